Context: an optimization exercise on an open-source flow, tuned for small area. The choices shown serve that exercise and are no tape-out recipe.
The RTL was checked by simulation tests, not by an equivalence proof against the original design.
Runs are listed by start time; runs that overlapped did not see each other's results, and the first one shown may already differ from the original design.
The series may have gaps, and a smaller design here may also do less where the tests do not look.
No activity file was given, so power comes from the tool's default toggle rates.

**config.mk**
```make
export PLATFORM = sky130hd
export DESIGN_NAME = cpu
export DESIGN_NICKNAME = cpu
export VERILOG_FILES = /design/flow/design.v
export SDC_FILE = /design/flow/constraint.sdc
export NUM_CORES = 4
export LEC_CHECK = 0
export CAP_MARGIN = 20
export CORE_MARGIN = 2
export CORE_UTILIZATION = 50
export CTS_CLUSTER_DIAMETER = 80
export CTS_CLUSTER_SIZE = 25
export SLEW_MARGIN = 20
export SYNTH_HIERARCHICAL = 1
export SYNTH_MINIMUM_KEEP_SIZE = 0
```
**constraint.sdc**
```tcl
create_clock -name core_clock -period 5.6 [get_ports {clock}]
set_input_delay 1.1200 -clock core_clock [delete_from_list [all_inputs] [get_ports {clock}]]
set_output_delay 1.1200 -clock core_clock [all_outputs]
set_load 0.01 [all_outputs]
```
**design.v**
```verilog
module rf_aoi222(a1, b1, a2, b2, a3, b3, y);
	input a1, b1, a2, b2, a3, b3;
	output y;
	assign y = ~((a1 & b1) | (a2 & b2) | (a3 & b3));
endmodule
module rf_read31(sel, d, y);
	input [30:0] sel;
	input [30:0] d;
	output y;
	wire [10:0] grp;
	genvar g;
	generate
		for (g = 0; g < 10; g = g + 1) begin : grpn
			rf_aoi222 u(.a1(sel[3*g]), .b1(d[3*g]), .a2(sel[3*g+1]), .b2(d[3*g+1]),
			            .a3(sel[3*g+2]), .b3(d[3*g+2]), .y(grp[g]));
		end
	endgenerate
	assign grp[10] = ~(sel[30] & d[30]);
	assign y = ~&grp;
endmodule
module rf_read33(sel, d, y);
	input [32:0] sel;
	input [32:0] d;
	output y;
	wire [10:0] grp;
	genvar g;
	generate
		for (g = 0; g < 11; g = g + 1) begin : grpn
			rf_aoi222 u(.a1(sel[3*g]), .b1(d[3*g]), .a2(sel[3*g+1]), .b2(d[3*g+1]),
			            .a3(sel[3*g+2]), .b3(d[3*g+2]), .y(grp[g]));
		end
	endgenerate
	assign y = ~&grp;
endmodule
module cpu(clock, reset, writeRegWb, resultWb, pcIf, pcSrcId, instrID,
		imem_rdata, dmem_addr, dmem_wdata, dmem_we, dmem_rdata);
	input clock;
	input reset;
	output [31:0] pcIf;
	output [1:0] pcSrcId;
	output [31:0] instrID;
	output [4:0] writeRegWb;
	output [31:0] resultWb;
	input  [31:0] imem_rdata;
	output [31:0] dmem_addr;
	output [31:0] dmem_wdata;
	output        dmem_we;
	input  [31:0] dmem_rdata;
	localparam OP_NONE = 2'd0, OP_ADD = 2'd1, OP_AND = 2'd2, OP_OR = 2'd3;
	reg [31:0] pcReg;           
	reg [31:0] ir;              
	reg [31:0] exV1, exV2;      
	reg [15:0] exImm;
	reg        exFwdA, exFwdB;  
	reg [1:0]  exOp;
	reg        exSub, exAluSrc;
	reg [4:0]  exWr;
	reg        exRegWrite, exMemtoReg, exMemWrite;
	reg [31:0] memAlu, memWdata;
	reg [4:0]  memWr;
	reg        memRegWrite, memMemtoReg, memMemWrite;
	reg [31:0] wbResult;
	reg [4:0]  wbWr;
	reg [31:0] ram [31:1];
	reg [31:1] nz;
	wire [5:0] op = ir[31:26];
	wire [5:0] funct = ir[5:0];
	wire [4:0] rs = ir[25:21];
	wire [4:0] rt = ir[20:16];
	wire [4:0] rd = ir[15:11];
	wire [15:0] imm = ir[15:0];
	wire isR  = (op == 6'b000000);
	wire iAdd = isR && (funct == 6'b100000);
	wire iSub = isR && (funct == 6'b100010);
	wire iAnd = isR && (funct == 6'b100100);
	wire iOr  = isR && (funct == 6'b100101);
	wire iJr  = isR && (funct == 6'b001000);
	wire iLw   = (op == 6'b100011);
	wire iSw   = (op == 6'b101011);
	wire iAddi = (op == 6'b001000);
	wire iSubi = (op == 6'b001100);
	wire iBeqz = (op == 6'b000100);
	wire regDst = iAdd | iSub | iAnd | iOr;
	wire regWriteId = regDst | iLw | iAddi | iSubi;
	wire aluSrcId = iAddi | iLw | iSw | iSubi;
	wire subId = iSub | iBeqz | iSubi;
	wire [1:0] opId = (iAdd | iLw | iSw | iAddi | subId) ? OP_ADD :
	                  iAnd ? OP_AND : iOr ? OP_OR : OP_NONE;
	wire [4:0] wrId = regDst ? rd : rt;
	wire [31:0] memResult = memMemtoReg ? dmem_rdata : memAlu;
	always @(posedge clock)
		if (memRegWrite && !reset && memWr != 5'd0) begin
			ram[memWr] <= memResult;
			nz[memWr] <= (memResult != 32'd0);
		end
	wire exFwdAId  = (rs != 5'd0) && (rs == exWr) && exRegWrite;
	wire exFwdBId  = (rt != 5'd0) && (rt == exWr) && exRegWrite;
	wire memFwdA = (rs != 5'd0) && (rs == memWr) && memRegWrite;
	wire memFwdB = (rt != 5'd0) && (rt == memWr) && memRegWrite;
	wire [30:0] sel1;
	wire [31:0] sel2;
	wire [31:0] rdata1, v2;
	wire rsNonzero;
	genvar gk, gb;
	generate
		for (gk = 1; gk < 32; gk = gk + 1) begin : rsel
			assign sel1[gk-1] = (rs == gk);
			assign sel2[gk-1] = (rt == gk) && !memFwdB;
		end
		for (gb = 0; gb < 32; gb = gb + 1) begin : rbit
			wire [30:0] d;
			for (gk = 1; gk < 32; gk = gk + 1) begin : w
				assign d[gk-1] = ram[gk][gb];
			end
			rf_read31 p1(.sel(sel1), .d(d), .y(rdata1[gb]));
			rf_read33 p2(.sel({1'b0, sel2}), .d({1'b0, memResult[gb], d}), .y(v2[gb]));
		end
	endgenerate
	assign sel2[31] = memFwdB;
	rf_read31 pz(.sel(sel1), .d(nz), .y(rsNonzero));
	wire [31:0] v1 = memFwdA ? memResult : rdata1;
	wire stall = exMemtoReg && ((rs == exWr) || (rt == exWr));
	wire zeroId = memFwdA ? (memAlu == 32'd0) : !rsNonzero;
	wire taken = iBeqz & zeroId;
	assign pcSrcId = {iJr, taken};
	wire [31:0] pcPlus4 = pcReg + 32'd4;
	wire [31:0] pcBranch = pcReg + {{14{imm[15]}}, imm, 2'b00};
	wire [31:0] pcNext = ({32{!taken && !iJr}} & pcPlus4) |
	                     ({32{taken}} & pcBranch) |
	                     ({32{iJr}} & rdata1);
	wire [31:0] srcA = exFwdA ? memAlu : exV1;
	wire [31:0] regB = exFwdB ? memAlu : exV2;
	wire [31:0] srcB = exAluSrc ? {{16{exImm[15]}}, exImm} : regB;
	wire [31:0] sum = srcA + (exSub ? ~srcB : srcB) + {31'd0, exSub};
	wire [31:0] aluResult = (exOp == OP_AND) ? (srcA & srcB) :
	                        (exOp == OP_OR) ? (srcA | srcB) : sum;
	always @(posedge clock) begin
		if (reset) pcReg <= 32'd0;
		else if (!stall) pcReg <= pcNext;
		if (reset || taken || iJr) ir <= 32'd0;
		else if (!stall) ir <= imem_rdata;
		exV1 <= v1;
		exV2 <= v2;
		exImm <= imm;
		exSub <= subId;
		exAluSrc <= aluSrcId;
		exFwdA <= exFwdAId;
		exFwdB <= exFwdBId;
		if (reset || stall) begin
			exWr <= 5'd0;
			exOp <= OP_NONE;
			exRegWrite <= 1'b0;
			exMemtoReg <= 1'b0;
			exMemWrite <= 1'b0;
		end else begin
			exWr <= wrId;
			exOp <= opId;
			exRegWrite <= regWriteId;
			exMemtoReg <= iLw;
			exMemWrite <= iSw;
		end
		memWdata <= regB;
		if (reset) begin
			memAlu <= 32'd0;
			memWr <= 5'd0;
			memRegWrite <= 1'b0;
			memMemtoReg <= 1'b0;
			memMemWrite <= 1'b0;
		end else begin
			if (exOp != OP_NONE) memAlu <= aluResult;
			memWr <= exWr;
			memRegWrite <= exRegWrite;
			memMemtoReg <= exMemtoReg;
			memMemWrite <= exMemWrite;
		end
		if (reset) begin
			wbResult <= 32'd0;
			wbWr <= 5'd0;
		end else begin
			wbResult <= memResult;
			wbWr <= memWr;
		end
	end
	assign pcIf = pcReg;
	assign instrID = ir;
	assign dmem_addr = memAlu;
	assign dmem_wdata = memWdata;
	assign dmem_we = memMemWrite;
	assign writeRegWb = wbWr;
	assign resultWb = wbResult;
endmodule
```
**run.sh**
```bash
#!/bin/bash
# synth_recipe.tcl (not shown) runs the flow's synth.tcl, then flattens the netlist and writes it again
# the make line also repeats each setting of config.mk as NAME=value (left out here)
make -C /OpenROAD-flow-scripts/flow DESIGN_CONFIG=/design/flow/config.mk WORK_HOME=/design/flow/orfs CLKGATE_MAP_FILE= SYNTH_SCRIPT=/design/flow/synth_recipe.tcl finish
```
==> results.txt, run 1 <==
outcome no timing/DRC/antenna violations; worst r2r path cells 14; post-synthesis mux area share 0.02490; most frequent cells in the layout edfxtp_1 (1,023), a222oi_1 (687), dfxtp_1 (264); post-route ant nets 0; Setup Fix Bufs, Post-CTS 0; DPL Wire Length 141,800 um; first-pass GRT wire length 293,400 um; GRT overflow 0; Via Count 43,530; delay of the slowest cell on the worst path 690 ps; H-tree levels 3; Worst-path clk slew 110 ps; most common cell after layout, fill and taps aside edfxtp_1; Die X 336.5 um; Placed Area 61,230 um^2; Die ar. 113,200 um^2; I/O Pins 234; number of global-route vias before repair 39,760; Mapped Cells 3,945; WL final 212,100 um; Clock Path Buffers 3; Nets 4,519; Crit path max-delay family simple AND/OR/NAND/NOR gates; First DRT Iteration DRCs 9,623; Synth Area in Adders 0.02001; WS Path Type flip-flop to output port; Worst Skew 29.85 ps; top routing layer used met5; final critical-path share of the clock period 0.9552; fmax 187.0 MHz; Worst-Margin Slew 1318 ps; CTS Buf Count 66; post-CTS resize count 0; area grow syn2layout 14.51%; vias per cell 7.370; largest family of logic cells by synthesized area compound AO/OA/AOI/OAI gates; Core ar. 109,300 um^2; Buf/Inv on CP 3; Max FO, Critical Path 11; worst skew pair latency 690 ps; die height 336.5 um; initial antenna violation count 16; P_leak 21.07 nW; Yosys cell types 86; worst vdd ir 0.2482 mV; Final Slew Violations 0; Primary FF master, synth edfxtp_1; CP Cell Sequence nand2b_1 > nor2_2 > a222oi_1 > nand2_1 > a2111o_1 > inv_1 > mux2i_1 > or3_4 > inv_2 > clkdlybuf4s50_1; Setup TNS 0 ps; Hold Path Depth 0; initial core utilization 0.5057; clk sinks 1,290; largest net degree at the start of global routing 65; Warnings, synthesis 7; met3 WL 29,310 um; Min Hold Slack 443.6 ps; Post-Layout Cell Count 5,906; # DRC 0; Syn Std Cell Area 55,280 um^2; minimum clock period 5349 ps; compound-cell area share of the yosys netlist 0.1901; CTS tree built; Critical-path top delay cell nand2b_1; Clock Root Buffer clkbuf_16; post-synthesis area per instance 14.01 um^2; dpl ws 703.9 ps; met2 WL 93,550 um; CP Capture Type output port; gr usage total 0.3625; fill count 8,907; Power Density 307.1 nW/um^2; hold_buf cts 0; row count 121; Post-synth EDFFs 1,023; Placed Cells 5,785; CP Launch Type flip-flop; data required time at the worst endpoint 4480 ps; final setup margin 251.1 ps; #FFs+latches synth 1,290; RePlAce Congestion 0.9566; CP arrival 4230 ps; port buffer count 233; Design Area, Final 63,300 um^2; post-DR wirelength/cell 35.92 um; layout cells sized above 1 0.1057; Final Hold Viols 0; Relative slew margins 0.1203; Synth Area in XOR/XNOR 0.01790; # setup viols final 0; simple logic cell fraction of the synthesized area 0.08169; type of the worst min-delay path flip-flop to flip-flop; max_cap viols 0; post-synthesis sequential area ratio 0.6524; Pre-antenna DRT Iters 13; FFs w/ async S/R, synth 0; CP Depth 10; WL met1 81,800 um; unrepaired setup endpoints after global routing false
cell usage after synthesis, drive strengths merged (8+ instances only):
| master | instances | area [um^2] |
|---|---|---|
| a2111o | 35 | 394.1 |
| a2111oi | 8 | 95.09 |
| a211oi | 32 | 240.2 |
| a21o | 27 | 202.7 |
| a21oi | 149 | 745.7 |
| a221oi | 32 | 286.5 |
| a222oi | 687 | 6877 |
| a31oi | 20 | 125.1 |
| and2 | 10 | 62.56 |
| and3 | 11 | 68.82 |
| buf | 35 | 171.4 |
| clkbuf | 83 | 312.8 |
| dfxtp | 267 | 5345 |
| edfxtp | 1023 | 30720 |
| ha | 74 | 925.9 |
| inv | 61 | 229.0 |
| maj3 | 14 | 140.1 |
| mux2 | 68 | 765.7 |
| mux2i | 61 | 610.6 |
| nand2 | 210 | 788.3 |
| nand2b | 12 | 75.07 |
| nand3 | 76 | 385.4 |
| nand3b | 12 | 90.09 |
| nand4 | 159 | 994.7 |
| nor2 | 277 | 1042 |
| nor2b | 19 | 118.9 |
| nor3 | 32 | 165.2 |
| nor3b | 9 | 72.57 |
| nor4 | 18 | 112.6 |
| o21a | 21 | 157.7 |
| o21ai | 106 | 530.5 |
| o31ai | 42 | 320.3 |
| or3 | 47 | 299.0 |
| xnor2 | 67 | 586.8 |
| xor2 | 46 | 402.9 |
area by class of cell:
type                            count  area, um^2  share of cell area
Tap cell                         1476        1847             0.02917
Clock buffer                       95        1877             0.02965
Multi-Input combinational cell   2538       19320              0.3051
Clock inverter                     14       166.4            0.002629
Sequential cell                  1290       36070              0.5698
Antenna cell                       12       30.03           0.0004744
Inverter                           62       232.7            0.003676
Timing Repair Buffer              419        3764             0.05946
per-stage QoR:
| step | utilization | total power [mW] |
|---|---|---|
| 4_1_cts | 0.5788 | 19.37 |
| 3_5_place_dp | 0.5601 | 13.90 |
| 5_1_grt | 0.5790 | 19.97 |
| 2_1_floorplan | - | 12.60 |
| 3_3_place_gp | 0.5601 | 13.89 |
| 6_report | 0.5791 | 19.44 |
modules after synthesis, one instance, submodules excluded:
module / flops+latches / cell area [um^2] / copies in the design / cells inside
rf_read33: 0 / 23.77 / 32 / 4
rf_aoi222: 0 / 10.01 / 682 / 1
rf_read31: 0 / 27.53 / 33 / 4
cpu: 1290 / 46780 / 1 / 3003
worst register-to-register path, delay by kind of cell (launching register included):
kind | cells | cell delay (ps)
xor+xnor | 1 | 660
flops | 1 | 450
simple gates | 6 | 2020
buf+inv | 1 | 170
fa+ha+maj | 2 | 550
compound gates | 4 | 750
flip-flops by register name, summed over array words and instances, names as in the netlist, 16 cells and up:
register / flops
exV2: 32
nz: 31
exV1: 32
wbResult: 32
exImm: 16
memWdata: 32
ir: 32
ram: 992
memAlu: 32
pcReg: 32
layer usage:
metal	vias to the layer above	GRT usage
met5	-	0
met4	8	0.1212
met3	391	0.1093
met2	3245	0.5560
met1	21820	0.4934
li1	18060	-
cells by family (layout without fill, tap and decap cells):
logic type                 count (synthesis)  after routing
buffers and inverters                    180            590
adders and majority gates                 90             90
and+or+nand+nor                          921            921
xor gates and xnor gates                 113            113
muxes                                    129            129
AOI/OAI and AO/OA                       1221           1221
DFF                                     1290           1290
other                                      1             76
report_power, final:
part,switching (mW),leakage [nW],internal (mW)
sequential,0.210,11.6,10.6
clock,3.22,0.994,2.42
combinational,1.90,8.48,1.09
path summary, 6_finish.rpt:
| kind | slack (ps) | start | to |
|---|---|---|---|
| max | 250 | ir[24]$_SDFFE_PP0N_ | pcSrcId[0] |
| min | 440 | ir[9]$_SDFFE_PP0N_ | exImm[9]$_DFF_P_ |
| max reg2reg | 730 | memWr[1]$_SDFF_PP0_ | nz[19]$_DFFE_PP_ |
| min reg2reg | 440 | ir[9]$_SDFFE_PP0N_ | exImm[9]$_DFF_P_ |
==> inputs of run 2 (changes only) <==
--- a/design.v
+++ b/design.v
@@ -18,18 +18,24 @@
 	assign grp[10] = ~(sel[30] & d[30]);
 	assign y = ~&grp;
 endmodule
-module rf_read33(sel, d, y);
-	input [32:0] sel;
-	input [32:0] d;
+module rf_aoi22(a1, b1, a2, b2, y);
+	input a1, b1, a2, b2;
+	output y;
+	assign y = ~((a1 & b1) | (a2 & b2));
+endmodule
+module rf_read32(sel, d, y);
+	input [31:0] sel;
+	input [31:0] d;
 	output y;
 	wire [10:0] grp;
 	genvar g;
 	generate
-		for (g = 0; g < 11; g = g + 1) begin : grpn
+		for (g = 0; g < 10; g = g + 1) begin : grpn
 			rf_aoi222 u(.a1(sel[3*g]), .b1(d[3*g]), .a2(sel[3*g+1]), .b2(d[3*g+1]),
 			            .a3(sel[3*g+2]), .b3(d[3*g+2]), .y(grp[g]));
 		end
 	endgenerate
+	rf_aoi22 u10(.a1(sel[30]), .b1(d[30]), .a2(sel[31]), .b2(d[31]), .y(grp[10]));
 	assign y = ~&grp;
 endmodule
 module cpu(clock, reset, writeRegWb, resultWb, pcIf, pcSrcId, instrID,
@@ -113,7 +119,7 @@
 				assign d[gk-1] = ram[gk][gb];
 			end
 			rf_read31 p1(.sel(sel1), .d(d), .y(rdata1[gb]));
-			rf_read33 p2(.sel({1'b0, sel2}), .d({1'b0, memResult[gb], d}), .y(v2[gb]));
+			rf_read32 p2(.sel(sel2), .d({memResult[gb], d}), .y(v2[gb]));
 		end
 	endgenerate
 	assign sel2[31] = memFwdB;
==> flow/run.sh (new file) <==
#!/bin/bash
# The standard layout, with the port buffers that global placement inserts
# made from the smallest buffer (sky130_fd_sc_hd__buf_1) instead of the
# default clkdlybuf4s50_1. Every input and output port still gets its own
# buffer; later repair steps may still resize them.
set -euo pipefail
export BUFFER_PORTS_ARGS="-buffer_cell sky130_fd_sc_hd__buf_1"
bash standard.sh > standard.log 2>&1
==> standard.sh (new file) <==
#!/bin/bash
# synth_recipe.tcl (not shown) runs the flow's synth.tcl, then flattens the netlist and writes it again
# the make line also repeats each setting of config.mk as NAME=value (left out here)
make -C /OpenROAD-flow-scripts/flow DESIGN_CONFIG=/design/flow/config.mk WORK_HOME=/design/flow/orfs CLKGATE_MAP_FILE= SYNTH_SCRIPT=/design/flow/synth_recipe.tcl "${@:-finish}"
--- a/config.mk
+++ b/config.mk
@@ -7,7 +7,7 @@
 export LEC_CHECK = 0
 export CAP_MARGIN = 20
 export CORE_MARGIN = 2
-export CORE_UTILIZATION = 50
+export CORE_UTILIZATION = 45
 export CTS_CLUSTER_DIAMETER = 80
 export CTS_CLUSTER_SIZE = 25
 export SLEW_MARGIN = 20
removed: run.sh
==> run 2 against run 1 <==
Compared with the run above:
- still clean
- sequential share of layout area grew 1.5 points
- first-iteration DRC count grew 13%
- clock skew shrank 8.6 ps
- die area grew 10%
- maximum frequency grew 5.7%
- power shrank 3.7%
- clock power shrank 4.8%
- critical endpoint unchanged
- largest power group unchanged
- highest routed layer unchanged
==> results.txt, run 2 <==
Via Count 43,730 (+0.47%); WS Path Type flip-flop to output port; CP Capture Type output port; max_cap viols 0 (unchanged); worst skew pair latency 750 ps (+60 ps); CTS Buf Count 61 (-7.6%); #FFs+latches synth 1,290 (unchanged); simple logic cell fraction of the synthesized area 0.08284 (+0.001156); Power Density 303.5 nW/um^2 (-1.2%); delay of the slowest cell on the worst path 730 ps (+40 ps); Hold Path Depth 0 (unchanged); Max FO, Critical Path 9 (-2); dpl ws 808.9 ps (+105.0 ps); Die ar. 125,000 um^2 (+10%); outcome no timing/DRC/antenna violations; top-count cell post-synth edfxtp_1; port buffer count 233 (unchanged); WL met1 79,400 um (-2.9%); Crit Reg-Reg Startpoint memWr[1]$_SDFF_PP0_; Worst-Margin Slew 1229 ps (-89.04 ps); reg-to-reg slack, setup 750 ps (+20 ps); critical hold path startpoint ir[7]$_SDFFE_PP0N_; post-synthesis sequential area ratio 0.6558 (+0.003414); Worst Skew 21.28 ps (-8.563 ps); Mapped Cells 3,892 (-1.3%); Top reg by flops ram; Logic pwr share 0.135 (-0.019); minimum clock period 5061 ps (-287.8 ps); data required time at the worst endpoint 4480 ps (about the same); number of global-route vias before repair 40,700 (+2.3%); met2 WL 95,560 um (+2.2%); type of the worst min-delay path flip-flop to flip-flop; I/O Pins 234 (unchanged); Clock Path Buffers 3 (unchanged); largest family of logic cells by synthesized area compound AO/OA/AOI/OAI gates; Critical R2R Capture nz[13]$_DFFE_PP_; Clock power frac 0.287 (-0.003); Nets 4,406 (-2.5%); Core ar. 121,600 um^2 (+11%); most common cell after layout, fill and taps aside edfxtp_1; Pre-antenna DRT Iters 12 (-1); first-pass GRT wire length 309,100 um (+5.4%); switching share of power 0.2739 (-0.0003750); Clock Root Buffer clkbuf_16; initial core utilization 0.4524 (-0.05333); Crit path max-delay family simple AND/OR/NAND/NOR gates; unrepaired setup endpoints after global routing false; top routing layer used met5; worst r2r path cells 14 (unchanged); H-tree levels 2 (-1); area grow syn2layout 12.13%; compound-cell area share of the yosys netlist 0.1810 (-0.009017); Synth Area in XOR/XNOR 0.01863 (+0.0007308); CP Launch Point ir[24]$_SDFFE_PP0N_; Psw 5.127 mW (-3.9%); share of Yosys cell area claimed by the top area cell type 0.5586 (+0.002908); Syn Std Cell Area 54,990 um^2 (-0.52%); Primary FF master, synth edfxtp_1; FFs w/ async S/R, synth 0 (unchanged); fmax 197.6 MHz (+5.7%); Critical-path top delay cell nand2b_1; First DRT Iteration DRCs 10,830 (+13%); most frequent cells after synthesis edfxtp_1 (1,023), a222oi_1 (655), nor2_1 (322), dfxtp_1 (267), nand2_1 (200); WL final 225,900 um (+6.5%); Relative slew margins 0.1786 (+0.05836); GRT overflow 0 (unchanged); DPL Wire Length 134,800 um (-4.9%); vias per cell 7.354 (-0.22%); CTS tree built; CP Cell Sequence nand2b_1 > nor2_4 > a222oi_1 > nand2_1 > a2111o_1 > or2_1 > a211oi_4 > buf_12 > buf_1; initial antenna violation count 15 (-1); post-route ant nets 0 (unchanged); Yosys cell types 81 (-5.8%); most frequent cells in the layout edfxtp_1 (1,023), a222oi_1 (655), dfxtp_1 (262); clk sinks 1,290 (unchanged); post-synth top area cell edfxtp_1; Post-synth EDFFs 1,023 (unchanged); Final Slew Violations 0 (unchanged); gr usage total 0.3483 (-0.01417); Die X 353.6 um (+5.1%); layout cells sized above 1 0.1177 (+0.01197); hold_buf cts 0 (unchanged); Final Hold Viols 0 (unchanged); post-synthesis area per instance 14.13 um^2 (+0.83%); post-DR wirelength/cell 37.99 um (+5.8%); Hold EP exImm[7]$_DFF_P_; Worst-path clk slew 100 ps (about the same); Setup TNS 0 ps (unchanged); max FFs per register 992 (unchanged); final critical-path share of the clock period 0.9038 (-0.05139); sequential power share 0.578 (+0.022); Buf/Inv on CP 2 (-1); CP arrival 3940 ps (-290 ps); RePlAce Congestion 0.9155 (-4.3%); post-synthesis mux area share 0.02883 (+0.003930); row count 128 (+5.8%); P_leak 20.41 nW (-3.1%); final setup margin 538.9 ps (+287.8 ps); worst vdd ir 0.2919 mV (+18%); Synth Area in Adders 0.02084 (+0.0008328); largest net degree at the start of global routing 76 (+17%); largest cells by area after synthesis edfxtp_1 (56%), a222oi_1 (12%), dfxtp_1 (9.7%), nor2_1 (2.2%), mux2_2 (1.8%); Cell Int Power 13.59 mW (-3.7%); Warnings, synthesis 7 (unchanged); die height 353.6 um (+5.1%); met3 WL 35,640 um (+22%); # setup viols final 0 (unchanged); # DRC 0 (unchanged); CP Launch Type flip-flop
## run 2: cell families after synthesis
logic type	count (synthesis)
XOR/XNOR	117
AO/OA/AOI/OAI	1129
buffers and inverters	167
AND/OR/NAND/NOR	948
multiplexers	147
flip-flops	1290
adder cells (fa/ha/maj)	94
## run 2: per-layer routing
metal / vias to the layer above / track usage
li1: 17600 / -
met1: 21460 / 0.4448
met2: 3864 / 0.5117
met3: 797 / 0.1246
met4: 8 / 0.2019
met5: - / 0.003396
## run 2: worst max path at each step
stage	to	slack, ps	depth (start not counted)
floorplan	ram[25][0]$_DFFE_PP_	570	3
global placement	pcReg[8]$_SDFFE_PP0N_	930	13
detailed placement	nz[13]$_DFFE_PP_	810	14
CTS	pcSrcId[0]	80	8
global route	pcSrcId[0]	430	9
finish	pcSrcId[0]	540	9
## run 2: cell type report
cell class                 count  area [um^2]
antenna                        5        12.51
clock buffer                  98         1675
clock inverter                18        201.4
fill                       10360        59890
inverter                      62        232.7
multi-input combinational   2435        19020
sequential                  1290        36070
tap                         1625         2033
timing repair buffer         414         2412
## run 2: Yosys stat by module, one instance, submodules excluded
module,cell area [um^2],flops+latches,copies in the design
cpu,46420,1290,1
rf_aoi22,12.51,0,32
rf_aoi222,10.01,0,650
rf_read31,27.53,0,33
rf_read32,23.77,0,32
## run 2: stage by stage
stage                     cell area, um^2  hold WS [ps]  utilization  total power, mW  instances
after CTS                           61610         424.0       0.5069            18.61       5939
after detailed placement            59730         403.1       0.4914            13.45       5823
after global routing                61650         436.4       0.5072            19.21       5942
after floorplan                     55000         408.3            -            12.38       3892
after global placement              59730         410.4       0.4914            13.44       5823
final                               61660         416.5       0.5073            18.72       5947
## run 2: what timing repair did
| action | CTS | global route |
|---|---|---|
| resized for setup | 0 | 1 |
| endpoints found under the setup margin | 0 | 1 |
| buffers inserted | 0 | 3 |
## run 2: power by group through the flow
stage	Combinational, mW	Sequential [mW]	Clock (mW)
after floorplan	1.46	10.9	0
after global placement	2.41	11.0	0
after detailed placement	2.43	11.0	0
after CTS	2.44	10.8	5.36
after global routing	2.68	10.8	5.69
final	2.53	10.8	5.37
==> inputs of run 3 (changes only) <==
--- a/design.v
+++ b/design.v
@@ -129,8 +129,16 @@
 	wire zeroId = memFwdA ? (memAlu == 32'd0) : !rsNonzero;
 	wire taken = iBeqz & zeroId;
 	assign pcSrcId = {iJr, taken};
-	wire [31:0] pcPlus4 = pcReg + 32'd4;
-	wire [31:0] pcBranch = pcReg + {{14{imm[15]}}, imm, 2'b00};
+	wire [16:0] brLo = {1'b0, pcReg[17:2]} + {1'b0, imm};
+	wire [16:0] incLo = {1'b0, pcReg[17:2]} + 17'd1;
+	wire [13:0] pcUp = pcReg[31:18];
+	wire [13:0] pcUpInc = pcUp + 14'd1;
+	wire [13:0] pcUpDec = pcUp - 14'd1;
+	wire [13:0] brUp = (brLo[16] && !imm[15]) ? pcUpInc :
+	                   (!brLo[16] && imm[15]) ? pcUpDec : pcUp;
+	wire [13:0] incUp = incLo[16] ? pcUpInc : pcUp;
+	wire [31:0] pcPlus4 = {incUp, incLo[15:0], pcReg[1:0]};
+	wire [31:0] pcBranch = {brUp, brLo[15:0], pcReg[1:0]};
 	wire [31:0] pcNext = ({32{!taken && !iJr}} & pcPlus4) |
 	                     ({32{taken}} & pcBranch) |
 	                     ({32{iJr}} & rdata1);
==> run 3 against run 2 <==
Compared with the run above:
- still clean on timing, DRC and antenna
- synthesized area grew 0.60%
- combinational power grew 5%
- die area grew 0.60%
- power grew 3.7%
- register-to-register slack gained 190 ps
- first-iteration DRC count shrank 5.7%
- clock skew grew 36 ps
- final area grew 1.2%
- sequential cell count is the same
- via count grew 1.1%
- non-clock buffer count grew 16
- routed wire length shrank 0.63%
- critical endpoint unchanged
- largest cell class unchanged
- largest power group unchanged
==> results.txt, run 3 <==
outcome no timing/DRC/antenna violations; dpl ws 1034 ps (+225.6 ps); post-synthesis sequential area ratio 0.6519 (-0.003916); post-route ant nets 0 (unchanged); H-tree levels 3 (+1); WS Path Type flip-flop to output port; CTS tree built; Top reg by flops ram; hold_buf cts 0 (unchanged); GRT overflow 0 (unchanged); I/O Pins 234 (unchanged); Worst-path clk slew 90 ps (about the same); Setup Fix Bufs, Post-CTS 0 (unchanged); area grow syn2layout 12.76%; post-synth top area cell edfxtp_1; Die ar. 125,800 um^2 (+0.60%); Mapped Cells 3,919 (+0.69%); First DRT Iteration DRCs 10,210 (-5.7%); fmax 196.2 MHz (-0.69%); Placed Cells 5,848 (+0.43%); RePlAce Congestion 0.9540 (+4.2%); initial antenna violation count 15 (unchanged); most frequent cells in the layout edfxtp_1 (1,023), a222oi_1 (651), dfxtp_1 (262); Pre-antenna DRT Iters 13 (+1); number of global-route vias before repair 41,220 (+1.3%); CP Cell Sequence nand2b_1 > nor2_4 > a222oi_1 > nand2_1 > a2111o_1 > mux2i_4 > nand2_2 > inv_2 > buf_1; most common cell after layout, fill and taps aside edfxtp_1; Clock Path Buffers 3 (unchanged); Max FO, Critical Path 17 (+8); most frequent cells after synthesis edfxtp_1 (1,023), a222oi_1 (651), dfxtp_1 (267), nor2_1 (262), nand2_1 (219); # setup viols final 0 (unchanged); Warnings, synthesis 7 (unchanged); final setup margin 503.9 ps (-34.99 ps); die height 354.6 um (+0.30%); Buf/Inv on CP 2 (unchanged); worst vdd ir 0.2779 mV (-4.8%); Post-Layout Cell Count 5,975 (+0.47%); P_leak 20.48 nW (+0.36%); CP Capture Type output port; #FFs+latches synth 1,290 (unchanged); Min Hold Slack 403.7 ps (-12.84 ps); max FFs per register 992 (unchanged); delay of the slowest cell on the worst path 710 ps (-20 ps); Die X 354.6 um (+0.30%); vias per cell 7.398 (+0.60%); post-DR wirelength/cell 37.57 um (-1.1%); CP Launch Type flip-flop; port buffer count 233 (unchanged); row count 128 (unchanged); max_cap viols 0 (unchanged); first-pass GRT wire length 308,000 um (-0.35%); CP arrival 3980 ps (+40 ps); Final Hold Viols 0 (unchanged); Setup TNS 0 ps (unchanged); minimum clock period 5096 ps (+34.99 ps); Critical-path top delay cell nand2b_1; Nets 4,427 (+0.48%); Power Density 311.1 nW/um^2 (+2.5%); Core ar. 121,900 um^2 (+0.26%); post-synthesis area per instance 14.12 um^2 (about the same); DPL Wire Length 144,300 um (+7.1%); top-count cell post-synth edfxtp_1; WL final 224,500 um (-0.63%); FFs w/ async S/R, synth 0 (unchanged); Worst-Margin Slew 1125 ps (-103.8 ps); Crit path max-delay family simple AND/OR/NAND/NOR gates; Design Area, Final 62,380 um^2 (+1.2%); largest net degree at the start of global routing 69 (-9.2%); post-CTS resize count 0 (unchanged); data required time at the worst endpoint 4480 ps (about the same); Worst Skew 57.42 ps (+36.13 ps); type of the worst min-delay path flip-flop to flip-flop; worst skew pair latency 720 ps (-30 ps); CTS Buf Count 70 (+15%); Final Slew Violations 0 (unchanged); unrepaired setup endpoints after global routing false; final critical-path share of the clock period 0.9100 (+0.006248); Primary FF master, synth edfxtp_1; share of Yosys cell area claimed by the top area cell type 0.5553 (-0.003335); Placed Area 60,090 um^2 (+0.59%); # DRC 0 (unchanged); largest cells by area after synthesis edfxtp_1 (56%), a222oi_1 (12%), dfxtp_1 (9.7%), nand4_1 (1.9%), nor2_1 (1.8%); Via Count 44,200 (+1.1%); initial core utilization 0.4539 (+0.001521); Relative slew margins 0.2490 (+0.07033); Syn Std Cell Area 55,320 um^2 (+0.60%); clk sinks 1,290 (unchanged); Clock Root Buffer clkbuf_16; layout cells sized above 1 0.1266 (+0.008908); Post-synth EDFFs 1,023 (unchanged); Yosys cell types 96 (+19%); gr usage total 0.3443 (-0.004072)
==> run 3: worst paths after layout <==
kind                        from                 to  slack (ps)  cells after the start
max          ir[23]$_SDFFE_PP0N_         pcSrcId[0]         500                      9
min          ir[10]$_SDFFE_PP0N_  exImm[10]$_DFF_P_         400                      0
max reg2reg  memWr[2]$_SDFF_PP0_    nz[7]$_DFFE_PP_         940                      8
min reg2reg  ir[10]$_SDFFE_PP0N_  exImm[10]$_DFF_P_         400                      0
==> run 3: logic make-up after synthesis <==
family | synth area share
DFF | 0.6519
AOI/OAI and AO/OA | 0.1883
and+or+nand+nor | 0.08332
buffers and inverters | 0.01436
muxes | 0.02771
xor gates and xnor gates | 0.01676
adders and majority gates | 0.01764
==> run 3: metal layers <==
| metal | vias up | GRT usage | part of all wire |
|---|---|---|---|
| met2 | 3712 | 0.4980 | 0.42 |
| met4 | 22 | 0.1736 | 0.057 |
| li1 | 17810 | - | - |
| met1 | 22050 | 0.4488 | 0.36 |
| met5 | - | 0.01396 | 0.0017 |
| met3 | 610 | 0.1332 | 0.16 |
==> run 3: Yosys stat by module, one instance, submodules excluded <==
| module | area [um^2] | cells inside |
|---|---|---|
| cpu | 46750 | 2977 |
| rf_aoi22 | 12.51 | 1 |
| rf_aoi222 | 10.01 | 1 |
| rf_read32 | 23.77 | 4 |
| rf_read31 | 27.53 | 4 |
==> run 3: area by class of cell <==
cell class,count,area (um^2)
Clock inverter,28,349.1
Sequential cell,1290,36070
Tap cell,1625,2033
Clock buffer,92,1898
Multi-Input combinational cell,2435,19200
Timing Repair Buffer,430,2550
Inverter,70,262.8
Fill cell,10450,59500
Antenna cell,5,12.51
==> run 3: report_power, final <==
group          internal (mW)  leakage, nW  switching [mW]
combinational          0.850         7.88            1.80
sequential              10.6         11.5           0.217
clock                   2.57         1.08            3.40
total                   14.0         20.5            5.42
==> run 3: through the flow <==
stage | total power, mW | util
floorplan | 12.41 | -
global placement | 13.52 | 0.4930
detailed placement | 13.51 | 0.4930
CTS | 19.32 | 0.5115
global route | 19.92 | 0.5118
finish | 19.41 | 0.5118
==> inputs of run 4 (changes only) <==
--- a/design.v
+++ b/design.v
@@ -3,10 +3,10 @@
 	output y;
 	assign y = ~((a1 & b1) | (a2 & b2) | (a3 & b3));
 endmodule
-module rf_read31(sel, d, y);
+module rf_read31(sel, d, ny);
 	input [30:0] sel;
 	input [30:0] d;
-	output y;
+	output [2:0] ny;
 	wire [10:0] grp;
 	genvar g;
 	generate
@@ -16,7 +16,7 @@
 		end
 	endgenerate
 	assign grp[10] = ~(sel[30] & d[30]);
-	assign y = ~&grp;
+	assign ny = {~&grp[10:8], ~&grp[7:4], ~&grp[3:0]};
 endmodule
 module rf_aoi22(a1, b1, a2, b2, y);
 	input a1, b1, a2, b2;
@@ -68,7 +68,6 @@
 	reg [31:0] wbResult;
 	reg [4:0]  wbWr;
 	reg [31:0] ram [31:1];
-	reg [31:1] nz;
 	wire [5:0] op = ir[31:26];
 	wire [5:0] funct = ir[5:0];
 	wire [4:0] rs = ir[25:21];
@@ -97,7 +96,6 @@
 	always @(posedge clock)
 		if (memRegWrite && !reset && memWr != 5'd0) begin
 			ram[memWr] <= memResult;
-			nz[memWr] <= (memResult != 32'd0);
 		end
 	wire exFwdAId  = (rs != 5'd0) && (rs == exWr) && exRegWrite;
 	wire exFwdBId  = (rt != 5'd0) && (rt == exWr) && exRegWrite;
@@ -106,7 +104,7 @@
 	wire [30:0] sel1;
 	wire [31:0] sel2;
 	wire [31:0] rdata1, v2;
-	wire rsNonzero;
+	wire [95:0] rsPart;    
 	genvar gk, gb;
 	generate
 		for (gk = 1; gk < 32; gk = gk + 1) begin : rsel
@@ -118,15 +116,17 @@
 			for (gk = 1; gk < 32; gk = gk + 1) begin : w
 				assign d[gk-1] = ram[gk][gb];
 			end
-			rf_read31 p1(.sel(sel1), .d(d), .y(rdata1[gb]));
+			wire [2:0] ny1;
+			rf_read31 p1(.sel(sel1), .d(d), .ny(ny1));
+			assign rdata1[gb] = |ny1;
+			assign rsPart[3*gb +: 3] = ny1;
 			rf_read32 p2(.sel(sel2), .d({memResult[gb], d}), .y(v2[gb]));
 		end
 	endgenerate
 	assign sel2[31] = memFwdB;
-	rf_read31 pz(.sel(sel1), .d(nz), .y(rsNonzero));
 	wire [31:0] v1 = memFwdA ? memResult : rdata1;
 	wire stall = exMemtoReg && ((rs == exWr) || (rt == exWr));
-	wire zeroId = memFwdA ? (memAlu == 32'd0) : !rsNonzero;
+	wire zeroId = memFwdA ? (memAlu == 32'd0) : !(|rsPart);
 	wire taken = iBeqz & zeroId;
 	assign pcSrcId = {iJr, taken};
 	wire [16:0] brLo = {1'b0, pcReg[17:2]} + {1'b0, imm};
==> run 4 against run 3 <==
Compared with the run above:
- the layout now fails its checks (setup timing)
- count of clock-buffer cells in the layout fell by 16
- die area fell by 4.1%
- routed wire length fell by 2.8%
- power fell by 8.2%
- sequential power fell by 4%
- sequential share of layout area rose by 0.66 points
- clock power fell by 13%
- setup slack got worse by 580 ps
- clock skew fell by 19 ps
- global-route usage rose by 0.35 points
==> results.txt, run 4 <==
outcome failed layout checks; SO Viols setup timing; Design Area, Final 60,110 um^2 (-3.6%); Cell Int Power 13.16 mW (-6.0%); most common cell after layout, fill and taps aside edfxtp_1; Placed Cells 5,584 (-4.5%); P_leak 19.53 nW (-4.7%); Relative slew margins 0.08616 (-0.1628); sequential power share 0.584 (+0.028); post-synthesis area per instance 14.17 um^2 (+0.40%); H-tree levels 2 (-1); gr usage total 0.3478 (+0.003515); Logic pwr share 0.124 (-0.012); Post-Layout Cell Count 5,698 (-4.6%); # setup viols final 1 (+1); largest cells by area after synthesis edfxtp_1 (56%), a222oi_1 (12%), dfxtp_1 (10%), mux2i_1 (1.8%), nand4_1 (1.8%); CP Launch Point ir[24]$_SDFFE_PP0N_; Post-synth EDFFs 992 (-3.0%); max_cap viols 0 (unchanged); Critical-path top delay cell a222oi_1; fmax 176.0 MHz (-10%); Psw 4.670 mW (-14%); #FFs+latches synth 1,259 (-2.4%); Warnings, synthesis 7 (unchanged); number of global-route vias before repair 40,120 (-2.7%); top-count cell post-synth edfxtp_1; CTS tree built; CP Cell Sequence or3b_2 > nor2_4 > a222oi_1 > nand4_1 > nor3_2 > nand4_1 > nor4_2 > nand3b_1 > a211o_1 > inv_2 > clkbuf_2; Clock Root Buffer clkbuf_16; crit path to pcSrcId[0]; Top reg by flops ram; Crit path max-delay family simple AND/OR/NAND/NOR gates; WS Path Type flip-flop to output port; dpl ws 58.34 ps (-976.1 ps); Final Hold Viols 0 (unchanged); total power 17.83 mW (-8.2%); vias per cell 7.453 (+0.75%); # DRC 0 (unchanged); die height 347.3 um (-2.1%); GRT overflow 0 (unchanged); FFs w/ async S/R, synth 0 (unchanged); data required time at the worst endpoint 4480 ps (about the same); area grow syn2layout 13.35%; Worst Skew 38.78 ps (-18.64 ps); first-pass GRT wire length 298,900 um (-3.0%); Clock Path Buffers 3 (unchanged); Yosys cell types 80 (-17%); worst vdd ir 0.2521 mV (-9.3%); Nets 4,261 (-3.7%); Syn Std Cell Area 53,030 um^2 (-4.1%); post-DR wirelength/cell 38.30 um (+1.9%); crit-path most repeated cell nand4_1; type of the worst min-delay path flip-flop to flip-flop; DPL Wire Length 141,000 um (-2.3%); Placed Area 57,880 um^2 (-3.7%); switching share of power 0.2620 (-0.01705); worst skew pair latency 750 ps (+30 ps); post-synth top area cell edfxtp_1; RePlAce Congestion 0.9693 (+1.6%); Core ar. 116,500 um^2 (-4.4%); Via Count 42,470 (-3.9%); I/O Pins 234 (unchanged); clk sinks 1,259 (-2.4%); post-route ant nets 0 (unchanged); reg-to-reg slack, setup 580 ps (-360 ps); worst r2r path cells 17 (+9); Buf/Inv on CP 2 (unchanged); Worst-path clk slew 100 ps (about the same); WL final 218,200 um (-2.8%); post-synthesis sequential area ratio 0.6625 (+0.01059); Clock power frac 0.292 (-0.016); Primary FF master, synth edfxtp_1; CP Launch Type flip-flop; Power Density 296.6 nW/um^2 (-4.7%); layout cells sized above 1 0.1330 (+0.006416); initial antenna violation count 13 (-2); CP Capture Type output port; Pre-antenna DRT Iters 13 (unchanged); share of Yosys cell area claimed by the top area cell type 0.5617 (+0.006421); Die ar. 120,600 um^2 (-4.1%); minimum clock period 5680 ps (+584.2 ps); row count 125 (-2.3%); Worst-Margin Slew 1369 ps (+244.0 ps); fill count 9,808 (-6.1%); final critical-path share of the clock period 1.014 (+0.1043); Max FO, Critical Path 25 (+8); delay of the slowest cell on the worst path 710 ps (about the same); Die X 347.3 um (-2.1%); Mapped Cells 3,742 (-4.5%); CP arrival 4560 ps (+580 ps); initial core utilization 0.4551 (+0.001225); most frequent cells after synthesis edfxtp_1 (992), a222oi_1 (645), dfxtp_1 (267), nor2_1 (240), nand2_1 (196); final setup margin -80.27 ps (-584.2 ps); Critical R2R Capture pcReg[29]$_SDFFE_PP0N_; Crit Reg-Reg Startpoint ir[24]$_SDFFE_PP0N_; largest net degree at the start of global routing 68 (-1.4%); port buffer count 233 (unchanged); CP Depth 11 (+2); CTS Buf Count 60 (-14%); most frequent cells in the layout edfxtp_1 (992), a222oi_1 (645), dfxtp_1 (257); First DRT Iteration DRCs 10,130 (-0.74%); max FFs per register 992 (unchanged); Final Slew Violations 0 (unchanged)
run 4: cell types whose count changed in the layout (fill, tap and decap cells not counted), moves of 17 or more:
cell,before,now
nand2_1,219,195
xor2_1,46,29
nor2_1,169,147
o21ai_0,53,74
edfxtp_1,1023,992
a21oi_1,163,122
nand3_1,68,98
mux2i_1,67,94
a2111o_1,33,1
run 4: cell type report:
| type | instances | area (um^2) | area share |
|---|---|---|---|
| Antenna cell | 1 | 2.502 | 0.00004163 |
| Clock buffer | 76 | 1625 | 0.02704 |
| Clock inverter | 18 | 190.2 | 0.003164 |
| Inverter | 69 | 259.0 | 0.004309 |
| Multi-Input combinational cell | 2300 | 18110 | 0.3013 |
| Sequential cell | 1259 | 35160 | 0.5849 |
| Tap cell | 1524 | 1907 | 0.03172 |
| Timing Repair Buffer | 451 | 2855 | 0.04750 |
run 4: repair_timing:
action | 4_1_cts | 5_1_grt
gates resized for setup | 36 | 18
pin swaps | 8 | 9
endpoints found under the setup margin | 1 | 1
hold buffers | 0 | 0
setup buffers | 8 | 7
cloned | 2 | 1
run 4: kinds of logic (layout without fill, tap and decap cells):
family                   after synthesis  in the layout  share of synthesized area
XOR/XNOR                             101            101                    0.01668
AND/OR/NAND/NOR                      908            911                    0.08406
multiplexers                         156            156                    0.03095
AO/OA/AOI/OAI                       1060           1060                     0.1757
adder cells (fa/ha/maj)               72             72                    0.01642
flip-flops                          1259           1259                     0.6625
other                                  0              1                          0
buffers and inverters                186            614                    0.01364
run 4: how the worst min path moves through the flow:
stage,end,from,slack (ps),cells after the start
global route,exImm[9]$_DFF_P_,ir[9]$_SDFFE_PP0N_,430,0
detailed placement,exImm[9]$_DFF_P_,ir[9]$_SDFFE_PP0N_,410,0
global placement,exImm[9]$_DFF_P_,ir[9]$_SDFFE_PP0N_,410,0
floorplan,exImm[10]$_DFF_P_,ir[10]$_SDFFE_PP0N_,410,0
CTS,exImm[9]$_DFF_P_,ir[9]$_SDFFE_PP0N_,420,0
finish,exImm[9]$_DFF_P_,ir[9]$_SDFFE_PP0N_,420,0
run 4: per-layer routing:
layer  routed length [um]  vias up  global-route usage
met5                  111        -            0.004402
met4                15080        8              0.1934
met3                30800      797             0.09666
met2                97870     3841              0.5491
met1                74350    20810              0.4320
li1                     -    17010                   -
run 4: worst reg2reg max path, stage by stage (launching register included):
cell	delay, ps
dfxtp_4	450
or3b_2	290
nor2_4	260
a222oi_1	720
nand4_1	210
nor3_2	710
nand4_1	210
nor4_2	240
nand3b_1	170
a211o_1	330
buf_4	150
buf_4	180
nand2_1	90
buf_4	140
o32ai_1	100
a221oi_1	310
a211oi_1	110
a41o_1	240
run 4: power by group through the flow:
stage                     combinational (mW)  sequential (mW)  clock, mW
after floorplan                         1.21             10.6          0
after global placement                  2.07             10.6          0
after detailed placement                2.08             10.6          0
after CTS                               2.12             10.4       5.23
after global routing                    2.34             10.4       5.53
final                                   2.22             10.4       5.20
run 4: stage by stage:
stage	hold WS (ps)	utilization	TNS, ps
finish	422.4	0.5159	-80.27
global route	431.1	0.5159	-25.13
CTS	420.4	0.5144	0
detailed placement	407.1	0.4967	0
global placement	408.8	0.4967	-1.948
floorplan	408.3	-	0
run 4: Yosys stat by module, one instance, submodules excluded:
module | flip-flops and latches | copies in the design | cells
rf_read32 | 0 | 32 | 4
rf_aoi22 | 0 | 32 | 1
rf_aoi222 | 0 | 640 | 1
rf_read31 | 0 | 32 | 4
cpu | 1259 | 1 | 2814
==> inputs of run 5 (changes only) <==
--- a/config.mk
+++ b/config.mk
@@ -10,6 +10,7 @@
 export CORE_UTILIZATION = 45
 export CTS_CLUSTER_DIAMETER = 80
 export CTS_CLUSTER_SIZE = 25
+export SETUP_SLACK_MARGIN = 0.15
 export SLEW_MARGIN = 20
 export SYNTH_HIERARCHICAL = 1
 export SYNTH_MINIMUM_KEEP_SIZE = 0
==> run 5 against run 4 <==
Compared with the run above:
- the layout fails its checks (capacitance limit, slew limit)
- worst hold slack improved by 1.7 ps
- sequential share of layout area fell by 0.51 points
- cell count rose by 0.86%
- setup slack improved by 210 ps
- critical path depth rose by 2
- first-iteration DRC count rose by 4.5%
- routed wire length rose by 2.3%
- die area did not move
- largest power group unchanged
- count of clock-buffer cells in the layout did not move
- synthesized area did not move
==> results.txt, run 5 <==
outcome failed layout checks; SO Viols capacitance limit, slew limit; CP Launch Type flip-flop; #FFs+latches synth 1,259 (unchanged); Via Count 43,000 (+1.2%); WL final 223,300 um (+2.3%); Warnings, synthesis 7 (unchanged); Worst-Margin Slew 1526 ps (+156.7 ps); largest net degree at the start of global routing 68 (unchanged); post-route ant nets 0 (unchanged); gr usage total 0.3504 (+0.002591); post-synthesis area per instance 14.17 um^2 (unchanged); final core utilization 0.5205 (+0.004563); WS Path Type flip-flop to output port; first-pass GRT wire length 300,700 um (+0.61%); FFs w/ async S/R, synth 0 (unchanged); Syn Std Cell Area 53,030 um^2 (unchanged); vias per cell 7.482 (+0.38%); unrepaired setup endpoints after global routing false; Core ar. 116,500 um^2 (unchanged); Placed Area 57,880 um^2 (unchanged); worst vdd ir 0.2562 mV (+1.6%); final setup margin 132.4 ps (+212.7 ps); most common cell after layout, fill and taps aside edfxtp_1; post-synth top area cell edfxtp_1; row count 125 (unchanged); CP Capture Type output port; I/O Pins 234 (unchanged); hold_buf cts 0 (unchanged); Design Area, Final 60,640 um^2 (+0.88%); Nets 4,307 (+1.1%); most frequent cells in the layout edfxtp_1 (992), a222oi_1 (645), dfxtp_1 (257); largest cells by area after synthesis edfxtp_1 (56%), a222oi_1 (12%), dfxtp_1 (10%), mux2i_1 (1.8%), nand4_1 (1.8%); H-tree levels 2 (unchanged); worst skew pair latency 750 ps (about the same); clk sinks 1,259 (unchanged); layout cells sized above 1 0.1434 (+0.01040); Worst Skew 40.99 ps (+2.207 ps); die height 347.3 um (unchanged); Clock Root Buffer clkbuf_16; # DRC 0 (unchanged); area grow syn2layout 14.35%; initial antenna violation count 10 (-3); Post-synth EDFFs 992 (unchanged); share of Yosys cell area claimed by the top area cell type 0.5617 (unchanged); max FFs per register 992 (unchanged); most frequent cells after synthesis edfxtp_1 (992), a222oi_1 (645), dfxtp_1 (267), nor2_1 (240), nand2_1 (196); minimum clock period 5468 ps (-212.7 ps); top-count cell post-synth edfxtp_1; max_cap viols 2 (+2); RePlAce Congestion 0.9693 (unchanged); final critical-path share of the clock period 0.9764 (-0.03798); CTS Buf Count 60 (unchanged); fmax 182.9 MHz (+3.9%); CTS tree built; Final Hold Viols 0 (unchanged); post-DR wirelength/cell 38.86 um (+1.5%); Primary FF master, synth edfxtp_1; type of the worst min-delay path flip-flop to flip-flop; Final Slew Violations 14 (+14); Die X 347.3 um (unchanged); Power Density 295.1 nW/um^2 (-0.49%); Top reg by flops ram; GRT overflow 0 (unchanged); number of global-route vias before repair 40,180 (+0.15%); DPL Wire Length 141,000 um (unchanged); # setup viols final 0 (-1); Pre-antenna DRT Iters 15 (+2); Clock Path Buffers 3 (unchanged); First DRT Iteration DRCs 10,590 (+4.5%); Yosys cell types 80 (unchanged); P_leak 19.78 nW (+1.3%); Relative slew margins -0.01840 (-0.1046); data required time at the worst endpoint 4480 ps (about the same); Mapped Cells 3,742 (unchanged); dpl ws 58.34 ps (unchanged); CP arrival 4350 ps (-210 ps); initial core utilization 0.4551 (unchanged); Die ar. 120,600 um^2 (unchanged); post-synthesis sequential area ratio 0.6625 (unchanged); Max FO, Critical Path 10 (-60%); total power 17.90 mW (+0.39%); Worst-path clk slew 100 ps (about the same); port buffer count 233 (unchanged)
run 5: cell counts after synthesis:
No cell type changed its count.
run 5: worst max-delay path: stages, from the launching register on:
cell      delay, ps
dfxtp_4         420
nand3b_1        150
buf_4           240
nor2_4          110
buf_4           230
a222oi_1        390
nand4_1         170
nor3_2          560
nand4_1         360
nor4_2          230
nand3b_1        170
a211o_1         360
inv_2            90
buf_4           130
run 5: layer usage:
metal,track usage,share of wire,vias to the layer above
met2,0.5502,0.44,3964
li1,-,-,17120
met4,0.2032,0.075,8
met3,0.1003,0.14,859
met1,0.4326,0.34,21050
met5,0.004402,0.00055,-
run 5: Yosys stat by module, one instance, submodules excluded:
module / copies in the design / flip-flops and latches / area, um^2
cpu: 1 / 1259 / 44780
rf_aoi22: 32 / 0 / 12.51
rf_aoi222: 640 / 0 / 10.01
rf_read31: 32 / 0 / 21.27
rf_read32: 32 / 0 / 23.77
run 5: timing repair:
item	CTS	global route
hold endpoints to repair	0	0
cloned	5	8
pin swaps	16	44
setup endpoints to repair	2	1
gates resized for setup	49	35
buffers inserted	12	39
run 5: per-stage QoR:
step	setup TNS, ps	instances	hold slack (ps)
2_1_floorplan	0	3742	408.3
3_3_place_gp	-1.948	5584	408.8
3_5_place_dp	0	5584	407.1
4_1_cts	0	5695	420.4
5_1_grt	0	5743	431.1
6_report	0	5747	424.0
run 5: cells by family after synthesis:
logic type	Yosys count	synth area share
mux	156	0.03095
fa+ha+maj	72	0.01642
simple gates	908	0.08406
buf+inv	186	0.01364
compound gates	1060	0.1757
xor+xnor	101	0.01668
flops	1259	0.6625
run 5: report_power, final:
part | switching (mW) | internal (mW)
Clock | 3.08 | 2.14
Combinational | 1.50 | 0.778
Sequential | 0.139 | 10.3
Total | 4.71 | 13.2
run 5: path summary, 6_finish.rpt:
path / start / end / slack [ps] / depth (start not counted)
worst max-delay path: ir[25]$_SDFFE_PP0N_ / pcSrcId[0] / 130 / 13
worst min-delay path: ir[9]$_SDFFE_PP0N_ / exImm[9]$_DFF_P_ / 420 / 0
worst max register to register: ir[19]$_SDFFE_PP0N_ / exV2[5]$_DFF_P_ / 560 / 10
worst min register to register: ir[9]$_SDFFE_PP0N_ / exImm[9]$_DFF_P_ / 420 / 0
run 5: cell type report:
cell class / instances / area (um^2)
diodes: 4 / 10.01
clock buffers: 76 / 1625
clock inverters: 18 / 190.2
fillers: 9764 / 55870
inverters: 69 / 259.0
multi-input cells: 2309 / 18260
flip-flops and latches: 1259 / 35160
well taps: 1524 / 1907
repair buffers: 488 / 3238
==> inputs of run 6 (changes only) <==
--- a/config.mk
+++ b/config.mk
@@ -7,10 +7,10 @@
 export LEC_CHECK = 0
 export CAP_MARGIN = 20
 export CORE_MARGIN = 2
-export CORE_UTILIZATION = 45
+export CORE_UTILIZATION = 50
 export CTS_CLUSTER_DIAMETER = 80
 export CTS_CLUSTER_SIZE = 25
-export SETUP_SLACK_MARGIN = 0.15
+export SETUP_SLACK_MARGIN = 0.1
 export SLEW_MARGIN = 20
 export SYNTH_HIERARCHICAL = 1
 export SYNTH_MINIMUM_KEEP_SIZE = 0
==> run 6 against run 5 <==
Compared with the run above:
- the layout fails its checks (setup timing)
- final area is 0.17% higher
- combinational power hardly changed
- clock skew shrank 6.8 ps
==> results.txt, run 6 <==
outcome failed layout checks; SO Viols setup timing; sequential power share 0.578 (-0.004); worst r2r path cells 17 (+7); Placed Area 57,800 um^2 (-0.13%); Logic pwr share 0.127 (about the same); Worst-path clk slew 100 ps (about the same); CTS tree built; # setup viols final 1 (+1); Power Density 296.1 nW/um^2 (+0.34%); Design Area, Final 60,740 um^2 (+0.17%); largest cells by area after synthesis edfxtp_1 (56%), a222oi_1 (12%), dfxtp_1 (10%), mux2i_1 (1.8%), nand4_1 (1.8%); Clock Root Buffer clkbuf_16; worst skew pair latency 750 ps (about the same); data required time at the worst endpoint 4480 ps (about the same); minimum clock period 5689 ps (+221.1 ps); Core ar. 105,300 um^2 (-9.7%); Final Slew Violations 0 (-14); post-synth top area cell edfxtp_1; layout cells sized above 1 0.1450 (+0.001618); top-count cell post-synth edfxtp_1; Worst-Margin Slew 1270 ps (-256.2 ps); Clock Path Buffers 3 (unchanged); number of global-route vias before repair 39,900 (-0.68%); FFs w/ async S/R, synth 0 (unchanged); H-tree levels 2 (unchanged); Die X 329.7 um (-5.1%); Min Hold Slack 401.1 ps (-22.88 ps); post-DR wirelength/cell 39.71 um (+2.2%); port buffer count 233 (unchanged); # DRC 0 (unchanged); post-synthesis sequential area ratio 0.6625 (unchanged); Nets 4,319 (+0.28%); Worst Skew 34.19 ps (-6.797 ps); WS Path Type flip-flop to output port; Psw 4.760 mW (+1.0%); Relative slew margins 0.1526 (+0.1710); met3 WL 32,910 um (+1.7%); clk sinks 1,259 (unchanged); gr usage total 0.3990 (+0.04863); Hold Path Depth 0 (unchanged); First DRT Iteration DRCs 10,510 (-0.80%); largest net degree at the start of global routing 69 (+1.5%); CP Capture Type output port; I/O Pins 234 (unchanged); Yosys cell types 80 (unchanged); most frequent cells in the layout edfxtp_1 (992), a222oi_1 (645), dfxtp_1 (257); Post-synth EDFFs 992 (unchanged); post-synthesis area per instance 14.17 um^2 (unchanged); max_cap viols 0 (-2); RePlAce Congestion 0.9846 (+1.6%); P_leak 19.88 nW (+0.51%); WL met1 74,930 um (about the same); most common cell after layout, fill and taps aside edfxtp_1; Via Count 43,070 (+0.17%); first-pass GRT wire length 303,200 um (+0.83%); Max FO, Critical Path 13 (+3); final critical-path share of the clock period 1.016 (+0.03948); share of Yosys cell area claimed by the top area cell type 0.5617 (unchanged); #FFs+latches synth 1,259 (unchanged); met2 WL 97,770 um (-1.5%); WL final 223,400 um (about the same); type of the worst min-delay path flip-flop to flip-flop; Pre-antenna DRT Iters 13 (-2); row count 119 (-4.8%); Cell Int Power 13.23 mW (+0.32%); Top reg by flops ram; vias per cell 7.654 (+2.3%); final setup margin -88.66 ps (-221.1 ps); initial core utilization 0.5038 (+0.04864); Die ar. 108,700 um^2 (-9.9%); unrepaired setup endpoints after global routing true; Syn Std Cell Area 53,030 um^2 (unchanged); DPL Wire Length 144,500 um (+2.5%); CP Launch Type flip-flop; initial antenna violation count 15 (+5); CTS Buf Count 61 (+1.7%); area grow syn2layout 14.54%; Clock power frac 0.294 (+0.003); post-route ant nets 0 (unchanged); fmax 175.8 MHz (-3.9%); most frequent cells after synthesis edfxtp_1 (992), a222oi_1 (645), dfxtp_1 (267), nor2_1 (240), nand2_1 (196); GRT overflow 0 (unchanged); Mapped Cells 3,742 (unchanged); switching share of power 0.2647 (+0.001402); Primary FF master, synth edfxtp_1; Setup TNS -88.66 ps (-88.66 ps); CP arrival 4570 ps (+220 ps); top routing layer used met5; die height 329.7 um (-5.1%); fill count 8,425 (-14%); Warnings, synthesis 7 (unchanged); worst vdd ir 0.2700 mV (+5.4%); max FFs per register 992 (unchanged); Final Hold Viols 0 (unchanged)
-- run 6: cell types whose count changed in the layout (fill, tap and decap cells not counted), sizes merged --
cell / delta
bufinv: +1
diode: -2
clkbuf: -1
clkinvlp: +2
clkinv: -3
buf: +9
inv: +4
nor2: +3
-- run 6: per-layer routing --
metal / up-vias / GRT usage
met5: - / 0.0004348
met4: 18 / 0.2665
li1: 17150 / -
met1: 21200 / 0.4940
met3: 901 / 0.1270
met2: 3806 / 0.6013
-- run 6: kinds of logic after synthesis --
logic type | count (synthesis) | share of synthesized area
and+or+nand+nor | 908 | 0.08406
AOI/OAI and AO/OA | 1060 | 0.1757
muxes | 156 | 0.03095
DFF | 1259 | 0.6625
adders and majority gates | 72 | 0.01642
buffers and inverters | 186 | 0.01364
xor gates and xnor gates | 101 | 0.01668
-- run 6: critical path, stage by stage (launching register included) --
cell	delay [ps]
dfxtp_4	410
or2_1	160
buf_12	190
nor2_4	170
a222oi_1	440
nand4_1	380
nor3_4	400
nand4_1	470
nor4_2	380
nand3b_1	220
a211o_1	330
inv_2	110
buf_2	140
-- run 6: cell type report --
cell class / count / area [um^2] / area share
diodes: 2 / 5.005 / 0.00008239
clock buffers: 76 / 1604 / 0.02641
clock inverters: 22 / 254.0 / 0.004181
inverters: 69 / 259.0 / 0.004264
multi-input cells: 2312 / 18260 / 0.3006
flip-flops and latches: 1259 / 35160 / 0.5788
well taps: 1391 / 1740 / 0.02865
repair buffers: 496 / 3466 / 0.05706
-- run 6: Yosys stat by module (local to each module, per instance) --
module     times used  cell area [um^2]  cells inside
rf_aoi22           32             12.51             1
rf_read31          32             21.27             4
cpu                 1             44780          2814
rf_read32          32             23.77             4
rf_aoi222         640             10.01             1
-- run 6: stage by stage --
step                      utilization  cells  power [mW]  worst slack [ps]
after global routing           0.5771   5627       18.41            -40.08
after CTS                      0.5759   5621       17.89             112.9
final                          0.5771   5627       17.99            -88.66
after floorplan                     -   3742       11.79             895.1
after global placement         0.5490   5452       12.70            -55.10
after detailed placement       0.5491   5452       12.70            -177.6
-- run 6: power by group through the flow --
| stage | sequential [mW] | combinational (mW) | clock (mW) |
|---|---|---|---|
| after floorplan | 10.6 | 1.21 | 0 |
| after global placement | 10.6 | 2.08 | 0 |
| after CTS | 10.4 | 2.18 | 5.31 |
| after global routing | 10.4 | 2.40 | 5.60 |
| after detailed placement | 10.6 | 2.09 | 0 |
| final | 10.4 | 2.29 | 5.30 |
-- run 6: final timing paths --
path	startpoint	to	slack (ps)
worst max-delay path	ir[22]$_SDFFE_PP0N_	pcSrcId[0]	-90
worst min-delay path	ir[8]$_SDFFE_PP0N_	exImm[8]$_DFF_P_	400
worst max register to register	ir[22]$_SDFFE_PP0N_	pcReg[21]$_SDFFE_PP0N_	710
worst min register to register	ir[8]$_SDFFE_PP0N_	exImm[8]$_DFF_P_	400
-- run 6: what timing repair did --
| action | 4_1_cts | 5_1_grt |
|---|---|---|
| resized for setup | 66 | 4 |
| setup endpoints to repair | 10 | 1 |
| buffers inserted | 56 | 1 |
| pin swaps | 42 | 3 |
| gates cloned | 15 | 0 |
| hold endpoints to repair | 0 | 0 |
| hold buffers | 0 | 0 |
==> inputs of run 7 (changes only) <==
==> flow/run.sh (replaced) <==
#!/bin/bash
# The standard layout, with the port buffers that global placement inserts
# made from the smallest buffer (sky130_fd_sc_hd__buf_1) instead of the
# default clkdlybuf4s50_1, and without gate cloning in timing repair (a
# cloned driver left after global routing can exceed the slew limit).
# Every input and output port still gets its own buffer; later repair steps
# may still resize them.
set -euo pipefail
export BUFFER_PORTS_ARGS="-buffer_cell sky130_fd_sc_hd__buf_1"
export SKIP_GATE_CLONING=1
bash standard.sh > standard.log 2>&1
--- a/config.mk
+++ b/config.mk
@@ -7,10 +7,10 @@
 export LEC_CHECK = 0
 export CAP_MARGIN = 20
 export CORE_MARGIN = 2
-export CORE_UTILIZATION = 50
+export CORE_UTILIZATION = 45
 export CTS_CLUSTER_DIAMETER = 80
 export CTS_CLUSTER_SIZE = 25
-export SETUP_SLACK_MARGIN = 0.1
+export SETUP_SLACK_MARGIN = 0.3
 export SLEW_MARGIN = 20
 export SYNTH_HIERARCHICAL = 1
 export SYNTH_MINIMUM_KEEP_SIZE = 0
==> run 7 against run 6 <==
Compared with the run above:
- the run now finishes clean
- combinational power about the same
- sequential power hardly changed
- maximum frequency is 3.6% higher
- highest routed layer unchanged
- worst hold slack better by 23 ps
- die area up 11%
==> results.txt, run 7 <==
Worst Skew 37.49 ps (+3.298 ps); gr usage total 0.3567 (-0.04227); Worst-path clk slew 90 ps (about the same); vias per cell 7.476 (-2.3%); first-pass GRT wire length 304,900 um (+0.58%); Post-synth EDFFs 992 (unchanged); # DRC 0 (unchanged); worst skew pair latency 750 ps (about the same); clk sinks 1,259 (unchanged); CP Launch Type flip-flop; Clock Root Buffer clkbuf_16; Top reg by flops ram; fmax 182.0 MHz (+3.6%); Primary FF master, synth edfxtp_1; fill count 9,731 (+16%); initial core utilization 0.4551 (-0.04864); dpl ws 58.34 ps (+235.9 ps); Final Slew Violations 0 (unchanged); reg-to-reg slack, setup 730 ps (+20 ps); Relative slew margins 0.1602 (+0.007609); final critical-path share of the clock period 0.9809 (-0.03490); Final Hold Viols 0 (unchanged); post-synthesis area per instance 14.17 um^2 (unchanged); post-DR wirelength/cell 39.08 um (-1.6%); First DRT Iteration DRCs 10,160 (-3.3%); CTS tree built; outcome no timing/DRC/antenna violations; number of global-route vias before repair 40,540 (+1.6%); RePlAce Congestion 0.9693 (-1.6%); initial antenna violation count 16 (+1); hold_buf cts 0 (unchanged); Nets 4,302 (-0.39%); FFs w/ async S/R, synth 0 (unchanged); CP Capture Type output port; Yosys cell types 80 (unchanged); Die ar. 120,600 um^2 (+11%); Pre-antenna DRT Iters 14 (+1); Hold EP exImm[9]$_DFF_P_; Mapped Cells 3,742 (unchanged); Power Density 294.4 nW/um^2 (-0.59%); minimum clock period 5493 ps (-195.5 ps); post-route ant nets 0 (unchanged); Min Hold Slack 423.8 ps (+22.66 ps); P_leak 19.85 nW (-0.13%); area grow syn2layout 14.61% (about the same); Via Count 42,930 (-0.31%); post-synthesis sequential area ratio 0.6625 (unchanged); Worst-Margin Slew 1257 ps (-13.03 ps); worst r2r path cells 10 (-7); CTS Buf Count 60 (-1.6%); port buffer count 233 (unchanged); Warnings, synthesis 7 (unchanged); critical hold path startpoint ir[9]$_SDFFE_PP0N_; Syn Std Cell Area 53,030 um^2 (unchanged); FF/Latch Area 35,160 um^2 (about the same); max_cap viols 0 (unchanged); worst vdd ir 0.2534 mV (-6.1%); die height 347.3 um (+5.3%); post-synth top area cell edfxtp_1; final setup margin 106.8 ps (+195.5 ps); most frequent cells in the layout edfxtp_1 (992), a222oi_1 (645), dfxtp_1 (257); largest net degree at the start of global routing 68 (-1.4%); top-count cell post-synth edfxtp_1; most common cell after layout, fill and taps aside edfxtp_1; GRT overflow 0 (unchanged); Hold Path Depth 0 (unchanged); multi-input logic area 18,160 um^2 (-0.55%); Core ar. 116,500 um^2 (+11%); max FFs per register 992 (unchanged); # setup viols final 0 (-1); Placed Cells 5,584 (+2.4%); most frequent cells after synthesis edfxtp_1 (992), a222oi_1 (645), dfxtp_1 (267), nor2_1 (240), nand2_1 (196); data required time at the worst endpoint 4480 ps (about the same); row count 125 (+5.0%); type of the worst min-delay path flip-flop to flip-flop; WL final 224,500 um (+0.46%); CP arrival 4370 ps (-200 ps); Clock Path Buffers 3 (unchanged); Post-Layout Cell Count 5,743 (+2.1%); H-tree levels 2 (unchanged); Crit Reg-Reg Startpoint ir[19]$_SDFFE_PP0N_; #FFs+latches synth 1,259 (unchanged); Critical R2R Capture exV2[2]$_DFF_P_; DPL Wire Length 141,000 um (-2.5%); WS Path Type flip-flop to output port; Die X 347.3 um (+5.3%); Max FO, Critical Path 22 (+9); share of Yosys cell area claimed by the top area cell type 0.5617 (unchanged); largest cells by area after synthesis edfxtp_1 (56%), a222oi_1 (12%), dfxtp_1 (10%), mux2i_1 (1.8%), nand4_1 (1.8%); unrepaired setup endpoints after global routing true; I/O Pins 234 (unchanged); layout cells sized above 1 0.1419 (-0.003109)
==> run 7: changes by cell type in the layout (fill, tap and decap cells not counted), sizes merged <==
| cell | delta |
|---|---|
| nor2 | -15 |
| inv | -4 |
| clkinv | +3 |
| diode | +3 |
| clkinvlp | -2 |
| buf | -1 |
| bufinv | -1 |
==> run 7: layout make-up <==
class,instances,area share
clock buffers,76,0.02674
multi-input cells,2297,0.2988
repair buffers,495,0.05710
diodes,5,0.0002059
well taps,1524,0.03137
flip-flops and latches,1259,0.5784
clock inverters,18,0.003129
inverters,69,0.004261
==> run 7: timing repair <==
| item | CTS | global route |
|---|---|---|
| cloned | 0 | 0 |
| pin swaps | 28 | 32 |
| buffers inserted | 47 | 12 |
| endpoints found under the setup margin | 35 | 1 |
| gates resized for setup | 64 | 10 |
==> run 7: Yosys stat by module (local to each module, per instance) <==
module	flops+latches	area, um^2	copies in the design
rf_aoi222	0	10.01	640
rf_read31	0	21.27	32
cpu	1259	44780	1
rf_read32	0	23.77	32
rf_aoi22	0	12.51	32
==> run 7: cell families after synthesis <==
logic type | Yosys count | synth area share
DFF | 1259 | 0.6625
AOI/OAI and AO/OA | 1060 | 0.1757
and+or+nand+nor | 908 | 0.08406
buffers and inverters | 186 | 0.01364
muxes | 156 | 0.03095
xor gates and xnor gates | 101 | 0.01668
adders and majority gates | 72 | 0.01642
==> run 7: power by group <==
part / leakage (nW) / total [mW] / switching, mW / internal (mW)
logic: 7.64 / 2.27 / 1.49 / 0.775
clock network: 0.888 / 5.22 / 3.08 / 2.14
registers: 11.3 / 10.4 / 0.139 / 10.3
==> run 7: worst max-delay path by stage <==
stage	start	slack, ps	to
2_1_floorplan	ir[23]$_SDFFE_PP0N_	900	pcSrcId[0]
3_3_place_gp	ir[23]$_SDFFE_PP0N_	-2	pcSrcId[0]
6_report	ir[22]$_SDFFE_PP0N_	110	pcSrcId[0]
5_1_grt	ir[23]$_SDFFE_PP0N_	120	pcSrcId[0]
3_5_place_dp	ir[23]$_SDFFE_PP0N_	60	pcSrcId[0]
4_1_cts	ir[23]$_SDFFE_PP0N_	270	pcSrcId[0]
==> run 7: worst max-delay path, stage by stage (launching register included) <==
cell	delay (ps)
dfxtp_4	390
or2_1	130
buf_6	170
buf_4	160
nor2_4	170
buf_4	250
a222oi_1	390
nand4_1	310
nor3_4	400
nand4_1	200
nor4_1	320
nand3b_1	180
a211o_1	360
inv_2	100
buf_6	110
==> run 7: stage by stage <==
| stage | setup TNS (ps) | total power [mW] | util | area, um^2 |
|---|---|---|---|---|
| floorplan | 0 | 11.79 | - | 53030 |
| global placement | -1.948 | 12.69 | 0.4967 | 57870 |
| detailed placement | 0 | 12.70 | 0.4967 | 57880 |
| CTS | 0 | 17.79 | 0.5197 | 60550 |
| global route | 0 | 18.33 | 0.5215 | 60770 |
| finish | 0 | 17.89 | 0.5217 | 60780 |
==> run 7: metal layers <==
| layer | vias to the layer above | routed length [um] | part of all wire | global-route usage |
|---|---|---|---|---|
| met2 | 3969 | 99410 | 0.44 | 0.5591 |
| met5 | - | 129 | 0.00057 | 0.004402 |
| met3 | 871 | 32410 | 0.14 | 0.1062 |
| met1 | 20980 | 75710 | 0.34 | 0.4375 |
| met4 | 12 | 16800 | 0.075 | 0.2099 |
| li1 | 17100 | - | - | - |

-- separate check: timing with driven ports --
The results above use ideal ports. As a check the final layouts listed here were re-extracted and re-timed, cells and wires unchanged.
Step 1 assumes that a clkbuf_16 drives the clock port and a buf_2 every other input.
Step 2 moves the port delays by t, midway between the first and last clock arrival at a register: inputs arrive t later, outputs are due t later. That takes back most of the time a late clock gives input paths.
Three values: ideal ports, drivers, drivers and shift; two values: the first two.
run	shift t [ns]	setup slack, ns	hold slack, ns	worst data-port slew with drivers (ns)	pins driven straight from the clock port
run 1	0.750	0.251 / 0.174 / 0.734	0.444 / 0.444 / 0.444	0.06	1
run 2	0.820	0.539 / 0.463 / 0.753	0.417 / 0.417 / 0.417	0.09	1
run 3	0.766	0.504 / 0.431 / 0.944	0.404 / 0.404 / 0.404	0.06	1
run 4	0.805	-0.080 / -0.155 / 0.585	0.422 / 0.422 / 0.422	0.04	1
run 5	0.804	0.132 / 0.061 / 0.562	0.424 / 0.424 / 0.424	0.04	1
run 6	0.806	-0.089 / -0.157 / 0.649	0.401 / 0.401 / 0.401	0.06	1
run 7	0.810	0.107 / 0.031 / 0.732	0.424 / 0.424 / 0.424	0.04	1
